What follows belongs to an exercise in optimizing a design on an open flow for small area, a short achievable clock period and few clock cycles; a production flow would make more cautious choices.
Only simulation tests tie the RTL to the original design; equivalence was not proved.
Runs are listed by start time; runs that overlapped did not see each other's results, and the first one shown may already differ from the original design.
Some runs may be left out. An edit can pass the tests and still lose a function that they never use.
No activity file was given, so power comes from the tool's default toggle rates.

[flow/config.mk]
export PLATFORM = sky130hd
export DESIGN_NAME = ascon_core_sca
export DESIGN_NICKNAME = ascon_core_sca
export VERILOG_FILES = /design/flow/design.v
export SDC_FILE = /design/flow/constraint.sdc
export NUM_CORES = 4
export LEC_CHECK = 0
export CAP_MARGIN = 30
export CORE_MARGIN = 2
export CORE_UTILIZATION = 25
export GPL_ROUTABILITY_DRIVEN = 1
export PLACE_DENSITY = 0.35
export SLEW_MARGIN = 20
[flow/constraint.sdc]
create_clock -name core_clock -period 11.0 [get_ports {clk}]
set_input_delay 2.2000 -clock core_clock [delete_from_list [all_inputs] [get_ports {clk}]]
set_output_delay 2.2000 -clock core_clock [all_outputs]
set_load 0.01 [all_outputs]
[flow/design.v]
parameter unsigned LANES = 5;
parameter unsigned LANE_BITS = 64;
parameter unsigned KEY_BITS = 128;
parameter logic [63:0] IV_AEAD = 64'h0000000080400c06;
parameter unsigned ROUNDS_A = 12;
parameter unsigned ROUNDS_B = 6;
parameter logic [63:0] IV_HASH = 64'h0000010000400c00;
parameter unsigned CCW = 32;
parameter unsigned CCSW = 32;
parameter logic [3:0] OP_DO_ENC = 4'h0;
parameter logic [3:0] OP_DO_DEC = 4'h1;
parameter logic [3:0] OP_DO_HASH = 4'h2;
parameter logic [3:0] OP_LD_KEY = 4'h3;
parameter logic [3:0] OP_LD_NONCE = 4'h4;
parameter logic [3:0] OP_LD_AD = 4'h5;
parameter logic [3:0] OP_LD_PT = 4'h6;
parameter logic [3:0] OP_LD_CT = 4'h7;
parameter logic [3:0] OP_LD_TAG = 4'h8;
parameter logic [3:0] D_NULL = 4'h0;
parameter logic [3:0] D_NONCE = 4'h1;
parameter logic [3:0] D_AD = 4'h2;   
parameter logic [3:0] D_PTCT = 4'h3;   
parameter logic [3:0] D_TAG = 4'h4;
parameter logic [3:0] D_HASH = 4'h5;
parameter unsigned SBOX_LATENCY = 1;
parameter integer NUM_SHARES = 2;
parameter unsigned UROL = 1;
module dom_and #(parameter W = 64) (
    input  logic [2*W-1:0] a_i,   
    input  logic [2*W-1:0] b_i,   
    output logic [2*W-1:0] x_o    
);
  assign x_o[W-1:0]   = a_i[W-1:0] & b_i[2*W-1:W];
  assign x_o[2*W-1:W] = a_i[2*W-1:W] & b_i[W-1:0];
endmodule
module ascon_aff1 (
    input  logic [639:0] x_i,
    input  logic [  7:0] rc,
    output logic [639:0] a_o
);
  genvar s;
  for (s = 0; s < 2; s++) begin : g_s
    assign a_o[s*320+0*64 +: 64] = x_i[s*320+0*64 +: 64] ^ x_i[s*320+4*64 +: 64];
    assign a_o[s*320+1*64 +: 64] = x_i[s*320+1*64 +: 64];
    assign a_o[s*320+2*64 +: 64] = x_i[s*320+2*64 +: 64] ^ x_i[s*320+1*64 +: 64] ^
                                   ((s == 0) ? {56'd0, rc} : 64'd0);
    assign a_o[s*320+3*64 +: 64] = x_i[s*320+3*64 +: 64];
    assign a_o[s*320+4*64 +: 64] = x_i[s*320+4*64 +: 64] ^ x_i[s*320+3*64 +: 64];
  end
endmodule
module ascon_cross (
    input  logic [639:0] x_i,
    input  logic [  7:0] rc,
    output logic [639:0] c_o
);
  logic [639:0] a;
  ascon_aff1 u_aff1 (.x_i(x_i), .rc(rc), .a_o(a));
  genvar i;
  for (i = 0; i < 5; i++) begin : g_lane
    logic [127:0] c;
    dom_and #(.W(64)) u_and (
        .a_i({a[320+((i+1)%5)*64 +: 64], ~a[((i+1)%5)*64 +: 64]}),
        .b_i({a[320+((i+2)%5)*64 +: 64], a[((i+2)%5)*64 +: 64]}),
        .x_o(c)
    );
    assign c_o[i*64 +: 64]     = c[63:0];
    assign c_o[320+i*64 +: 64] = c[127:64];
  end
endmodule
module asconp (
    input  logic [639:0] x_i,    
    input  logic [639:0] c_i,    
    input  logic [  7:0] rc,     
    output logic [639:0] x_o     
);
  logic [639:0] a, chi;
  ascon_aff1 u_aff1 (.x_i(x_i), .rc(rc), .a_o(a));
  genvar s, i;
  for (s = 0; s < 2; s++) begin : g_s
    for (i = 0; i < 5; i++) begin : g_lane
      logic [63:0] n;
      assign n = (s == 0) ? ~a[s*320+((i+1)%5)*64 +: 64] : a[s*320+((i+1)%5)*64 +: 64];
      assign chi[s*320+i*64 +: 64] = a[s*320+i*64 +: 64] ^ (n & a[s*320+((i+2)%5)*64 +: 64]) ^
                                     c_i[s*320+i*64 +: 64];
    end
    logic [63:0] y0, y1, y2, y3, y4;
    assign y0 = chi[s*320+0*64 +: 64] ^ chi[s*320+4*64 +: 64];
    assign y1 = chi[s*320+1*64 +: 64] ^ chi[s*320+0*64 +: 64];
    assign y2 = chi[s*320+2*64 +: 64];
    assign y3 = chi[s*320+3*64 +: 64] ^ chi[s*320+2*64 +: 64];
    assign y4 = chi[s*320+4*64 +: 64];
    assign x_o[s*320+0*64 +: 64] = y0 ^ {y0[18:0], y0[63:19]} ^ {y0[27:0], y0[63:28]};
    assign x_o[s*320+1*64 +: 64] = y1 ^ {y1[60:0], y1[63:61]} ^ {y1[38:0], y1[63:39]};
    if (s == 0) begin : g_x2
      assign x_o[s*320+2*64 +: 64] = y2 ^ {y2[0], y2[63:1]} ^ {y2[5:0], y2[63:6]};
    end else begin : g_nx2
      assign x_o[s*320+2*64 +: 64] = ~(y2 ^ {y2[0], y2[63:1]} ^ {y2[5:0], y2[63:6]});
    end
    assign x_o[s*320+3*64 +: 64] = y3 ^ {y3[9:0], y3[63:10]} ^ {y3[16:0], y3[63:17]};
    assign x_o[s*320+4*64 +: 64] = y4 ^ {y4[6:0], y4[63:7]} ^ {y4[40:0], y4[63:41]};
  end
endmodule
module ascon_core_sca #(parameter D = NUM_SHARES) (
    input  logic              clk,
    input  logic              rst,
    input  logic [D*CCSW-1:0] key,
    input  logic              key_valid,
    output logic              key_ready,
    input  logic [ D*CCW-1:0] bdi,
    input  logic              bdi_valid,
    output logic              bdi_ready,
    input  logic [       3:0] bdi_type,
    input  logic              bdi_eot,
    input  logic              bdi_eoi,
    input  logic              decrypt,
    input  logic              hash,
    output logic [ D*CCW-1:0] bdo,
    output logic              bdo_valid,
    input  logic              bdo_ready,
    output logic [       3:0] bdo_type,
    output logic              bdo_eot,
    output logic              auth,
    output logic              auth_valid,
    input  logic              auth_ready
);
  localparam logic [319:0] HASH_S0 = 320'h5e8d41f43fad61388605739fcd2fad293697f8352b4c1977dc2f1d954a6561c411044c070e4afff5;
  localparam logic [319:0] HASH_S1 = 320'h6a02e43dea888078c51deabe75d74ec1821d6aeeb399c315579d05a48c6a71c6ff97d4add52d0fc8;
  localparam logic [639:0] HASH_S = {HASH_S1, HASH_S0};
  localparam logic [2:0] F_IDLE = 3'd0, F_NONCE = 3'd1, F_PERM = 3'd2, F_ABS = 3'd3,
                         F_SQZ = 3'd4, F_TAGV = 3'd5;
  localparam logic [2:0] P_INIT = 3'd0, P_AD = 3'd1, P_PT = 3'd2, P_FINAL = 3'd3,
                         P_HASH = 3'd4;
  function automatic integer wo(input integer s, input integer p);
    wo = s * 320 + (p / 2) * 64 + ((p % 2 == 0) ? 32 : 0);
  endfunction
  function automatic logic [7:0] rcon(input logic [3:0] t);
    rcon = {4'hF - t, t};
  endfunction
  function automatic logic [4:0] cons(input logic ibv, input logic [3:0] ity, input logic ih,
                                     input logic [2:0] f, input logic [3:0] tt,
                                     input logic [2:0] p, input logic fe, input logic fa,
                                     input logic fh, input logic [1:0] sg, input logic en,
                                     input logic [1:0] ep, input logic o2,
                                     input logic [1:0] w);
    logic lr, an, ac, hl;
    lr = (f == F_PERM) & (tt == 4'd11);
    case (p)
      P_INIT:  an = !fe;
      P_AD:    an = !(fa & fe);
      P_PT:    an = 1'b1;
      P_HASH:  an = !fa;
      default: an = 1'b0;
    endcase
    ac = (f == F_ABS) | (lr & an);
    hl = (f == F_IDLE) & (!en | ((ep == 2'd3) & !o2));
    cons[4] = ibv & (ity == D_NONCE) & (f == F_IDLE) & (!en | (ep != 2'd0) | !o2);
    cons[3] = ibv & (ity == D_AD) & ih & hl;
    cons[2] = ibv & (ity == D_NONCE) & (f == F_NONCE) & (!en | (ep > w) | ((ep == w) & !o2));
    cons[1] = ibv & ac & (ity == D_AD) & (fh | (sg != 2'd2));
    cons[0] = ibv & ac & (ity == D_PTCT) & !fh & (sg != 2'd1) & !o2;
  endfunction
  logic [639:0] x;            
  logic [639:0] cr;           
  logic [255:0] kr;           
  logic [  3:0] t;            
  logic [2:0] fsm, pk;
  logic [1:0] wc;             
  logic [1:0] seg;            
  logic [1:0] hcnt;           
  logic       sqw;            
  logic       fdec, fhash, feoi, fadeot, dsep;
  logic [1:0] kcnt;           
  logic       kbusy;          
  logic       eng;            
  logic [1:0] eptr;
  logic       aint, tailblk, rdy;
  logic        ib_v, ib_eot, ib_eoi, ib_hash, ib_dec;
  logic [ 3:0] ib_type;
  logic [63:0] ib_d;
  logic        ov, oe, ov2, oe2;
  logic [ 3:0] ot, ot2;
  logic [63:0] od, od2;
  logic [255:0] kl;
  assign kl = {kr[191:128], kr[255:192], kr[63:0], kr[127:64]};
  logic [639:0] r, xn, cn;
  logic [  3:0] tn;
  asconp i_asconp (.x_i(x), .c_i(cr), .rc(rcon(t)), .x_o(r));
  ascon_cross i_cross (.x_i(xn), .rc(rcon(tn)), .c_o(cn));
  logic lastr, abs_next, fin_direct, hl, rnd, sqz_rnd, blk_end;
  logic c_n0, c_h0, c_n, c_ad, c_pt, consume;
  logic start12, start6, kx12, kx34, dsep_now, pad_now, nonce_st;
  logic [4:0] cv;
  assign lastr = (fsm == F_PERM) & (t == 4'd11);
  always_comb begin
    case (pk)
      P_INIT:  abs_next = !feoi;
      P_AD:    abs_next = !(fadeot & feoi);
      P_PT:    abs_next = 1'b1;
      P_HASH:  abs_next = !fadeot;
      default: abs_next = 1'b0;
    endcase
  end
  assign fin_direct = lastr & (((pk == P_INIT) & feoi) | ((pk == P_AD) & fadeot & feoi));
  assign hl = (fsm == F_IDLE) & (!eng | ((eptr == 2'd3) & !ov2));
  assign cv = cons(ib_v, ib_type, ib_hash, fsm, t, pk, feoi, fadeot, fhash, seg, eng, eptr, ov2, wc);
  assign {c_n0, c_h0, c_n, c_ad, c_pt} = cv;
  assign consume = |cv;
  assign sqz_rnd = (fsm == F_SQZ) & sqw & !ov2 & (hcnt != 2'd3);
  assign rnd = (fsm == F_PERM) | sqz_rnd;
  assign blk_end = wc[0] | ib_eot;
  assign nonce_st = (fsm == F_NONCE);
  assign kx12 = nonce_st | fin_direct | (c_pt & ib_eot);
  assign kx34 = lastr & ((pk == P_INIT) | (pk == P_FINAL));
  assign dsep_now = (c_pt & dsep) | fin_direct;
  assign pad_now = fin_direct;
  assign start12 = (c_n & (wc == 2'd3)) | (c_h0 & ib_eot) | (c_ad & fhash & blk_end) |
                   (c_pt & ib_eot) | fin_direct;
  assign start6 = (c_ad & !fhash & blk_end) | (c_pt & !ib_eot & wc[0]);
  always_comb begin
    if (start6) tn = 4'd6;
    else if (start12 | lastr) tn = 4'd0;
    else if (rnd) tn = t + 4'd1;
    else tn = t;
  end
  always_comb begin
    for (int p = 0; p < 10; p++) begin
      logic ldw, sr, sx, sh, kx, dx;
      ldw = ((p < 2) & c_pt & fdec & (wc[0] == p[0])) | ((p == 6) & c_n0) |
            ((p >= 6) & c_n & (wc == p - 6));
      sr = rnd & !ldw;
      sh = hl & !ldw;
      sx = !rnd & !hl & !ldw & !(nonce_st & (p < 6));
      kx = ((p >= 2) & (p < 6) & kx12) | ((p >= 6) & kx34);
      dx = ((p < 2) & (c_ad | c_pt) & (wc[0] == p[0])) | ((p == 0) & c_h0) | ldw;
      for (int s = 0; s < 2; s++) begin
        logic [31:0] w;
        w = ({32{sr}} & r[wo(s, p) +: 32]) | ({32{sx}} & x[wo(s, p) +: 32]) |
            ({32{sh}} & HASH_S[wo(s, p) +: 32]);
        if (p >= 2) w = w ^ ({32{kx}} & kl[s*128 + wo(0, p) - ((p < 6) ? 64 : 192) +: 32]);
        w = w ^ ({32{dx}} & ib_d[s*32 +: 32]);
        if ((s == 0) & (p == 0)) w = w ^ ({32{nonce_st}} & IV_AEAD[31:0]);
        if ((s == 0) & (p == 1)) w = w ^ ({32{nonce_st}} & IV_AEAD[63:32]);
        if (p == 0) w[31] = w[31] ^ pad_now;
        if ((s == 0) & (p == 9)) w[0] = w[0] ^ dsep_now;
        xn[wo(s, p) +: 32] = w;
      end
    end
  end
  logic [63:0] pt_out;
  always_comb begin
    for (int s = 0; s < 2; s++)
      pt_out[s*32 +: 32] = (wc[0] ? (rnd ? r[wo(s, 1) +: 32] : x[wo(s, 1) +: 32])
                                  : (rnd ? r[wo(s, 0) +: 32] : x[wo(s, 0) +: 32])) ^
                           ib_d[s*32 +: 32];
  end
  logic cap, cap_tv, ktake;
  assign cap = bdi_valid & rdy & ((bdi_type != D_PTCT) | bdo_ready) & (fsm != F_TAGV);
  assign cap_tv = bdi_valid & rdy & (fsm == F_TAGV) & (bdi_type == D_TAG);
  assign ktake = key_valid & !kbusy;
  logic [31:0] tv_st;
  logic        tv_eq;
  always_comb begin
    tv_st = 32'd0;
    for (int w = 0; w < 4; w++)
      if (wc == w) tv_st = x[wo(0, 6 + w) +: 32] ^ x[wo(1, 6 + w) +: 32];
    tv_eq = ((bdi[31:0] ^ bdi[63:32]) == tv_st);
  end
  logic        push;
  logic [63:0] pd;
  logic [ 3:0] pty;
  logic        pe;
  always_comb begin
    push = 1'b0;
    pd = pt_out;
    pty = D_PTCT;
    pe = ib_eot;
    if (c_pt) begin
      push = 1'b1;
    end else if (lastr & (pk == P_FINAL) & !fdec & !ov2) begin
      push = 1'b1;
      pd = {xn[wo(1, 6) +: 32], xn[wo(0, 6) +: 32]};
      pty = D_TAG;
      pe = 1'b0;
    end else if (lastr & (pk == P_HASH) & fadeot & !ov2) begin
      push = 1'b1;
      pd = {r[wo(1, 0) +: 32], r[wo(0, 0) +: 32]};
      pty = D_HASH;
      pe = 1'b0;
    end else if ((fsm == F_SQZ) & !ov2) begin
      push = 1'b1;
      pd = sqw ? {x[wo(1, 1) +: 32], x[wo(0, 1) +: 32]} : {x[wo(1, 0) +: 32], x[wo(0, 0) +: 32]};
      pty = D_HASH;
      pe = sqw & (hcnt == 2'd3);
    end else if (eng & !ov2) begin
      push = 1'b1;
      for (int w = 0; w < 4; w++)
        if (eptr == w) pd = {x[wo(1, 6 + w) +: 32], x[wo(0, 6 + w) +: 32]};
      pty = D_TAG;
      pe = (eptr == 2'd3);
    end
  end
  logic [2:0] fsm_n, pk_n;
  logic [1:0] wc_n, seg_n, hcnt_n, kcnt_n, eptr_n;
  logic sqw_n, fdec_n, fhash_n, feoi_n, fadeot_n, dsep_n, kbusy_n, eng_n, aint_n, tailblk_n;
  logic auth_n, auth_valid_n, ib_v_n, ov_n, ov2_n, rdy_n;
  logic [3:0] ib_type_n;
  logic ib_hash_n;
  logic [4:0] cv_n;
  always_comb begin
    fsm_n = fsm;
    pk_n = pk;
    wc_n = wc;
    seg_n = seg;
    hcnt_n = hcnt;
    kcnt_n = kcnt;
    eptr_n = eptr;
    sqw_n = sqw;
    fdec_n = fdec;
    fhash_n = fhash;
    feoi_n = feoi;
    fadeot_n = fadeot;
    dsep_n = dsep;
    kbusy_n = kbusy;
    eng_n = eng;
    aint_n = aint;
    tailblk_n = tailblk;
    auth_n = auth;
    auth_valid_n = auth_valid;
    if (eng & !ov2) begin
      eptr_n = eptr + 2'd1;
      if (eptr == 2'd3) eng_n = 1'b0;
    end
    case (fsm)
      F_IDLE: begin
        if (c_n0) begin
          fsm_n = F_NONCE;
          wc_n = 2'd1;
          fdec_n = ib_dec;
          fhash_n = 1'b0;
          feoi_n = 1'b0;
          fadeot_n = 1'b0;
          seg_n = 2'd0;
          dsep_n = 1'b1;
          kbusy_n = 1'b1;
        end else if (c_h0) begin
          fsm_n = ib_eot ? F_PERM : F_ABS;
          pk_n = P_HASH;
          wc_n = ib_eot ? 2'd0 : 2'd1;
          fdec_n = 1'b0;
          fhash_n = 1'b1;
          feoi_n = ib_eoi;
          fadeot_n = ib_eot;
          hcnt_n = 2'd0;
        end
      end
      F_NONCE: begin
        if (c_n) begin
          wc_n = wc + 2'd1;
          if (wc == 2'd3) begin
            feoi_n = ib_eoi;
            fsm_n = F_PERM;
            pk_n = P_INIT;
          end
        end
      end
      F_SQZ: begin
        if (!ov2) begin
          sqw_n = 1'b1;
          if (sqw) begin
            sqw_n = 1'b0;
            if (hcnt == 2'd3) fsm_n = F_IDLE;
            else begin
              hcnt_n = hcnt + 2'd1;
              fsm_n = F_PERM;
              pk_n = P_HASH;
            end
          end
        end
      end
      F_TAGV: begin
        if (cap_tv) begin
          wc_n = wc + 2'd1;
          aint_n = aint & tv_eq;
          if (wc == 2'd3) begin
            auth_valid_n = 1'b1;
            auth_n = aint & tv_eq;
            fsm_n = F_IDLE;
          end
        end
      end
      default: ;
    endcase
    if (lastr) begin
      if (abs_next) begin
        fsm_n = F_ABS;
        wc_n = 2'd0;
      end else if (pk == P_FINAL) begin
        kbusy_n = 1'b0;
        if (fdec) begin
          fsm_n = F_TAGV;
          wc_n = 2'd0;
          aint_n = 1'b1;
          tailblk_n = 1'b0;
        end else begin
          fsm_n = F_IDLE;
          eng_n = 1'b1;
          eptr_n = ov2 ? 2'd0 : 2'd1;
        end
      end else if (pk == P_HASH) begin
        fsm_n = F_SQZ;
        sqw_n = !ov2;
      end else begin
        fsm_n = F_PERM;   
        pk_n = P_FINAL;
        dsep_n = 1'b0;
      end
    end
    if (c_ad) begin
      fadeot_n = ib_eot;
      feoi_n = feoi | ib_eoi;
      seg_n = ib_eot ? 2'd2 : 2'd1;
      if (fhash & ib_eot) hcnt_n = 2'd0;
      pk_n = fhash ? P_HASH : P_AD;
    end
    if (c_pt) begin
      seg_n = 2'd2;
      dsep_n = 1'b0;
      pk_n = ib_eot ? P_FINAL : P_PT;
    end
    if (c_ad | c_pt) begin
      if (blk_end) begin
        fsm_n = F_PERM;
        wc_n = 2'd0;
      end else begin
        fsm_n = F_ABS;
        wc_n = 2'd1;
      end
    end
    ib_v_n = cap | (ib_v & !consume);
    ib_type_n = cap ? bdi_type : ib_type;
    ib_hash_n = cap ? hash : ib_hash;
    if (cap | ktake) auth_valid_n = 1'b0;
    if (cap & bdi_eoi & decrypt & !hash) tailblk_n = 1'b1;
    if (ktake) kcnt_n = kcnt + 2'd1;
    ov_n = ov;
    ov2_n = ov2;
    if (!ov | bdo_ready) begin
      ov_n = ov2 | push;
      ov2_n = 1'b0;
    end else if (push) begin
      ov2_n = 1'b1;
    end
    if (rst) begin
      fsm_n = F_IDLE;
      eng_n = 1'b0;
      kbusy_n = 1'b0;
      kcnt_n = 2'd0;
      ib_v_n = 1'b0;
      ov_n = 1'b0;
      ov2_n = 1'b0;
      tailblk_n = 1'b0;
      auth_valid_n = 1'b0;
    end
    cv_n = cons(ib_v_n, ib_type_n, ib_hash_n, fsm_n, tn, pk_n, feoi_n, fadeot_n, fhash_n, seg_n,
                eng_n, eptr_n, ov2_n, wc_n);
    rdy_n = (fsm_n == F_TAGV) | (!tailblk_n & (!ib_v_n | (|cv_n)));
  end
  always_ff @(posedge clk) begin
    x <= xn;
    cr <= cn;
    t <= tn;
    fsm <= fsm_n;
    pk <= pk_n;
    wc <= wc_n;
    seg <= seg_n;
    hcnt <= hcnt_n;
    kcnt <= kcnt_n;
    eptr <= eptr_n;
    sqw <= sqw_n;
    fdec <= fdec_n;
    fhash <= fhash_n;
    feoi <= feoi_n;
    fadeot <= fadeot_n;
    dsep <= dsep_n;
    kbusy <= kbusy_n;
    eng <= eng_n;
    aint <= aint_n;
    tailblk <= tailblk_n;
    auth <= auth_n;
    auth_valid <= auth_valid_n;
    ib_v <= ib_v_n;
    ib_type <= ib_type_n;
    ib_hash <= ib_hash_n;
    rdy <= rdy_n;
    ov <= ov_n;
    ov2 <= ov2_n;
    if (cap) begin
      ib_d <= bdi;
      ib_eot <= bdi_eot;
      ib_eoi <= bdi_eoi;
      ib_dec <= decrypt;
    end
    if (ktake) begin
      for (int w = 0; w < 4; w++) begin
        if (kcnt == w) begin
          kr[(3-w)*32 +: 32] <= key[31:0];
          kr[128+(3-w)*32 +: 32] <= key[63:32];
        end
      end
    end
    if (!ov | bdo_ready) begin
      if (ov2) begin
        od <= od2;
        ot <= ot2;
        oe <= oe2;
      end else if (push) begin
        od <= pd;
        ot <= pty;
        oe <= pe;
      end
    end else if (push) begin
      od2 <= pd;
      ot2 <= pty;
      oe2 <= pe;
    end
  end
  assign key_ready = !kbusy;
  assign bdi_ready = rdy;
  assign bdo = od;
  assign bdo_valid = ov;
  assign bdo_type = ot;
  assign bdo_eot = oe;
endmodule
[flow/run.sh]
#!/bin/bash
# synth_recipe.tcl (not shown) runs the flow's synth.tcl, then flattens the netlist and writes it again
# the make line also repeats each setting of config.mk as NAME=value (left out here)
make -C /OpenROAD-flow-scripts/flow DESIGN_CONFIG=/design/flow/config.mk WORK_HOME=/design/flow/orfs CLKGATE_MAP_FILE= SYNTH_SCRIPT=/design/flow/synth_recipe.tcl finish
==> results.cfg, run 1 <==
[sta]
slew_headroom = 0.178
hold_viol = 0
period_needed_ns = 6.72
setup_tns_ns = 0
fin_crit_sh = 0.611
setup_viol = 0
tightest_slew_ns = 1.23
rsz0062_at_grt = false
maxSlewViolCount = 0
skew_ns = 0.0882
max_freq_mhz = 149

[layout]
final_core_util = 0.305
regArea_um2 = 40300
stdcell_count = 18300
drive_above_1_share = 0.129
final_nets = 12500
syn_to_final_growth_pct = 21.4
multi_input_area_um2 = 70100
postLayoutCellArea_um2 = 137000
fill_cells = 47000

[synthesis]
synthFlopType = dfxtp_1
yosysWarnings = 1
ys_seq_elements = 1780
synth-seq-area-share = 0.357
netlist_top_cells_area = dfxtp_1, xnor2_1, edfxtp_1, xor2_1, xnor3_1
synthArstFlopShare = 0
synth.cell_area_um2 = 113000
syn_nets = 12000
synth_top_area_share = 0.234
postSynthCellCount = 11600
synth_cell_type_count = 85
synth_edf_count = 461
avgSynthCellArea_um2 = 9.74
yosys.area.top_type = dfxtp_1

[worst_hold_path]
hp-class = reg -> reg
hold_path_end = seg[1]
holdPathStages = 2
worstHoldStart = seg[1]

[floorplanning]
die_area_um2 = 457000
start_util = 0.251
die_w_um = 676
row_count = 246
io-pin-count = 216
die_y_um = 676
coreArea_um2 = 449000

[placed_design]
placed_area_um2 = 128000
hpwl_um = 665000
place_inst = 17800
gp_congestion = 1.06
io_buffers = 213

[routing]
wl_per_cell_um = 46.6
first_pass_iters = 9
drt_iter0_markers = 15700
drc = 0
vias = 100000
routed_via_density = 5.47
routed_wl_um = 853000
ant_nets = 0

[clock_tree]
cts_setup_buffers = 0
cts_resized = 0
cts-root-buf = clkbuf_16
cts_tree = done
cts.htree.levels = 4
clk-insertion-delay-late_ns = 1.04
cts.sinks = 1780
path_clk_slew_ns = 0.06
clockBufferDepth = 4
cts_hold_buffers = 0
cts_made_buffers = 236

[grt]
grt_max_degree = 88
grt_pass1_vias = 93700
grt_antenna_before_repair = 136
grt_use_total = 0.362
grt_pass1_wl_um = 1060000
gr-total-overflow = 0

[worst_setup_path]
reg2reg_depth = 14
worst-setup-path-type = reg -> reg
r2r_slack_ns = 4.28
cp.arrival_ns = 7.37
worstPathMaxFanout = 19
rr_endpoint = auth
rr_startpoint = wc[0]
cp.required_ns = 11.65
cp-start-kind = flip-flop
endpoint_kind = flip-flop

[status]
outcome = finished clean

[run]
maxCapViolations = 0
stage by stage:
| step | setup WS [ns] | hold WS, ns |
|---|---|---|
| 2_1_floorplan | 4.64 | 0.431 |
| 3_3_place_gp | 4.70 | 0.456 |
| 3_5_place_dp | 4.77 | 0.447 |
| 4_1_cts | 4.76 | 0.455 |
| 5_1_grt | 4.51 | 0.474 |
| 6_report | 4.28 | 0.454 |
worst max-delay path by stage:
stage                     depth (start not counted)       to  slack (ns)       from
final                                            14     auth        4.28      wc[0]
after global routing                             13  cr[621]        4.51     fsm[1]
after global placement                           13   od[28]        4.70      wc[0]
after detailed placement                         14     auth        4.77      wc[0]
after CTS                                        14     auth        4.76      wc[0]
after floorplan                                   2   od2[0]        4.64  bdo_ready
layout make-up:
cell class	count	area share
Timing Repair Buffer	889	0.0589
Multi-Input combinational cell	8463	0.511
Inverter	733	0.0202
Sequential cell	1780	0.294
Clock buffer	337	0.0514
Clock inverter	107	0.00876
Tap cell	5952	0.0543
Antenna cell	72	0.00131
state kept, by name, summed over array words and instances (netlist names), 4 cells and up:
register  cells
cr          640
x           640
kr          256
ib_d         64
od2          64
od           64
ib_type       4
t             4
routing by layer:
metal / track usage / wire [um] / part of all wire
met1: 0.458 / 344000 / 0.40
met2: 0.513 / 345000 / 0.40
met3: 0.109 / 86300 / 0.10
met4: 0.281 / 77700 / 0.091
met5: 0.00295 / 512 / 0.00060
critical path: stages (launching register included):
cell,delay (ns)
dfxtp_4,0.51
inv_4,0.47
buf_4,0.68
ha_1,0.28
inv_1,0.09
nor2_4,0.40
buf_4,0.59
a221oi_1,0.19
a211oi_1,0.32
a21oi_1,0.25
xnor2_1,0.37
nor4_1,0.40
buf_4,0.29
nand4_1,0.36
nor4_2,1.06
synthesized netlist by cell type, types with 141 or more instances:
library cell and count:
a22oi_1 443, a221oi_1 160, nor2_1 695, xnor3_1 194
ha_1 265, xnor2_1 2500, mux2i_1 141, inv_1 730
clkbuf_1 459, dfxtp_1 1319, nor2b_1 145, o21ai_0 292
xor2_1 1123, nand2_1 891, and2_1 155, edfxtp_1 461
a21oi_1 390
layout by cell type, fill, tap and decap left out, types with 141 or more instances in the layout:
| master | count |
|---|---|
| nand2_1 | 882 |
| o21ai_0 | 289 |
| dfxtp_1 | 1317 |
| xor2_1 | 1100 |
| mux2i_1 | 141 |
| xnor3_1 | 193 |
| inv_1 | 729 |
| clkdlybuf4s50_1 | 213 |
| buf_4 | 581 |
| a22oi_1 | 443 |
| ha_1 | 259 |
| nor2b_1 | 145 |
| a21oi_1 | 385 |
| xnor2_2 | 243 |
| and2_1 | 145 |
| xnor2_1 | 2266 |
| edfxtp_1 | 461 |
| nor2_1 | 680 |
| a221oi_1 | 160 |
| clkbuf_16 | 247 |
logic make-up (layout without fill, tap and decap cells):
group,count (synthesis),count (layout),share of synthesized area
XOR/XNOR,3911,3911,0.338
AND/OR/NAND/NOR,2043,2043,0.0779
AO/OA/AOI/OAI,1878,1878,0.114
flip-flops,1780,1780,0.357
buffers and inverters,1340,2066,0.0456
adder cells (fa/ha/maj),373,373,0.0390
multiplexers,257,257,0.0290
other,1,73,0.0000332
Testbench counts, summed over its fixed seeds: cycles 20,743.
Power of run 1 is left out: the tool's default activity adds up to more than one toggle a clock period on the data nets, which glitch-free logic cannot reach.
==> inputs of run 2 (changes only) <==
--- a/flow/design.v
+++ b/flow/design.v
@@ -137,27 +137,4 @@
     rcon = {4'hF - t, t};
   endfunction
-  function automatic logic [4:0] cons(input logic ibv, input logic [3:0] ity, input logic ih,
-                                     input logic [2:0] f, input logic [3:0] tt,
-                                     input logic [2:0] p, input logic fe, input logic fa,
-                                     input logic fh, input logic [1:0] sg, input logic en,
-                                     input logic [1:0] ep, input logic o2,
-                                     input logic [1:0] w);
-    logic lr, an, ac, hl;
-    lr = (f == F_PERM) & (tt == 4'd11);
-    case (p)
-      P_INIT:  an = !fe;
-      P_AD:    an = !(fa & fe);
-      P_PT:    an = 1'b1;
-      P_HASH:  an = !fa;
-      default: an = 1'b0;
-    endcase
-    ac = (f == F_ABS) | (lr & an);
-    hl = (f == F_IDLE) & (!en | ((ep == 2'd3) & !o2));
-    cons[4] = ibv & (ity == D_NONCE) & (f == F_IDLE) & (!en | (ep != 2'd0) | !o2);
-    cons[3] = ibv & (ity == D_AD) & ih & hl;
-    cons[2] = ibv & (ity == D_NONCE) & (f == F_NONCE) & (!en | (ep > w) | ((ep == w) & !o2));
-    cons[1] = ibv & ac & (ity == D_AD) & (fh | (sg != 2'd2));
-    cons[0] = ibv & ac & (ity == D_PTCT) & !fh & (sg != 2'd1) & !o2;
-  endfunction
   logic [639:0] x;            
   logic [639:0] cr;           
@@ -174,8 +151,12 @@
   logic       eng;            
   logic [1:0] eptr;
-  logic       aint, tailblk, rdy;
+  logic       aint, rdy, kfree;
+  logic [1:0] za;             
   logic        ib_v, ib_eot, ib_eoi, ib_hash, ib_dec;
   logic [ 3:0] ib_type;
   logic [63:0] ib_d;
+  logic        ib1_v, ib1_eot, ib1_eoi, ib1_hash, ib1_dec;
+  logic [ 3:0] ib1_type;
+  logic [63:0] ib1_d;
   logic        ov, oe, ov2, oe2;
   logic [ 3:0] ot, ot2;
@@ -187,34 +168,19 @@
   asconp i_asconp (.x_i(x), .c_i(cr), .rc(rcon(t)), .x_o(r));
   ascon_cross i_cross (.x_i(xn), .rc(rcon(tn)), .c_o(cn));
-  logic lastr, abs_next, fin_direct, hl, rnd, sqz_rnd, blk_end;
-  logic c_n0, c_h0, c_n, c_ad, c_pt, consume;
-  logic start12, start6, kx12, kx34, dsep_now, pad_now, nonce_st;
-  logic [4:0] cv;
-  assign lastr = (fsm == F_PERM) & (t == 4'd11);
-  always_comb begin
-    case (pk)
-      P_INIT:  abs_next = !feoi;
-      P_AD:    abs_next = !(fadeot & feoi);
-      P_PT:    abs_next = 1'b1;
-      P_HASH:  abs_next = !fadeot;
-      default: abs_next = 1'b0;
-    endcase
-  end
-  assign fin_direct = lastr & (((pk == P_INIT) & feoi) | ((pk == P_AD) & fadeot & feoi));
-  assign hl = (fsm == F_IDLE) & (!eng | ((eptr == 2'd3) & !ov2));
-  assign cv = cons(ib_v, ib_type, ib_hash, fsm, t, pk, feoi, fadeot, fhash, seg, eng, eptr, ov2, wc);
-  assign {c_n0, c_h0, c_n, c_ad, c_pt} = cv;
-  assign consume = |cv;
-  assign sqz_rnd = (fsm == F_SQZ) & sqw & !ov2 & (hcnt != 2'd3);
-  assign rnd = (fsm == F_PERM) | sqz_rnd;
-  assign blk_end = wc[0] | ib_eot;
-  assign nonce_st = (fsm == F_NONCE);
-  assign kx12 = nonce_st | fin_direct | (c_pt & ib_eot);
-  assign kx34 = lastr & ((pk == P_INIT) | (pk == P_FINAL));
-  assign dsep_now = (c_pt & dsep) | fin_direct;
-  assign pad_now = fin_direct;
-  assign start12 = (c_n & (wc == 2'd3)) | (c_h0 & ib_eot) | (c_ad & fhash & blk_end) |
-                   (c_pt & ib_eot) | fin_direct;
-  assign start6 = (c_ad & !fhash & blk_end) | (c_pt & !ib_eot & wc[0]);
+  logic lastr, abs_next, fin_direct, abs_cyc, hl, rnd, sqz_rnd;
+  logic c_n0, c_h0, c_n, c_ad, c_pt, dual, c_data, cons1, cons2;
+  logic l_eot, l_eoi, blk_end, wl;
+  logic start12, start6, kx12, kx34, dsep_now, nonce_st;
+  logic dx_hi, dx_lo, dec_hi, dec_lo, tg0, tg1;
+  logic o_push, o_rhi, o_rlo, o_r6, o_xhi, o_xlo, o_d, o_k, o_t3, o_t4, o_pe;
+  logic [3:0] o_xe;
+  logic [9:0] w_sr, w_sx, w_sh, w_kx, w_dx;
+  localparam integer NDEC = 97;
+  logic [NDEC-1:0] dq, dn;
+  assign {lastr, abs_next, fin_direct, abs_cyc, hl, rnd, sqz_rnd,
+          c_n0, c_h0, c_n, c_ad, c_pt, dual, c_data, cons1, cons2,
+          l_eot, l_eoi, blk_end, wl, start12, start6, kx12, kx34, dsep_now, nonce_st,
+          dx_hi, dx_lo, dec_hi, dec_lo, tg0, tg1, w_sr, w_sx, w_sh, w_kx, w_dx,
+          o_push, o_rhi, o_rlo, o_r6, o_xhi, o_xlo, o_xe, o_d, o_k, o_t3, o_t4, o_pe} = dq;
   always_comb begin
     if (start6) tn = 4'd6;
@@ -223,14 +189,15 @@
     else tn = t;
   end
+  logic [63:0] d_hi, d_lo;
+  assign d_hi = ib_d;
+  assign d_lo = (dual | tg1) ? ib1_d : ib_d;
   always_comb begin
     for (int p = 0; p < 10; p++) begin
-      logic ldw, sr, sx, sh, kx, dx;
-      ldw = ((p < 2) & c_pt & fdec & (wc[0] == p[0])) | ((p == 6) & c_n0) |
-            ((p >= 6) & c_n & (wc == p - 6));
-      sr = rnd & !ldw;
-      sh = hl & !ldw;
-      sx = !rnd & !hl & !ldw & !(nonce_st & (p < 6));
-      kx = ((p >= 2) & (p < 6) & kx12) | ((p >= 6) & kx34);
-      dx = ((p < 2) & (c_ad | c_pt) & (wc[0] == p[0])) | ((p == 0) & c_h0) | ldw;
+      logic sr, sx, sh, kx, dx;
+      sr = w_sr[p];
+      sx = w_sx[p];
+      sh = w_sh[p];
+      kx = w_kx[p];
+      dx = w_dx[p];
       for (int s = 0; s < 2; s++) begin
         logic [31:0] w;
@@ -238,8 +205,9 @@
             ({32{sh}} & HASH_S[wo(s, p) +: 32]);
         if (p >= 2) w = w ^ ({32{kx}} & kl[s*128 + wo(0, p) - ((p < 6) ? 64 : 192) +: 32]);
-        w = w ^ ({32{dx}} & ib_d[s*32 +: 32]);
+        if ((p == 1) | (p == 7)) w = w ^ ({32{dx}} & d_lo[s*32 +: 32]);
+        else w = w ^ ({32{dx}} & d_hi[s*32 +: 32]);
         if ((s == 0) & (p == 0)) w = w ^ ({32{nonce_st}} & IV_AEAD[31:0]);
         if ((s == 0) & (p == 1)) w = w ^ ({32{nonce_st}} & IV_AEAD[63:32]);
-        if (p == 0) w[31] = w[31] ^ pad_now;
+        if (p == 0) w[31] = w[31] ^ fin_direct;
         if ((s == 0) & (p == 9)) w[0] = w[0] ^ dsep_now;
         xn[wo(s, p) +: 32] = w;
@@ -247,15 +215,8 @@
     end
   end
-  logic [63:0] pt_out;
-  always_comb begin
-    for (int s = 0; s < 2; s++)
-      pt_out[s*32 +: 32] = (wc[0] ? (rnd ? r[wo(s, 1) +: 32] : x[wo(s, 1) +: 32])
-                                  : (rnd ? r[wo(s, 0) +: 32] : x[wo(s, 0) +: 32])) ^
-                           ib_d[s*32 +: 32];
-  end
   logic cap, cap_tv, ktake;
   assign cap = bdi_valid & rdy & ((bdi_type != D_PTCT) | bdo_ready) & (fsm != F_TAGV);
   assign cap_tv = bdi_valid & rdy & (fsm == F_TAGV) & (bdi_type == D_TAG);
-  assign ktake = key_valid & !kbusy;
+  assign ktake = key_valid & kfree;
   logic [31:0] tv_st;
   logic        tv_eq;
@@ -266,45 +227,34 @@
     tv_eq = ((bdi[31:0] ^ bdi[63:32]) == tv_st);
   end
-  logic        push;
-  logic [63:0] pd;
+  logic tv_z;
+  assign tv_z = (!za[0] | ((x[wo(0, 6) +: 32] ^ x[wo(1, 6) +: 32]) == 32'd0)) &
+                (!za[1] | ((x[wo(0, 7) +: 32] ^ x[wo(1, 7) +: 32]) == 32'd0));
+  logic        push, push2;
+  logic [63:0] pd, pd2;
   logic [ 3:0] pty;
-  logic        pe;
+  logic        pe, pe2;
   always_comb begin
-    push = 1'b0;
-    pd = pt_out;
-    pty = D_PTCT;
-    pe = ib_eot;
-    if (c_pt) begin
-      push = 1'b1;
-    end else if (lastr & (pk == P_FINAL) & !fdec & !ov2) begin
-      push = 1'b1;
-      pd = {xn[wo(1, 6) +: 32], xn[wo(0, 6) +: 32]};
-      pty = D_TAG;
-      pe = 1'b0;
-    end else if (lastr & (pk == P_HASH) & fadeot & !ov2) begin
-      push = 1'b1;
-      pd = {r[wo(1, 0) +: 32], r[wo(0, 0) +: 32]};
-      pty = D_HASH;
-      pe = 1'b0;
-    end else if ((fsm == F_SQZ) & !ov2) begin
-      push = 1'b1;
-      pd = sqw ? {x[wo(1, 1) +: 32], x[wo(0, 1) +: 32]} : {x[wo(1, 0) +: 32], x[wo(0, 0) +: 32]};
-      pty = D_HASH;
-      pe = sqw & (hcnt == 2'd3);
-    end else if (eng & !ov2) begin
-      push = 1'b1;
-      for (int w = 0; w < 4; w++)
-        if (eptr == w) pd = {x[wo(1, 6 + w) +: 32], x[wo(0, 6 + w) +: 32]};
-      pty = D_TAG;
-      pe = (eptr == 2'd3);
-    end
+    for (int s = 0; s < 2; s++) begin
+      logic [31:0] rw, xw, mw;
+      rw = ({32{o_rhi}} & r[wo(s, 0) +: 32]) | ({32{o_rlo}} & r[wo(s, 1) +: 32]) |
+           ({32{o_r6}} & r[wo(s, 6) +: 32]);
+      xw = ({32{o_xhi}} & x[wo(s, 0) +: 32]) | ({32{o_xlo}} & x[wo(s, 1) +: 32]);
+      for (int w = 0; w < 4; w++) xw = xw | ({32{o_xe[w]}} & x[wo(s, 6 + w) +: 32]);
+      mw = ({32{o_d}} & ib_d[s*32 +: 32]) | ({32{o_k}} & kr[s*128 + 96 +: 32]);
+      pd[s*32 +: 32] = rw ^ (xw ^ mw);
+      pd2[s*32 +: 32] = (rnd ? r[wo(s, 1) +: 32] : x[wo(s, 1) +: 32]) ^ ib1_d[s*32 +: 32];
+    end
+    push = o_push;
+    push2 = c_pt & dual;
+    pty = o_t3 ? D_PTCT : o_t4 ? D_TAG : D_HASH;
+    pe = o_pe;
+    pe2 = ib1_eot;
   end
   logic [2:0] fsm_n, pk_n;
   logic [1:0] wc_n, seg_n, hcnt_n, kcnt_n, eptr_n;
-  logic sqw_n, fdec_n, fhash_n, feoi_n, fadeot_n, dsep_n, kbusy_n, eng_n, aint_n, tailblk_n;
-  logic auth_n, auth_valid_n, ib_v_n, ov_n, ov2_n, rdy_n;
-  logic [3:0] ib_type_n;
-  logic ib_hash_n;
-  logic [4:0] cv_n;
+  logic sqw_n, fdec_n, fhash_n, feoi_n, fadeot_n, dsep_n, kbusy_n, eng_n, aint_n;
+  logic [1:0] za_n;
+  logic auth_n, auth_valid_n, ov_n, ov2_n, rdy_n;
+  logic ib_v_n, ib1_v_n;
   always_comb begin
     fsm_n = fsm;
@@ -324,5 +274,5 @@
     eng_n = eng;
     aint_n = aint;
-    tailblk_n = tailblk;
+    za_n = za;
     auth_n = auth;
     auth_valid_n = auth_valid;
@@ -344,11 +294,8 @@
           kbusy_n = 1'b1;
         end else if (c_h0) begin
-          fsm_n = ib_eot ? F_PERM : F_ABS;
-          pk_n = P_HASH;
-          wc_n = ib_eot ? 2'd0 : 2'd1;
           fdec_n = 1'b0;
           fhash_n = 1'b1;
-          feoi_n = ib_eoi;
-          fadeot_n = ib_eot;
+          feoi_n = l_eoi;
+          fadeot_n = l_eot;
           hcnt_n = 2'd0;
         end
@@ -381,8 +328,8 @@
         if (cap_tv) begin
           wc_n = wc + 2'd1;
-          aint_n = aint & tv_eq;
+          aint_n = aint & tv_eq & tv_z;
           if (wc == 2'd3) begin
             auth_valid_n = 1'b1;
-            auth_n = aint & tv_eq;
+            auth_n = aint & tv_eq & tv_z;
             fsm_n = F_IDLE;
           end
@@ -399,7 +346,7 @@
         if (fdec) begin
           fsm_n = F_TAGV;
-          wc_n = 2'd0;
+          wc_n = {tg1, tg0 & !tg1};
+          za_n = {tg1, tg0};
           aint_n = 1'b1;
-          tailblk_n = 1'b0;
         end else begin
           fsm_n = F_IDLE;
@@ -417,16 +364,16 @@
     end
     if (c_ad) begin
-      fadeot_n = ib_eot;
-      feoi_n = feoi | ib_eoi;
-      seg_n = ib_eot ? 2'd2 : 2'd1;
-      if (fhash & ib_eot) hcnt_n = 2'd0;
-      pk_n = fhash ? P_HASH : P_AD;
+      fadeot_n = l_eot;
+      feoi_n = feoi | l_eoi;
+      seg_n = l_eot ? 2'd2 : 2'd1;
+      if (fhash & l_eot) hcnt_n = 2'd0;
     end
+    if (c_ad | c_h0) pk_n = fhash_n ? P_HASH : P_AD;
     if (c_pt) begin
       seg_n = 2'd2;
       dsep_n = 1'b0;
-      pk_n = ib_eot ? P_FINAL : P_PT;
+      pk_n = l_eot ? P_FINAL : P_PT;
     end
-    if (c_ad | c_pt) begin
+    if (c_data) begin
       if (blk_end) begin
         fsm_n = F_PERM;
@@ -437,9 +384,11 @@
       end
     end
-    ib_v_n = cap | (ib_v & !consume);
-    ib_type_n = cap ? bdi_type : ib_type;
-    ib_hash_n = cap ? hash : ib_hash;
+    ib_v_n = cons2 ? 1'b0 : cons1 ? ib1_v : ib_v;
+    ib1_v_n = (cons1 | cons2) ? 1'b0 : ib1_v;
+    if (cap) begin
+      if (ib_v_n) ib1_v_n = 1'b1;
+      else ib_v_n = 1'b1;
+    end
     if (cap | ktake) auth_valid_n = 1'b0;
-    if (cap & bdi_eoi & decrypt & !hash) tailblk_n = 1'b1;
     if (ktake) kcnt_n = kcnt + 2'd1;
     ov_n = ov;
@@ -447,5 +396,5 @@
     if (!ov | bdo_ready) begin
       ov_n = ov2 | push;
-      ov2_n = 1'b0;
+      ov2_n = push2;
     end else if (push) begin
       ov2_n = 1'b1;
@@ -457,16 +406,49 @@
       kcnt_n = 2'd0;
       ib_v_n = 1'b0;
+      ib1_v_n = 1'b0;
       ov_n = 1'b0;
       ov2_n = 1'b0;
-      tailblk_n = 1'b0;
       auth_valid_n = 1'b0;
     end
-    cv_n = cons(ib_v_n, ib_type_n, ib_hash_n, fsm_n, tn, pk_n, feoi_n, fadeot_n, fhash_n, seg_n,
-                eng_n, eptr_n, ov2_n, wc_n);
-    rdy_n = (fsm_n == F_TAGV) | (!tailblk_n & (!ib_v_n | (|cv_n)));
+    rdy_n = (fsm_n == F_TAGV) |
+            (!ib1_v_n & !((fsm_n == F_PERM) & (pk_n == P_FINAL) & fdec_n & (tn == 4'd11)));
   end
+  logic [3:0] ib_type_n, ib1_type_n;
+  logic ib_hash_n, ib_eot_n, ib_eoi_n, ib1_eot_n, ib1_eoi_n;
+  always_comb begin
+    ib_type_n = ib_type;
+    ib_hash_n = ib_hash;
+    ib_eot_n = ib_eot;
+    ib_eoi_n = ib_eoi;
+    if (ib_ld_cap) begin
+      ib_type_n = bdi_type;
+      ib_hash_n = hash;
+      ib_eot_n = bdi_eot;
+      ib_eoi_n = bdi_eoi;
+    end else if (ib_ld_shift) begin
+      ib_type_n = ib1_type;
+      ib_hash_n = ib1_hash;
+      ib_eot_n = ib1_eot;
+      ib_eoi_n = ib1_eoi;
+    end
+    ib1_type_n = ib1_ld_cap ? bdi_type : ib1_type;
+    ib1_eot_n = ib1_ld_cap ? bdi_eot : ib1_eot;
+    ib1_eoi_n = ib1_ld_cap ? bdi_eoi : ib1_eoi;
+  end
+  ascon_dec i_dec (
+      .fsm(fsm_n), .t(tn), .pk(pk_n), .feoi(feoi_n), .fadeot(fadeot_n), .fhash(fhash_n),
+      .fdec(fdec_n), .seg(seg_n), .eng(eng_n), .eptr(eptr_n), .ov(ov_n), .ov2(ov2_n),
+      .wc(wc_n), .ib_v(ib_v_n), .ib_type(ib_type_n), .ib_hash(ib_hash_n), .ib_eot(ib_eot_n),
+      .ib_eoi(ib_eoi_n), .ib1_v(ib1_v_n), .ib1_type(ib1_type_n), .ib1_eot(ib1_eot_n),
+      .ib1_eoi(ib1_eoi_n), .sqw(sqw_n), .hcnt(hcnt_n), .dsep(dsep_n), .d_o(dn)
+  );
+  logic ib_ld_cap, ib_ld_shift, ib1_ld_cap;
+  assign ib_ld_shift = cons1 & !cons2 & ib1_v;
+  assign ib_ld_cap = cap & !(cons2 ? 1'b0 : cons1 ? ib1_v : ib_v);
+  assign ib1_ld_cap = cap & (cons2 ? 1'b0 : cons1 ? ib1_v : ib_v);
   always_ff @(posedge clk) begin
     x <= xn;
     cr <= cn;
+    dq <= dn;
     t <= tn;
     fsm <= fsm_n;
@@ -486,18 +468,35 @@
     eng <= eng_n;
     aint <= aint_n;
-    tailblk <= tailblk_n;
+    za <= za_n;
+    kfree <= !kbusy_n;
     auth <= auth_n;
     auth_valid <= auth_valid_n;
     ib_v <= ib_v_n;
-    ib_type <= ib_type_n;
-    ib_hash <= ib_hash_n;
+    ib1_v <= ib1_v_n;
     rdy <= rdy_n;
     ov <= ov_n;
     ov2 <= ov2_n;
-    if (cap) begin
+    if (ib_ld_cap) begin
       ib_d <= bdi;
+      ib_type <= bdi_type;
       ib_eot <= bdi_eot;
       ib_eoi <= bdi_eoi;
+      ib_hash <= hash;
       ib_dec <= decrypt;
+    end else if (ib_ld_shift) begin
+      ib_d <= ib1_d;
+      ib_type <= ib1_type;
+      ib_eot <= ib1_eot;
+      ib_eoi <= ib1_eoi;
+      ib_hash <= ib1_hash;
+      ib_dec <= ib1_dec;
+    end
+    if (ib1_ld_cap) begin
+      ib1_d <= bdi;
+      ib1_type <= bdi_type;
+      ib1_eot <= bdi_eot;
+      ib1_eoi <= bdi_eoi;
+      ib1_hash <= hash;
+      ib1_dec <= decrypt;
     end
     if (ktake) begin
@@ -519,4 +518,9 @@
         oe <= pe;
       end
+      if (push2) begin
+        od2 <= pd2;
+        ot2 <= D_PTCT;
+        oe2 <= pe2;
+      end
     end else if (push) begin
       od2 <= pd;
@@ -525,5 +529,5 @@
     end
   end
-  assign key_ready = !kbusy;
+  assign key_ready = kfree;
   assign bdi_ready = rdy;
   assign bdo = od;
@@ -532,2 +536,113 @@
   assign bdo_eot = oe;
 endmodule
+module ascon_dec (
+    input  logic [2:0] fsm,
+    input  logic [3:0] t,
+    input  logic [2:0] pk,
+    input  logic       feoi, fadeot, fhash, fdec,
+    input  logic [1:0] seg,
+    input  logic       eng,
+    input  logic [1:0] eptr,
+    input  logic       ov, ov2,
+    input  logic [1:0] wc,
+    input  logic       ib_v,
+    input  logic [3:0] ib_type,
+    input  logic       ib_hash, ib_eot, ib_eoi, ib1_v,
+    input  logic [3:0] ib1_type,
+    input  logic       ib1_eot, ib1_eoi, sqw,
+    input  logic [1:0] hcnt,
+    input  logic       dsep,
+    output logic [96:0] d_o
+);
+  localparam logic [3:0] D_NONCE = 4'h1, D_AD = 4'h2, D_PTCT = 4'h3, D_TAG = 4'h4;
+  localparam logic [2:0] F_IDLE = 3'd0, F_NONCE = 3'd1, F_PERM = 3'd2, F_ABS = 3'd3,
+                         F_SQZ = 3'd4, F_TAGV = 3'd5;
+  localparam logic [2:0] P_INIT = 3'd0, P_AD = 3'd1, P_PT = 3'd2, P_FINAL = 3'd3,
+                         P_HASH = 3'd4;
+  logic lastr, abs_next, fin_direct, abs_cyc, hl, rnd, sqz_rnd;
+  logic c_n0, c_h0, c_n, c_ad, c_pt, dual, c_data, cons1, cons2;
+  logic l_eot, l_eoi, blk_end, wl;
+  logic start12, start6, kx12, kx34, dsep_now, nonce_st;
+  assign lastr = (fsm == F_PERM) & (t == 4'd11);
+  always_comb begin
+    case (pk)
+      P_INIT:  abs_next = !feoi;
+      P_AD:    abs_next = !(fadeot & feoi);
+      P_PT:    abs_next = 1'b1;
+      P_HASH:  abs_next = !fadeot;
+      default: abs_next = 1'b0;
+    endcase
+  end
+  assign fin_direct = lastr & (((pk == P_INIT) & feoi) | ((pk == P_AD) & fadeot & feoi));
+  assign abs_cyc = (fsm == F_ABS) | (lastr & abs_next);
+  assign hl = (fsm == F_IDLE) & (!eng | ((eptr == 2'd3) & !ov2));
+  assign c_n0 = ib_v & (ib_type == D_NONCE) & (fsm == F_IDLE) & (!eng | (eptr != 2'd0) | !ov2);
+  assign c_h0 = ib_v & (ib_type == D_AD) & ib_hash & hl;
+  assign c_n = ib_v & (ib_type == D_NONCE) & nonce_st &
+               (!eng | (eptr > wc) | ((eptr == wc) & !ov2));
+  assign c_ad = ib_v & abs_cyc & (ib_type == D_AD) & (fhash | (seg != 2'd2));
+  assign c_pt = ib_v & abs_cyc & (ib_type == D_PTCT) & !fhash & (seg != 2'd1) & !ov2;
+  assign dual = ib1_v & !ib_eot & ((c_h0 | (c_ad & !wc[0])) & (ib1_type == D_AD) |
+                                   (c_pt & !wc[0] & (ib1_type == D_PTCT) & !ov));
+  assign c_data = c_h0 | c_ad | c_pt;
+  assign cons1 = c_n0 | c_n | c_data | tg0;
+  assign cons2 = dual | tg1;
+  assign l_eot = dual ? ib1_eot : ib_eot;
+  assign l_eoi = dual ? ib1_eoi : ib_eoi;
+  assign wl = dual | (wc[0] & !c_h0);
+  assign blk_end = wl | l_eot;
+  assign sqz_rnd = (fsm == F_SQZ) & sqw & !ov2 & (hcnt != 2'd3);
+  assign rnd = (fsm == F_PERM) | sqz_rnd;
+  assign nonce_st = (fsm == F_NONCE);
+  assign kx12 = nonce_st | fin_direct | (c_pt & l_eot);
+  assign kx34 = lastr & ((pk == P_INIT) | (pk == P_FINAL));
+  assign dsep_now = (c_pt & dsep) | fin_direct;
+  assign start12 = (c_n & (wc == 2'd3)) | ((c_h0 | (c_ad & fhash)) & blk_end) |
+                   (c_pt & l_eot) | fin_direct;
+  assign start6 = (c_ad & !fhash & blk_end) | (c_pt & !l_eot & wl);
+  logic dx_hi, dx_lo, dec_hi, dec_lo, tg0, tg1;
+  assign tg0 = lastr & (pk == P_FINAL) & fdec & ib_v & (ib_type == D_TAG);
+  assign tg1 = tg0 & ib1_v & (ib1_type == D_TAG);
+  assign dx_hi = c_data & (!wc[0] | c_h0);
+  assign dx_lo = dual | (c_data & wc[0] & !c_h0);
+  assign dec_hi = c_pt & fdec & dx_hi;
+  assign dec_lo = c_pt & fdec & dx_lo;
+  logic tag0p, dig0p, sqzp, engp;
+  logic o_push, o_rhi, o_rlo, o_r6, o_xhi, o_xlo, o_d, o_k, o_t3, o_t4, o_pe;
+  logic [3:0] o_xe;
+  assign tag0p = lastr & (pk == P_FINAL) & !fdec & !ov2;
+  assign dig0p = lastr & (pk == P_HASH) & fadeot & !ov2;
+  assign sqzp = (fsm == F_SQZ) & !ov2;
+  assign engp = eng & !ov2 & !c_pt & !tag0p & !dig0p & !sqzp;
+  assign o_push = c_pt | tag0p | dig0p | sqzp | engp;
+  assign o_rhi = (c_pt & rnd & dx_hi) | dig0p;
+  assign o_rlo = c_pt & rnd & !dx_hi;
+  assign o_r6 = tag0p;
+  assign o_xhi = (c_pt & !rnd & dx_hi) | (sqzp & !sqw);
+  assign o_xlo = (c_pt & !rnd & !dx_hi) | (sqzp & sqw);
+  assign o_xe = {4{engp}} & (4'b0001 << eptr);
+  assign o_d = c_pt;
+  assign o_k = tag0p;
+  assign o_t3 = c_pt;
+  assign o_t4 = tag0p | engp;
+  assign o_pe = c_pt ? ib_eot : engp ? (eptr == 2'd3) : sqzp & sqw & (hcnt == 2'd3);
+  logic [9:0] w_sr, w_sx, w_sh, w_kx, w_dx;
+  always_comb begin
+    for (int p = 0; p < 10; p++) begin
+      logic ldw;
+      ldw = ((p == 0) & dec_hi) | ((p == 1) & dec_lo) | ((p == 6) & c_n0) |
+            ((p >= 6) & c_n & (wc == p - 6));
+      w_sr[p] = rnd & !ldw;
+      w_sh[p] = hl & !ldw;
+      w_sx[p] = !rnd & !hl & !ldw & !(nonce_st & (p < 6));
+      w_kx[p] = ((p >= 2) & (p < 6) & kx12) | ((p >= 6) & kx34);
+      w_dx[p] = ((p == 0) & dx_hi) | ((p == 1) & dx_lo) | ((p >= 6) & ldw) |
+                ((p == 6) & tg0) | ((p == 7) & tg1);
+    end
+  end
+  assign d_o = {lastr, abs_next, fin_direct, abs_cyc, hl, rnd, sqz_rnd,
+                c_n0, c_h0, c_n, c_ad, c_pt, dual, c_data, cons1, cons2,
+                l_eot, l_eoi, blk_end, wl, start12, start6, kx12, kx34, dsep_now, nonce_st,
+                dx_hi, dx_lo, dec_hi, dec_lo, tg0, tg1, w_sr, w_sx, w_sh, w_kx, w_dx,
+                o_push, o_rhi, o_rlo, o_r6, o_xhi, o_xlo, o_xe, o_d, o_k, o_t3, o_t4, o_pe};
+endmodule
==> flow/flow/run.sh (new file) <==
#!/bin/bash
# Layout: the standard flow (standard.sh, unchanged synthesis and steps)
# with ORFS's timing repair asked for more setup slack than the clock needs,
# so that it sizes and buffers the critical paths for a shorter period. The
# clock, constraints and everything else are the standard flow's. make's
# full output goes to make_finish.log in this folder; the tools' own logs
# are under orfs/logs.
set -o pipefail
bash standard.sh SETUP_SLACK_MARGIN=7.0 finish > make_finish.log 2>&1
==> flow/standard.sh (new file) <==
#!/bin/bash
# synth_recipe.tcl (not shown) runs the flow's synth.tcl, then flattens the netlist and writes it again
# the make line also repeats each setting of config.mk as NAME=value (left out here)
make -C /OpenROAD-flow-scripts/flow DESIGN_CONFIG=/design/flow/config.mk WORK_HOME=/design/flow/orfs CLKGATE_MAP_FILE= SYNTH_SCRIPT=/design/flow/synth_recipe.tcl "${@:-finish}"
--- a/flow/config.mk
+++ b/flow/config.mk
@@ -8,6 +8,7 @@
 export CAP_MARGIN = 30
 export CORE_MARGIN = 2
-export CORE_UTILIZATION = 25
+export CORE_UTILIZATION = 30
 export GPL_ROUTABILITY_DRIVEN = 1
-export PLACE_DENSITY = 0.35
+export GPL_TIMING_DRIVEN = 1
+export PLACE_DENSITY = 0.45
 export SLEW_MARGIN = 20
removed: flow/run.sh
==> run 2 against run 1 <==
Final cell count decreased by 0.98%; first-iteration DRC count increased by 0.12%; wire length increased by 6.9%; sequential share of layout area increased by 0.38 points; final area increased by 7.6%; fmax increased by 60%; core utilization increased by 7.0 points.
==> results.cfg, run 2 <==
[placed_design]
io_buffers = 213
hpwl_um = 717000
placed_area_um2 = 134000
dp_slack_ns = 4.59
gp_congestion = 1.11

[sta]
slew_headroom = 0.184
setup_slack_ns = 6.80
maxSlewViolCount = 0
hold_viol = 0
max_freq_mhz = 238
period_needed_ns = 4.20
setup_tns_ns = 0
skew_ns = 0.0620
tightest_slew_ns = 1.22
setup_viol = 0
fin_crit_sh = 0.382
rsz0062_at_grt = true

[floorplanning]
row_count = 230
die_y_um = 632
start_util = 0.302
io-pin-count = 216
die_area_um2 = 400000
die_w_um = 632
coreArea_um2 = 393000

[synthesis]
synth_commonest_cells = xnor2_1, dfxtp_1, nand2_1, xor2_1, inv_1
synth-simple-area-share = 0.0888
ys_seq_elements = 1917
synth_edf_count = 526
synth-xor-area-share = 0.353
synthFlopType = dfxtp_1
synth_top_family_by_area = XOR/XNOR gates
synth-seq-area-share = 0.368
synthMuxAreaShare = 0.0289
netlist_top_cells_area = dfxtp_1, xnor2_1, edfxtp_1, xor2_1, xnor3_1
postSynthCellCount = 11800
synth_compound_area_frac = 0.0856
synthArstFlopShare = 0
synth_fa_ha_area_frac = 0.0330
synth_cell_type_count = 89
synth.cell_area_um2 = 118000
yosys.area.top_type = dfxtp_1
avgSynthCellArea_um2 = 10.0
yosysWarnings = 2
syn_nets = 12200
yosys.cell_count.top_type = xnor2_1
synth_top_area_share = 0.235

[worst_setup_path]
path_common_cell = buf_6
rr_startpoint = x[462]
slowest_stage = and3_4
max_stage_delay_ns = 0.72
cp-start-kind = primary input
cp.required_ns = 11.56
cp.arrival_ns = 4.76
worstPathMaxFanout = 23
endpoint_kind = flip-flop
reg2reg_depth = 10
crit_path_start = key_valid
worst-setup-path-type = in -> reg
cp_cell_sequence = clkdlybuf4s50_1 -> and3_4 -> buf_6 -> buf_6

[clock_tree]
clk-insertion-delay-late_ns = 0.99
cts.htree.levels = 5
path_clk_slew_ns = 0.05
cts.sinks = 1917
clockBufferDepth = 4
cts_made_buffers = 266
cts-root-buf = clkbuf_16
cts_tree = done
cts_hold_buffers = 0

[layout]
postLayoutCellArea_um2 = 148000
drive_above_1_share = 0.168
mostFrequentLayoutCell = xnor2_1
syn_to_final_growth_pct = 24.5
final_cell_mix = xnor2_1, dfxtp_1, nand2_1
final_nets = 13000
reg_top3 = cr x640, x x640, kr x256

[power]
peakVddDrop_mv = 0.142
p_per_area_nw_per_um2 = 268
p_leak_nw = 59.2

[routing]
vias = 103000
ant_nets = 0
routed_wl_um = 912000
drt_iter0_markers = 15700
wl_per_cell_um = 50.2
drc = 0
first_pass_iters = 9
routed_via_density = 5.66

[worst_hold_path]
holdPathStages = 2
worstHoldStart = seg[1]
hp-class = reg -> reg

[grt]
grt_pass1_vias = 97300
grt_use_total = 0.444
gr-total-overflow = 0
grt_pass1_wl_um = 1130000
grt_antenna_before_repair = 141
grt_max_degree = 84

[status]
outcome = finished clean

[run]
maxCapViolations = 0
## run 2: path summary, 6_finish.rpt
check	endpoint	slack, ns
worst max register to register	cr[392]	6.85
worst max-delay path	kr[13]	6.80
worst min-delay path	seg[1]	0.48
worst min register to register	seg[1]	0.48
## run 2: per-stage QoR
stage	util	power (mW)	std cells	hold WS, ns
final	0.376	39.5	18200	0.479
after global routing	0.375	38.9	18100	0.510
after CTS	0.372	37.9	18000	0.483
after detailed placement	0.340	27.9	17400	0.472
after global placement	0.337	27.6	17300	0.466
after floorplan	-	15.8	11800	0.432
## run 2: final cells by class
class | count | area, um2
tap | 5220 | 6530
clock buffer | 405 | 8120
fill | 39500 | 245000
clock inverter | 75 | 778
timing repair buffer | 970 | 8930
inverter | 812 | 3060
antenna | 147 | 368
sequential | 1917 | 43900
multi-input combinational | 8608 | 75900
## run 2: timing repair
action	CTS	global route
setup endpoints to repair	875	223
resized for setup	584	215
buffers inserted	94	23
hold endpoints to repair	0	0
pin swaps	96	58
gates cloned	2	0
## run 2: where the power goes
group	leakage, nW	internal [mW]	switching [mW]
sequential	16.1	7.73	0.528
clock	4.39	5.36	3.81
combinational	38.7	6.69	15.3
total	59.2	19.8	19.7
## run 2: routing by layer
metal,track usage,routed length (um),vias up
met5,0,314,-
met4,0.398,99400,44
met3,0.128,90900,2097
met2,0.643,375000,6867
met1,0.532,347000,52800
li1,-,-,40900
## run 2: kinds of logic (layout without fill, tap and decap cells)
| group | Yosys count | count (layout) |
|---|---|---|
| compound gates | 1326 | 1326 |
| xor+xnor | 4216 | 4216 |
| fa+ha+maj | 326 | 326 |
| buf+inv | 1305 | 2262 |
| flops | 1917 | 1917 |
| mux | 333 | 333 |
| other cells | 1 | 148 |
| simple gates | 2404 | 2406 |
## run 2: critical path: cells and delay by family
kind                   cells  cell delay [ns]
and+or+nand+nor            1             0.72
buffers and inverters      3             1.62
Testbench counts for the RTL of run 2, summed over its fixed seeds: cycles 19,240.
==> inputs of run 3 (changes only) <==
--- a/flow/design.v
+++ b/flow/design.v
@@ -152,4 +152,5 @@
   logic [1:0] eptr;
   logic       aint, rdy, kfree;
+  logic [3:0] kwe;            
   logic [1:0] za;             
   logic        ib_v, ib_eot, ib_eoi, ib_hash, ib_dec;
@@ -470,4 +471,5 @@
     za <= za_n;
     kfree <= !kbusy_n;
+    kwe <= {4{!kbusy_n}} & (4'b0001 << kcnt_n);
     auth <= auth_n;
     auth_valid <= auth_valid_n;
@@ -500,10 +502,8 @@
       ib1_dec <= decrypt;
     end
-    if (ktake) begin
-      for (int w = 0; w < 4; w++) begin
-        if (kcnt == w) begin
-          kr[(3-w)*32 +: 32] <= key[31:0];
-          kr[128+(3-w)*32 +: 32] <= key[63:32];
-        end
+    for (int w = 0; w < 4; w++) begin
+      if (key_valid & kwe[w]) begin
+        kr[(3-w)*32 +: 32] <= key[31:0];
+        kr[128+(3-w)*32 +: 32] <= key[63:32];
       end
     end
--- a/flow/config.mk
+++ b/flow/config.mk
@@ -8,7 +8,7 @@
 export CAP_MARGIN = 30
 export CORE_MARGIN = 2
-export CORE_UTILIZATION = 30
+export CORE_UTILIZATION = 28
 export GPL_ROUTABILITY_DRIVEN = 1
 export GPL_TIMING_DRIVEN = 1
-export PLACE_DENSITY = 0.45
+export PLACE_DENSITY = 0.38
 export SLEW_MARGIN = 20
==> run 3 against run 2 <==
Clock skew is 0.0071 ns lower; still clean on timing, DRC and antenna; final area is 1.1% higher; via count is 0.66% lower; synthesized cell count is 0.24% higher; fmax is 1.1% lower; area after synthesis is 0.61% higher.
==> results.cfg, run 3 <==
[status]
outcome = finished clean

[grt]
met3_usage = 0.0920
grt-busiest-layer = met2
grt_pass1_vias = 97500
grt_use_met1 = 0.505
grt_antenna_before_repair = 127
gr-total-overflow = 0
use_met2 = 0.593
grt_max_degree = 96
grt_pass1_wl_um = 1120000
grt_use_total = 0.404

[routing]
drc = 0
first_pass_iters = 8
drt_iter0_markers = 14400
routed_wl_um = 898000
ant_nets = 0
vias = 102000
routed_via_density = 5.47
wl_per_cell_um = 48.1

[synthesis]
ys_seq_elements = 1921
synthFlopType = dfxtp_1
synth_cell_type_count = 97
yosys.area.top_type = dfxtp_1
synth_edf_count = 526
synthArstFlopShare = 0
synth_top_area_share = 0.234
netlist_top_cells_area = dfxtp_1, xnor2_1, edfxtp_1, xor2_1, xnor3_1
yosys.cell_count.top_type = xnor2_1
synth.cell_area_um2 = 119000
postSynthCellCount = 11900
avgSynthCellArea_um2 = 10.1
synth-seq-area-share = 0.367
syn_nets = 12300
synth_commonest_cells = xnor2_1, dfxtp_1, nand2_1, xor2_1, inv_1
yosysWarnings = 2

[sta]
rsz0062_at_grt = true
maxSlewViolCount = 0
skew_ns = 0.0550
period_needed_ns = 4.25
setup_tns_ns = 0
tightest_slew_ns = 1.22
max_freq_mhz = 236
setup_viol = 0
fin_crit_sh = 0.386
slew_headroom = 0.184
hold_viol = 0

[floorplanning]
coreArea_um2 = 424000
die_y_um = 656
die_area_um2 = 431000
die_w_um = 656
start_util = 0.281
row_count = 239
io-pin-count = 216

[clock_tree]
cts-root-buf = clkbuf_16
clockBufferDepth = 4
cts.sinks = 1921
cts.htree.levels = 5
path_clk_slew_ns = 0.06
cts_hold_buffers = 0
cts_made_buffers = 271
clk-insertion-delay-late_ns = 0.99
cts_tree = done

[layout]
syn_to_final_growth_pct = 25.2
final_core_util = 0.352
final_nets = 13000
mostFrequentLayoutCell = xnor2_1
drive_above_1_share = 0.166
reg_top3 = cr x640, x x640, kr x256
final_cell_mix = xnor2_1, dfxtp_1, nand2_1

[worst_setup_path]
cp.required_ns = 11.86
rr_startpoint = x[615]
cp.arrival_ns = 5.11
r2r_slack_ns = 6.81
cp-start-kind = primary input
endpoint_kind = flip-flop
worst-setup-path-type = in -> reg
rr_endpoint = od2[43]
reg2reg_depth = 10
worstPathMaxFanout = 6

[placed_design]
gp_congestion = 1.08
hpwl_um = 700000
io_buffers = 213

[worst_hold_path]
worstHoldStart = ib1_eoi
hp-class = reg -> reg
holdPathStages = 1
hold_path_end = ib1_eoi

[run]
maxCapViolations = 0
==> run 3: cell types whose count changed after synthesis, sizes merged, moves of 8 or more <==
| cell | previous run | this run |
|---|---|---|
| a21oi | 112 | 138 |
| a221o | 0 | 14 |
| a221oi | 356 | 343 |
| buf | 116 | 124 |
| inv | 811 | 797 |
| nand2b | 111 | 119 |
| nor2 | 534 | 523 |
| nor3 | 16 | 28 |
| xnor2 | 2729 | 2748 |
| xor2 | 1151 | 1136 |
==> run 3: cell families after synthesis <==
logic type,count (synthesis),share of synthesized area
other,1,0.0000315
XOR/XNOR,4220,0.355
adder cells (fa/ha/maj),322,0.0324
buffers and inverters,1294,0.0415
multiplexers,333,0.0288
AND/OR/NAND/NOR,2423,0.0894
AO/OA/AOI/OAI,1342,0.0857
flip-flops,1921,0.367
==> run 3: what timing repair did <==
item,in CTS,in global routing
setup buffers,109,39
cloned,8,0
resized for setup,577,164
pin swaps,95,63
endpoints found under the setup margin,831,189
==> run 3: per-stage QoR <==
step / hold slack (ns) / cells / setup WS (ns) / instance area, um2
after floorplan: 0.409 / 11900 / 5.94 / 119000
after global placement: 0.487 / 17700 / 4.59 / 133000
final: 0.505 / 18600 / 6.75 / 149000
after global routing: 0.516 / 18600 / 6.72 / 149000
after CTS: 0.509 / 18400 / 6.73 / 147000
after detailed placement: 0.496 / 17800 / 4.56 / 135000
==> run 3: how the worst max path moves through the flow <==
stage	depth (start not counted)	slack, ns	start	end
after global placement	11	4.59	bdi_type[0]	dq[81]
final	12	6.75	bdi_type[0]	dq[76]
after global routing	15	6.72	bdi_type[0]	dq[52]
after floorplan	12	5.94	bdi_type[0]	dq[76]
after detailed placement	11	4.56	bdi_type[2]	dq[81]
after CTS	13	6.73	bdi_type[1]	dq[76]
==> run 3: cell type report <==
type	count	area, um2
flip-flops and latches	1921	43900
fillers	43100	275000
multi-input cells	8643	76200
repair buffers	954	9320
clock buffers	402	8280
well taps	5663	7090
inverters	797	3000
diodes	179	448
clock inverters	90	876
==> run 3: critical path, stage by stage <==
cell	delay, ns
buf_8	0.11
or3b_4	0.43
o31a_1	0.31
or3_4	0.36
a31oi_4	0.28
buf_4	0.17
buf_6	0.10
nand3b_1	0.14
o21a_2	0.16
a2bb2oi_4	0.21
a32oi_1	0.20
a2111o_1	0.42
==> run 3: routing by layer <==
metal,routed length [um],part of all wire,up-vias
met1,358000,0.40,52700
met3,77000,0.086,1861
met2,374000,0.42,6351
met5,232,0.00026,-
met4,88800,0.099,32
li1,-,-,41100
Testbench counts for the RTL of run 3, summed over its fixed seeds: cycles 19,240.
Power of run 3 is not shown: the default activity estimate is doubtful for this run.
==> inputs of run 4 (changes only) <==
==> flow/flow/run.sh (replaced) <==
#!/bin/bash
# Layout: the standard flow (standard.sh, unchanged synthesis and steps)
# with two optimisation settings changed:
#  - ORFS's timing repair is asked for more setup slack than the clock needs,
#    so that it sizes and buffers the critical paths for a shorter period;
#  - the port buffers that placement inserts on every input and output are
#    buf_4 cells instead of the tool's default pick (a delay cell).
# The clock, constraints and everything else are the standard flow's. make's
# full output goes to make_finish.log in this folder; the tools' own logs
# are under orfs/logs.
set -o pipefail
bash standard.sh SETUP_SLACK_MARGIN=7.25 "BUFFER_PORTS_ARGS=-buffer_cell sky130_fd_sc_hd__buf_4" \
  finish > make_finish.log 2>&1
==> run 4 against run 3 <==
Final area increased by 2.5%; hold slack worse by 0.011 ns; core utilization is 0.87 points higher; first-iteration DRC count up 5.6%; worst setup slack worse by 0.062 ns; global-route usage shrank 1.8 points; largest cell class unchanged; critical endpoint is now dq[54]; die area stayed put; clock skew is 0.0033 ns lower; critical path depth is 3 higher.
==> results.cfg, run 4 <==
[floorplanning]
die_w_um = 656
die_area_um2 = 431000
die_y_um = 656
coreArea_um2 = 424000
row_count = 239
io-pin-count = 216
start_util = 0.281

[synthesis]
synthFlopType = dfxtp_1
yosysWarnings = 2
yosys.cell_count.top_type = xnor2_1
avgSynthCellArea_um2 = 10.1
synth_cell_type_count = 97
syn_nets = 12300
synth.cell_area_um2 = 119000
synth_commonest_cells = xnor2_1, dfxtp_1, nand2_1, xor2_1, inv_1
ys_seq_elements = 1921
postSynthCellCount = 11900
synth_top_area_share = 0.234
synth-seq-area-share = 0.367
netlist_top_cells_area = dfxtp_1, xnor2_1, edfxtp_1, xor2_1, xnor3_1
synth_edf_count = 526
synthArstFlopShare = 0
yosys.area.top_type = dfxtp_1

[routing]
wl_per_cell_um = 45.8
vias = 102000
ant_nets = 0
drc = 0
drt_iter0_markers = 15200
routed_wl_um = 860000
first_pass_iters = 9
routed_via_density = 5.44

[layout]
final_nets = 13100
drive_above_1_share = 0.223
reg_top3 = cr x640, x x640, kr x256
fill_cells = 42900
final_cell_mix = xnor2_1, nand2_1, dfxtp_1
mostFrequentLayoutCell = xnor2_1
postLayoutCellArea_um2 = 153000
syn_to_final_growth_pct = 28.3

[sta]
rsz0062_at_grt = true
hold_viol = 0
tightest_slew_ns = 1.23
fin_crit_sh = 0.392
setup_viol = 0
slew_headroom = 0.178
period_needed_ns = 4.31
setup_tns_ns = 0
max_freq_mhz = 232
skew_ns = 0.0517
maxSlewViolCount = 0

[worst_setup_path]
worstPathMaxFanout = 6
r2r_slack_ns = 7.02
cp-start-kind = primary input
endpoint_kind = flip-flop
cp.arrival_ns = 5.19
cp.required_ns = 11.88
worst-setup-path-type = in -> reg

[placed_design]
gp_congestion = 1.10
hpwl_um = 672000
placed_area_um2 = 133000
io_buffers = 213

[grt]
grt_use_total = 0.386
grt_pass1_vias = 97300
gr-total-overflow = 0
grt_pass1_wl_um = 1080000
grt_max_degree = 88
grt_antenna_before_repair = 134

[clock_tree]
clockBufferDepth = 4
cts_hold_buffers = 0
cts_tree = done
cts.sinks = 1921
cts-root-buf = clkbuf_16
path_clk_slew_ns = 0.06
clk-insertion-delay-late_ns = 0.99
cts.htree.levels = 5
cts_made_buffers = 265

[worst_hold_path]
hp-class = reg -> reg

[run]
maxCapViolations = 0

[status]
outcome = finished clean
[run 4: cell types whose count changed in the layout (fill, tap and decap cells not counted), sizes merged, moves of 2 or more]
cell / before / now
and2: 145 / 147
buf: 739 / 1119
bufbuf: 6 / 0
bufinv: 12 / 10
clkbuf: 403 / 385
clkdlybuf4s15: 6 / 0
clkdlybuf4s50: 113 / 0
diode: 179 / 158
dlygate4sd2: 88 / 0
inv: 806 / 819
[run 4: final timing paths]
check                                  from      to  cells past startpoint
worst max-delay path            bdi_type[0]  dq[54]                     15
worst min-delay path                  dq[1]  ot2[0]                      1
worst max register to register        wc[0]    aint                     13
worst min register to register        dq[1]  ot2[0]                      1
[run 4: worst max-delay path, cell delays in order]
cell and delay (ns):
buf_8 0.11, or3b_4 0.42, o31a_1 0.32, or3_4 0.36, a31oi_4 0.27, ha_4 0.25, nand2b_4 0.14, a21oi_2 0.14
a31oi_1 0.05, o211ai_1 0.26, inv_1 0.14, and3_4 0.17, buf_6 0.11, buf_6 0.11, nor3_2 0.13
[run 4: final cells by class]
class	count	area, um2	area share
clock buffers	382	8060	0.0527
flip-flops and latches	1921	44100	0.288
well taps	5663	7090	0.0464
clock inverters	102	927	0.00607
repair buffers	1122	10800	0.0706
inverters	797	3000	0.0196
diodes	158	395	0.00259
multi-input cells	8644	78500	0.514
[run 4: routing by layer]
metal / vias to the layer above / global-route usage / share of wire
met5: - / 0.000776 / 0.00025
met4: 28 / 0.322 / 0.10
met3: 1907 / 0.105 / 0.098
met2: 6638 / 0.564 / 0.41
met1: 52300 / 0.473 / 0.39
li1: 41400 / - / -
[run 4: cells by family after synthesis]
logic type | Yosys count | synth area share
buf+inv | 1294 | 0.0415
other cells | 1 | 0.0000315
xor+xnor | 4220 | 0.355
fa+ha+maj | 322 | 0.0324
compound gates | 1342 | 0.0857
flops | 1921 | 0.367
simple gates | 2423 | 0.0894
mux | 333 | 0.0288
[run 4: what timing repair did]
action,CTS,global route
buffers inserted,256,115
pin swaps,304,197
cloned,1,2
gates resized for setup,879,352
setup endpoints to repair,1095,423
hold endpoints to repair,0,0
[run 4: per-stage QoR]
| stage | cells | hold WS, ns | worst slack (ns) | util |
|---|---|---|---|---|
| 6_report | 18800 | 0.494 | 6.69 | 0.361 |
| 5_1_grt | 18700 | 0.499 | 6.63 | 0.360 |
| 4_1_cts | 18500 | 0.493 | 6.67 | 0.353 |
| 3_5_place_dp | 17800 | 0.483 | 5.26 | 0.314 |
| 3_3_place_gp | 17600 | 0.485 | 5.19 | 0.311 |
| 2_1_floorplan | 11900 | 0.409 | 5.94 | - |
Power of run 4 is not shown: the default activity estimate is doubtful for this run.
==> inputs of run 5 (changes only) <==
--- a/flow/design.v
+++ b/flow/design.v
@@ -154,4 +154,6 @@
   logic [3:0] kwe;            
   logic [1:0] za;             
+  logic [1:0] tw;             
+  logic       tv_done;        
   logic        ib_v, ib_eot, ib_eoi, ib_hash, ib_dec;
   logic [ 3:0] ib_type;
@@ -217,6 +219,6 @@
   end
   logic cap, cap_tv, ktake;
-  assign cap = bdi_valid & rdy & ((bdi_type != D_PTCT) | bdo_ready) & (fsm != F_TAGV);
-  assign cap_tv = bdi_valid & rdy & (fsm == F_TAGV) & (bdi_type == D_TAG);
+  assign cap = bdi_valid & rdy & ((bdi_type != D_PTCT) | bdo_ready) & ((fsm != F_TAGV) | tv_done);
+  assign cap_tv = bdi_valid & rdy & (fsm == F_TAGV) & !tv_done & (bdi_type == D_TAG);
   assign ktake = key_valid & kfree;
   logic [31:0] tv_st;
@@ -225,5 +227,5 @@
     tv_st = 32'd0;
     for (int w = 0; w < 4; w++)
-      if (wc == w) tv_st = x[wo(0, 6 + w) +: 32] ^ x[wo(1, 6 + w) +: 32];
+      if (tw == w) tv_st = x[wo(0, 6 + w) +: 32] ^ x[wo(1, 6 + w) +: 32];
     tv_eq = ((bdi[31:0] ^ bdi[63:32]) == tv_st);
   end
@@ -255,6 +257,8 @@
   logic [1:0] wc_n, seg_n, hcnt_n, kcnt_n, eptr_n;
   logic sqw_n, fdec_n, fhash_n, feoi_n, fadeot_n, dsep_n, kbusy_n, eng_n, aint_n;
-  logic [1:0] za_n;
-  logic auth_n, auth_valid_n, ov_n, ov2_n, rdy_n;
+  logic [1:0] za_n, tw_n;
+  logic tv_done_n;
+  logic auth_n, auth_valid_n, ov_n, ov2_n;
+  logic rdy_n;
   logic ib_v_n, ib1_v_n;
   always_comb begin
@@ -278,4 +282,15 @@
     auth_n = auth;
     auth_valid_n = auth_valid;
+    tw_n = tw;
+    tv_done_n = tv_done & (fsm != F_TAGV);
+    if (cap_tv) begin
+      tw_n = tw + 2'd1;
+      aint_n = aint & tv_eq & tv_z;
+      if (tw == 2'd3) begin
+        auth_valid_n = 1'b1;
+        auth_n = aint & tv_eq & tv_z;
+        tv_done_n = 1'b1;
+      end
+    end
     if (eng & !ov2) begin
       eptr_n = eptr + 2'd1;
@@ -327,13 +342,5 @@
       end
       F_TAGV: begin
-        if (cap_tv) begin
-          wc_n = wc + 2'd1;
-          aint_n = aint & tv_eq & tv_z;
-          if (wc == 2'd3) begin
-            auth_valid_n = 1'b1;
-            auth_n = aint & tv_eq & tv_z;
-            fsm_n = F_IDLE;
-          end
-        end
+        if (tv_done) fsm_n = F_IDLE;
       end
       default: ;
@@ -347,6 +354,6 @@
         if (fdec) begin
           fsm_n = F_TAGV;
-          wc_n = {tg1, tg0 & !tg1};
           za_n = {tg1, tg0};
+          tw_n = {tg1, tg0 & !tg1};
           aint_n = 1'b1;
         end else begin
@@ -401,18 +408,10 @@
       ov2_n = 1'b1;
     end
-    if (rst) begin
-      fsm_n = F_IDLE;
-      eng_n = 1'b0;
-      kbusy_n = 1'b0;
-      kcnt_n = 2'd0;
-      ib_v_n = 1'b0;
-      ib1_v_n = 1'b0;
-      ov_n = 1'b0;
-      ov2_n = 1'b0;
-      auth_valid_n = 1'b0;
-    end
-    rdy_n = (fsm_n == F_TAGV) |
-            (!ib1_v_n & !((fsm_n == F_PERM) & (pk_n == P_FINAL) & fdec_n & (tn == 4'd11)));
   end
+  logic dn_cons;
+  assign dn_cons = rst ? 1'b0 : bdo_ready ? (dn_p[82] | dn_p[81]) : (dn_q[82] | dn_q[81]);
+  assign rdy_n = (fsm_n == F_TAGV) |
+                 ((!ib1_v_n | dn_cons) &
+                  !((fsm_n == F_PERM) & (pk_n == P_FINAL) & fdec_n & (tn >= 4'd10)));
   logic [3:0] ib_type_n, ib1_type_n;
   logic ib_hash_n, ib_eot_n, ib_eoi_n, ib1_eot_n, ib1_eoi_n;
@@ -437,11 +436,45 @@
     ib1_eoi_n = ib1_ld_cap ? bdi_eoi : ib1_eoi;
   end
-  ascon_dec i_dec (
+  logic       dnc_v, dnc1_v, dnc_hash, dnc_eot, dnc_eoi, dnc1_eot, dnc1_eoi;
+  logic [3:0] dnc_type, dnc1_type;
+  logic       shift_nc;
+  assign shift_nc = cons1 & !cons2 & ib1_v;
+  assign dnc_v = cons2 ? 1'b0 : cons1 ? ib1_v : ib_v;
+  assign dnc1_v = (cons1 | cons2) ? 1'b0 : ib1_v;
+  assign dnc_type = shift_nc ? ib1_type : ib_type;
+  assign dnc_hash = shift_nc ? ib1_hash : ib_hash;
+  assign dnc_eot = shift_nc ? ib1_eot : ib_eot;
+  assign dnc_eoi = shift_nc ? ib1_eoi : ib_eoi;
+  assign dnc1_type = ib1_type;
+  assign dnc1_eot = ib1_eot;
+  assign dnc1_eoi = ib1_eoi;
+  logic ovp_n, ov2p_n, ovq_n, ov2q_n;
+  assign ovp_n = ov2 | push;
+  assign ov2p_n = push2;
+  assign ovq_n = ov ? ov : (ov2 | push);
+  assign ov2q_n = ov ? (ov2 | push) : push2;
+  logic [NDEC-1:0] dn_p, dn_q, dn_r;
+  ascon_dec i_dec_p (
       .fsm(fsm_n), .t(tn), .pk(pk_n), .feoi(feoi_n), .fadeot(fadeot_n), .fhash(fhash_n),
-      .fdec(fdec_n), .seg(seg_n), .eng(eng_n), .eptr(eptr_n), .ov(ov_n), .ov2(ov2_n),
-      .wc(wc_n), .ib_v(ib_v_n), .ib_type(ib_type_n), .ib_hash(ib_hash_n), .ib_eot(ib_eot_n),
-      .ib_eoi(ib_eoi_n), .ib1_v(ib1_v_n), .ib1_type(ib1_type_n), .ib1_eot(ib1_eot_n),
-      .ib1_eoi(ib1_eoi_n), .sqw(sqw_n), .hcnt(hcnt_n), .dsep(dsep_n), .d_o(dn)
+      .fdec(fdec_n), .seg(seg_n), .eng(eng_n), .eptr(eptr_n), .ov(ovp_n), .ov2(ov2p_n),
+      .wc(wc_n), .ib_v(dnc_v), .ib_type(dnc_type), .ib_hash(dnc_hash), .ib_eot(dnc_eot),
+      .ib_eoi(dnc_eoi), .ib1_v(dnc1_v), .ib1_type(dnc1_type), .ib1_eot(dnc1_eot),
+      .ib1_eoi(dnc1_eoi), .sqw(sqw_n), .hcnt(hcnt_n), .dsep(dsep_n), .d_o(dn_p)
+  );
+  ascon_dec i_dec_q (
+      .fsm(fsm_n), .t(tn), .pk(pk_n), .feoi(feoi_n), .fadeot(fadeot_n), .fhash(fhash_n),
+      .fdec(fdec_n), .seg(seg_n), .eng(eng_n), .eptr(eptr_n), .ov(ovq_n), .ov2(ov2q_n),
+      .wc(wc_n), .ib_v(dnc_v), .ib_type(dnc_type), .ib_hash(dnc_hash), .ib_eot(dnc_eot),
+      .ib_eoi(dnc_eoi), .ib1_v(dnc1_v), .ib1_type(dnc1_type), .ib1_eot(dnc1_eot),
+      .ib1_eoi(dnc1_eoi), .sqw(sqw_n), .hcnt(hcnt_n), .dsep(dsep_n), .d_o(dn_q)
+  );
+  ascon_dec i_dec_r (
+      .fsm(F_IDLE), .t(4'd0), .pk(3'd0), .feoi(1'b0), .fadeot(1'b0), .fhash(1'b0),
+      .fdec(1'b0), .seg(2'd0), .eng(1'b0), .eptr(2'd0), .ov(1'b0), .ov2(1'b0),
+      .wc(2'd0), .ib_v(1'b0), .ib_type(4'd0), .ib_hash(1'b0), .ib_eot(1'b0),
+      .ib_eoi(1'b0), .ib1_v(1'b0), .ib1_type(4'd0), .ib1_eot(1'b0),
+      .ib1_eoi(1'b0), .sqw(1'b0), .hcnt(2'd0), .dsep(1'b0), .d_o(dn_r)
   );
+  assign dn = rst ? dn_r : bdo_ready ? dn_p : dn_q;
   logic ib_ld_cap, ib_ld_shift, ib1_ld_cap;
   assign ib_ld_shift = cons1 & !cons2 & ib1_v;
@@ -453,10 +486,10 @@
     dq <= dn;
     t <= tn;
-    fsm <= fsm_n;
+    fsm <= rst ? F_IDLE : fsm_n;
     pk <= pk_n;
     wc <= wc_n;
     seg <= seg_n;
     hcnt <= hcnt_n;
-    kcnt <= kcnt_n;
+    kcnt <= rst ? 2'd0 : kcnt_n;
     eptr <= eptr_n;
     sqw <= sqw_n;
@@ -466,17 +499,19 @@
     fadeot <= fadeot_n;
     dsep <= dsep_n;
-    kbusy <= kbusy_n;
-    eng <= eng_n;
+    kbusy <= !rst & kbusy_n;
+    eng <= !rst & eng_n;
     aint <= aint_n;
     za <= za_n;
-    kfree <= !kbusy_n;
-    kwe <= {4{!kbusy_n}} & (4'b0001 << kcnt_n);
+    kfree <= rst | !kbusy_n;
+    kwe <= rst ? 4'b0001 : {4{!kbusy_n}} & (4'b0001 << kcnt_n);
     auth <= auth_n;
-    auth_valid <= auth_valid_n;
-    ib_v <= ib_v_n;
-    ib1_v <= ib1_v_n;
-    rdy <= rdy_n;
-    ov <= ov_n;
-    ov2 <= ov2_n;
+    auth_valid <= !rst & auth_valid_n;
+    ib_v <= !rst & ib_v_n;
+    ib1_v <= !rst & ib1_v_n;
+    rdy <= rst | rdy_n;
+    ov <= !rst & ov_n;
+    ov2 <= !rst & ov2_n;
+    tw <= tw_n;
+    tv_done <= !rst & tv_done_n;
     if (ib_ld_cap) begin
       ib_d <= bdi;
==> run 5 against run 4 <==
Fmax increased by 10%; final area decreased by 1.1%; critical path depth decreased by 9; worst setup slack improved by 0.40 ns; register-to-register slack improved by 0.08 ns.
==> results.cfg, run 5 <==
[status]
outcome = finished clean

[floorplanning]
start_util = 0.281
row_count = 239
io-pin-count = 216
die_y_um = 657
coreArea_um2 = 424000
die_w_um = 657
die_area_um2 = 431000

[placed_design]
hpwl_um = 676000
gp_congestion = 1.08
io_buffers = 213

[sta]
rsz0062_at_grt = true
tightest_slew_ns = 1.23
hold_viol = 0
skew_ns = 0.0585
fin_crit_sh = 0.355
period_needed_ns = 3.91
setup_viol = 0
setup_tns_ns = 0
slew_headroom = 0.177
maxSlewViolCount = 0
max_freq_mhz = 256
hold_ws_ns = 0.440

[clock_tree]
path_clk_slew_ns = 0.06
clockBufferDepth = 4
cts_made_buffers = 266
cts.sinks = 1924
clk-insertion-delay-late_ns = 1.01
cts-root-buf = clkbuf_16
cts_tree = done
cts.htree.levels = 5
cts_hold_buffers = 0

[worst_setup_path]
cp-start-kind = primary input
crit_path_start = bdi[57]
endpoint_kind = flip-flop
r2r_slack_ns = 7.10
rr_startpoint = x[230]
cp.required_ns = 11.79
worst-setup-path-type = in -> reg
cp.arrival_ns = 4.70
worstPathMaxFanout = 4

[routing]
wl_per_cell_um = 46.1
routed_via_density = 5.44
first_pass_iters = 7
routed_wl_um = 861000
vias = 102000
drc = 0
ant_nets = 0
drt_iter0_markers = 14600

[layout]
final_cell_mix = xnor2_1, dfxtp_1, nand2_1
syn_to_final_growth_pct = 26.7
reg_top3 = cr x640, x x640, kr x256
mostFrequentLayoutCell = xnor2_1
drive_above_1_share = 0.210
final_core_util = 0.357
final_nets = 13100

[synthesis]
netlist_top_cells_area = dfxtp_1, xnor2_1, edfxtp_1, xor2_1, xnor3_1
postSynthCellCount = 11900
ys_seq_elements = 1924
yosysWarnings = 2
synth_top_area_share = 0.234
synth_cell_type_count = 91
yosys.cell_count.top_type = xnor2_1
synthFlopType = dfxtp_1
synth_edf_count = 532
syn_nets = 12300
yosys.area.top_type = dfxtp_1
synth_commonest_cells = xnor2_1, dfxtp_1, xor2_1, nand2_1, inv_1
synth-seq-area-share = 0.368
avgSynthCellArea_um2 = 10.0
synthArstFlopShare = 0
synth.cell_area_um2 = 119000

[grt]
gr-total-overflow = 0
grt_use_total = 0.386
grt_pass1_wl_um = 1080000
grt_max_degree = 99
grt_pass1_vias = 96800
grt_antenna_before_repair = 102

[worst_hold_path]
hp-class = reg -> reg
worstHoldStart = dq[66]

[run]
maxCapViolations = 0
## run 5: metal layers
layer / vias to the layer above / part of all wire / track usage / wire, um
li1: 41400 / - / - / -
met1: 52300 / 0.40 / 0.492 / 343000
met2: 6200 / 0.42 / 0.570 / 359000
met3: 1656 / 0.094 / 0.0899 / 80700
met4: 34 / 0.090 / 0.282 / 77500
met5: - / 0.00026 / 0 / 225
## run 5: timing repair
action	CTS	global route
gates resized for setup	813	358
pin swaps	206	162
endpoints found under the setup margin	1031	400
buffers inserted	166	83
gates cloned	4	1
## run 5: layout make-up
class                      count  area [um2]
sequential                  1924       44200
antenna                       98         245
clock buffer                 389        7910
clock inverter                98         903
timing repair buffer        1033       10000
inverter                     832        3140
fill                       43100      273000
tap                         5663        7090
multi-input combinational   8629       77700
## run 5: logic make-up after synthesis
logic type,Yosys count,synth area share
AO/OA/AOI/OAI,1389,0.0881
XOR/XNOR,4208,0.351
multiplexers,387,0.0338
buffers and inverters,1329,0.0421
AND/OR/NAND/NOR,2317,0.0852
other,1,0.0000314
flip-flops,1924,0.368
adder cells (fa/ha/maj),325,0.0327
## run 5: per-stage QoR
step	cells	setup slack (ns)	cell area [um2]
2_1_floorplan	11900	6.72	119000
3_3_place_gp	17700	5.10	132000
3_5_place_dp	17800	5.08	134000
4_1_cts	18500	7.07	148000
5_1_grt	18600	7.11	151000
6_report	18700	7.09	151000
## run 5: final timing paths
path | end | depth (start not counted)
worst max register to register | od[10] | 10
worst min register to register | za[0] | 0
worst min-delay path | za[0] | 0
worst max-delay path | auth | 6
## run 5: worst max-delay path, cell delays in order
cell and delay [ns]:
buf_4 0.14, xnor2_1 0.85, o22ai_1 0.27, or4_1 0.61, nor4_4 0.32, buf_6 0.26
Testbench counts for the RTL of run 5, summed over its fixed seeds: cycles 19,418.
Power of run 5 is left out: the tool's default activity adds up to more than one toggle a clock period on the data nets, which glitch-free logic cannot reach.
==> inputs of run 6 (changes only) <==
--- a/flow/design.v
+++ b/flow/design.v
@@ -505,5 +505,5 @@
     kfree <= rst | !kbusy_n;
     kwe <= rst ? 4'b0001 : {4{!kbusy_n}} & (4'b0001 << kcnt_n);
-    auth <= auth_n;
+    auth <= auth_q;
     auth_valid <= !rst & auth_valid_n;
     ib_v <= !rst & ib_v_n;
@@ -543,14 +543,8 @@
       end
     end
+    od <= od_n;
+    ot <= ot_n;
+    oe <= oe_n;
     if (!ov | bdo_ready) begin
-      if (ov2) begin
-        od <= od2;
-        ot <= ot2;
-        oe <= oe2;
-      end else if (push) begin
-        od <= pd;
-        ot <= pty;
-        oe <= pe;
-      end
       if (push2) begin
         od2 <= pd2;
@@ -564,4 +558,16 @@
     end
   end
+  logic        o_sel2, o_selp, o_selh;
+  logic [63:0] od_n;
+  logic [ 3:0] ot_n;
+  logic        oe_n, auth_q, a_set;
+  assign o_sel2 = (!ov | bdo_ready) & ov2;
+  assign o_selp = (!ov | bdo_ready) & !ov2 & push;
+  assign o_selh = !(o_sel2 | o_selp);
+  assign od_n = ({64{o_sel2}} & od2) | ({64{o_selp}} & pd) | ({64{o_selh}} & od);
+  assign ot_n = ({4{o_sel2}} & ot2) | ({4{o_selp}} & pty) | ({4{o_selh}} & ot);
+  assign oe_n = (o_sel2 & oe2) | (o_selp & pe) | (o_selh & oe);
+  assign a_set = cap_tv & (tw == 2'd3);
+  assign auth_q = (a_set & aint & tv_eq & tv_z) | (!a_set & auth);
   assign key_ready = kfree;
   assign bdi_ready = rdy;
--- a/flow/flow/run.sh
+++ b/flow/flow/run.sh
@@ -10,4 +10,4 @@
 # are under orfs/logs.
 set -o pipefail
-bash standard.sh SETUP_SLACK_MARGIN=7.25 "BUFFER_PORTS_ARGS=-buffer_cell sky130_fd_sc_hd__buf_4" \
+bash standard.sh SETUP_SLACK_MARGIN=7.35 "BUFFER_PORTS_ARGS=-buffer_cell sky130_fd_sc_hd__buf_4" \
   finish > make_finish.log 2>&1
==> run 6 against run 5 <==
Still clean; fmax down 0.44%; flip-flop and latch count up 1; global-route usage up 1.5 points; clock skew up 0.0025 ns; wire length up 3.9%; non-clock buffer count up 184; register-to-register slack better by 0.06 ns; synthesized cell count up 1.7%; first-iteration DRC count up 8.5%; critical endpoint is now bdo[59].
==> results.cfg, run 6 <==
[status]
outcome = finished clean

[placed_design]
gp_congestion = 1.10
io_buffers = 214
dp_slack_ns = 4.94
hpwl_um = 684000
placed_area_um2 = 134000
place_inst = 18100

[synthesis]
yosys.cell_count.top_type = xnor2_1
synth_commonest_cells = xnor2_1, dfxtp_1, nand2_1, xor2_1, inv_1
synth_top_area_share = 0.246
synth_edf_count = 463
ys_seq_elements = 1925
synth-seq-area-share = 0.363
synth_cell_type_count = 87
netlist_top_cells_area = dfxtp_1, xnor2_1, edfxtp_1, xor2_1, xnor3_1
postSynthCellCount = 12100
synth.cell_area_um2 = 119000
synthArstFlopShare = 0
syn_nets = 12500
yosys.area.top_type = dfxtp_1
avgSynthCellArea_um2 = 9.85
yosysWarnings = 2
synthFlopType = dfxtp_1

[worst_setup_path]
r2r_slack_ns = 7.16
cp.required_ns = 8.80
rr_startpoint = x[522]
worstPathMaxFanout = 2
reg2reg_depth = 11
max_stage_delay_ns = 0.55
cpLargestDelayFamily = flip-flops
slowest_stage = dfxtp_4
cp.buffers_inverters = 1
worst-setup-path-type = reg -> out
cp.arrival_ns = 1.73
cp-start-kind = flip-flop
endpoint_kind = output pin
rr_endpoint = aint
cp_cell_sequence = buf_6

[worst_hold_path]
holdPathStages = 0
hold_path_end = za[0]
worstHoldStart = dq[66]
hp-class = reg -> reg

[clock_tree]
cts.htree.levels = 5
cts_hold_buffers = 0
cts_made_buffers = 268
clk-insertion-delay-late_ns = 1.01
cts_tree = done
path_clk_slew_ns = 0.06
clockBufferDepth = 4
cts-root-buf = clkbuf_16
cts.sinks = 1925

[sta]
setup_slack_ns = 7.07
tightest_slew_ns = 1.42
maxSlewViolCount = 0
period_needed_ns = 3.93
rsz0062_at_grt = true
slew_headroom = 0.0522
setup_tns_ns = 0
hold_viol = 0
fin_crit_sh = 0.357
skew_ns = 0.0610
setup_viol = 0
max_freq_mhz = 255

[grt]
grt_antenna_before_repair = 126
gr-total-overflow = 0
grt_max_degree = 98
grt_pass1_vias = 98500
grt_pass1_wl_um = 1110000
grt_use_total = 0.401

[layout]
regArea_um2 = 43800
multi_input_area_um2 = 79600
reg_top3 = cr x640, x x640, kr x256
syn_to_final_growth_pct = 29.9
final_nets = 13500
postLayoutCellArea_um2 = 155000
mostFrequentLayoutCell = xnor2_1
final_cell_mix = xnor2_1, nand2_1, dfxtp_1
stdcell_count = 19000
drive_above_1_share = 0.236
fill_cells = 42800

[floorplanning]
start_util = 0.281
coreArea_um2 = 423000
die_y_um = 656
die_w_um = 656
row_count = 239
die_area_um2 = 430000
io-pin-count = 216

[routing]
drt_iter0_markers = 15800
routed_wl_um = 894000
first_pass_iters = 9
ant_nets = 0
routed_via_density = 5.55
drc = 0
vias = 105000
wl_per_cell_um = 47.1

[run]
maxCapViolations = 0
==> run 6: cell count changes in the layout (fill, tap and decap cells not counted), moves of 69 or more <==
cell / change
buf_4: +85
dfxtp_2: +82
xnor2_1: -82
xnor2_2: +80
nand2_1: +74
edfxtp_1: -69
==> run 6: how the worst max path moves through the flow <==
stage / depth (start not counted) / slack, ns / startpoint / to
3_5_place_dp: 8 / 4.94 / bdo_ready / ib_d[46]
2_1_floorplan: 8 / 6.89 / bdo_ready / rdy
5_1_grt: 1 / 7.09 / od[3] / bdo[3]
4_1_cts: 1 / 7.08 / od[3] / bdo[3]
6_report: 1 / 7.07 / od[59] / bdo[59]
3_3_place_gp: 8 / 4.93 / bdo_ready / ib_d[10]
==> run 6: area by class of cell <==
cell class | count | share of cell area
antenna | 49 | 0.000793
clock buffer | 402 | 0.0519
clock inverter | 82 | 0.00474
inverter | 829 | 0.0202
multi-input combinational | 8817 | 0.515
sequential | 1925 | 0.283
tap | 5663 | 0.0458
timing repair buffer | 1217 | 0.0788
==> run 6: metal layers <==
layer / part of all wire / up-vias / GRT usage / routed length (um)
met5: 0.00045 / - / 0 / 400
met4: 0.082 / 40 / 0.261 / 73200
met3: 0.12 / 1742 / 0.141 / 108000
met2: 0.39 / 7137 / 0.549 / 346000
met1: 0.41 / 54100 / 0.528 / 366000
li1: - / 42300 / - / -
==> run 6: per-stage QoR <==
step	hold slack, ns	utilization
finish	0.436	0.365
CTS	0.444	0.355
floorplan	0.408	-
global route	0.466	0.365
detailed placement	0.439	0.316
global placement	0.432	0.313
==> run 6: cell families (layout without fill, tap and decap cells) <==
| group | after synthesis | in the layout | share of synthesized area |
|---|---|---|---|
| xor gates and xnor gates | 4224 | 4224 | 0.350 |
| DFF | 1925 | 1925 | 0.363 |
| and+or+nand+nor | 2421 | 2428 | 0.0895 |
| muxes | 326 | 326 | 0.0281 |
| adders and majority gates | 326 | 326 | 0.0328 |
| buffers and inverters | 1349 | 2530 | 0.0428 |
| other | 0 | 49 | 0 |
| AOI/OAI and AO/OA | 1513 | 1513 | 0.0946 |
==> run 6: what timing repair did <==
action / 4_1_cts / 5_1_grt
gates cloned: 11 / 0
setup buffers: 215 / 172
gates resized for setup: 1115 / 505
endpoints found under the setup margin: 1225 / 463
pin swaps: 269 / 251
Testbench counts for the RTL of run 6, summed over its fixed seeds: cycles 19,418.
Power of run 6 is left out for the same reason.
==> inputs of run 7 (changes only) <==
--- a/flow/flow/run.sh
+++ b/flow/flow/run.sh
@@ -10,4 +10,4 @@
 # are under orfs/logs.
 set -o pipefail
-bash standard.sh SETUP_SLACK_MARGIN=7.35 "BUFFER_PORTS_ARGS=-buffer_cell sky130_fd_sc_hd__buf_4" \
+bash standard.sh SETUP_SLACK_MARGIN=7.1 "BUFFER_PORTS_ARGS=-buffer_cell sky130_fd_sc_hd__buf_4" \
   finish > make_finish.log 2>&1
==> run 7 against run 6 <==
Count of clock-buffer cells in the layout down 10; sequential share of layout area up 0.70 points; hold slack worse by 0.034 ns; flip-flop and latch count unchanged; worst setup slack worse by 0.096 ns; first-iteration DRC count up 0.39%; critical endpoint is now od2[60].
==> results.cfg, run 7 <==
[synthesis]
synth.cell_area_um2 = 119000
yosysWarnings = 2
ys_seq_elements = 1925
synth-xor-area-share = 0.350
postSynthCellCount = 12100
yosys.area.top_type = dfxtp_1
synth_compound_area_frac = 0.0946
synth-seq-area-share = 0.363
synth-simple-area-share = 0.0895
synth_commonest_cells = xnor2_1, dfxtp_1, nand2_1, xor2_1, inv_1
synthMuxAreaShare = 0.0281
synth_top_family_by_area = XOR/XNOR gates
synth_cell_type_count = 87
yosys.cell_count.top_type = xnor2_1
avgSynthCellArea_um2 = 9.85
synth_fa_ha_area_frac = 0.0328
synth_edf_count = 463
netlist_top_cells_area = dfxtp_1, xnor2_1, edfxtp_1, xor2_1, xnor3_1
synth_top_area_share = 0.246
synthFlopType = dfxtp_1
synthArstFlopShare = 0
syn_nets = 12500

[worst_setup_path]
max_stage_delay_ns = 0.65
cp.arrival_ns = 4.70
path_common_cell = xnor2_4
cp.buffers_inverters = 1
cpLargestDelayFamily = XOR/XNOR gates
cp-start-kind = flip-flop
endpoint_kind = flip-flop
worstPathMaxFanout = 4
worst-setup-path-type = reg -> reg
slowest_stage = a222oi_1
cp_cell_sequence = inv_1 -> ha_1 -> xor2_1 -> xnor2_4 -> xnor2_4 -> xnor3_1 -> a222oi_1 -> xnor2_4 -> o21ai_0
cp.required_ns = 11.68

[layout]
final_cell_mix = xnor2_1, dfxtp_1, nand2_1
syn_to_final_growth_pct = 25.9
postLayoutCellArea_um2 = 150000
drive_above_1_share = 0.191
fill_cells = 43100
stdcell_count = 18800
reg_top3 = cr x640, x x640, kr x256
mostFrequentLayoutCell = xnor2_1
final_nets = 13300
final_core_util = 0.354

[sta]
hold_viol = 0
max_freq_mhz = 249
fin_crit_sh = 0.366
tightest_slew_ns = 1.24
setup_tns_ns = 0
slew_headroom = 0.169
rsz0062_at_grt = true
skew_ns = 0.0579
period_needed_ns = 4.02
maxSlewViolCount = 0
setup_viol = 0

[grt]
grt_pass1_wl_um = 1150000
gr-total-overflow = 0
grt_antenna_before_repair = 123
grt_use_total = 0.415
grt_max_degree = 100
grt_pass1_vias = 97800

[clock_tree]
path_clk_slew_ns = 0.06
cts_made_buffers = 271
cts-root-buf = clkbuf_16
cts.sinks = 1925
cts.htree.levels = 5
clk-insertion-delay-late_ns = 0.99
cts_hold_buffers = 0
cts_tree = done
clockBufferDepth = 4

[floorplanning]
die_area_um2 = 430000
row_count = 239
start_util = 0.281
die_w_um = 656
coreArea_um2 = 423000
die_y_um = 656
io-pin-count = 216

[routing]
wl_met1_um = 392000
drt_iter0_markers = 15900
vias = 104000
wl_met3_um = 99200
ant_nets = 0
routed.top_layer = met5
first_pass_iters = 9
wl_per_cell_um = 49.3
drc = 0
routed_wl_um = 927000
wl_met2_um = 367000
routed_via_density = 5.54

[worst_hold_path]
hp-class = reg -> reg

[placed_design]
gp_congestion = 1.07
hpwl_um = 718000
placed_area_um2 = 134000
place_inst = 18100
io_buffers = 214

[run]
maxCapViolations = 0

[status]
outcome = finished clean
==> run 7: kinds of logic after synthesis <==
logic type,Yosys count
simple gates,2421
flops,1925
compound gates,1513
mux,326
fa+ha+maj,326
buf+inv,1349
xor+xnor,4224
==> run 7: stage by stage <==
stage,worst slack [ns],hold WS (ns)
floorplan,6.90,0.408
global placement,4.86,0.427
detailed placement,5.14,0.423
CTS,6.98,0.408
global route,6.99,0.439
finish,6.98,0.402
==> run 7: final cells by class <==
cell class,instances,area (um2),share of cell area
clock inverters,103,1090,0.00729
clock buffers,392,8090,0.0540
repair buffers,1018,9520,0.0635
inverters,829,3120,0.0208
flip-flops and latches,1925,43500,0.290
multi-input cells,8815,77400,0.516
diodes,51,128,0.000851
well taps,5663,7090,0.0473
==> run 7: metal layers <==
| layer | GRT usage | vias to the layer above |
|---|---|---|
| li1 | - | 42000 |
| met1 | 0.561 | 54000 |
| met2 | 0.580 | 6622 |
| met3 | 0.121 | 1484 |
| met4 | 0.249 | 30 |
| met5 | 0 | - |
==> run 7: what timing repair did <==
action                                  4_1_cts  5_1_grt
gates resized for setup                     513      289
setup buffers                               120       52
endpoints found under the setup margin      820      323
pin swaps                                   117       96
hold endpoints to repair                      0        0
cloned                                        5        2
==> run 7: path summary, 6_finish.rpt <==
path / from / end / slack (ns) / depth (start not counted)
worst max register to register: x[461] / od2[60] / 6.98 / 9
worst min-delay path: dq[66] / za[0] / 0.40 / 0
worst min register to register: dq[66] / za[0] / 0.40 / 0
worst max-delay path: x[461] / od2[60] / 6.98 / 9
Power of run 7 is left out for the same reason.
==> inputs of run 8 (changes only) <==
--- a/flow/design.v
+++ b/flow/design.v
@@ -505,5 +505,5 @@
     kfree <= rst | !kbusy_n;
     kwe <= rst ? 4'b0001 : {4{!kbusy_n}} & (4'b0001 << kcnt_n);
-    auth <= auth_q;
+    auth <= auth_n;
     auth_valid <= !rst & auth_valid_n;
     ib_v <= !rst & ib_v_n;
@@ -543,8 +543,14 @@
       end
     end
-    od <= od_n;
-    ot <= ot_n;
-    oe <= oe_n;
     if (!ov | bdo_ready) begin
+      if (ov2) begin
+        od <= od2;
+        ot <= ot2;
+        oe <= oe2;
+      end else if (push) begin
+        od <= pd;
+        ot <= pty;
+        oe <= pe;
+      end
       if (push2) begin
         od2 <= pd2;
@@ -558,16 +564,4 @@
     end
   end
-  logic        o_sel2, o_selp, o_selh;
-  logic [63:0] od_n;
-  logic [ 3:0] ot_n;
-  logic        oe_n, auth_q, a_set;
-  assign o_sel2 = (!ov | bdo_ready) & ov2;
-  assign o_selp = (!ov | bdo_ready) & !ov2 & push;
-  assign o_selh = !(o_sel2 | o_selp);
-  assign od_n = ({64{o_sel2}} & od2) | ({64{o_selp}} & pd) | ({64{o_selh}} & od);
-  assign ot_n = ({4{o_sel2}} & ot2) | ({4{o_selp}} & pty) | ({4{o_selh}} & ot);
-  assign oe_n = (o_sel2 & oe2) | (o_selp & pe) | (o_selh & oe);
-  assign a_set = cap_tv & (tw == 2'd3);
-  assign auth_q = (a_set & aint & tv_eq & tv_z) | (!a_set & auth);
   assign key_ready = kfree;
   assign bdi_ready = rdy;
--- a/flow/flow/run.sh
+++ b/flow/flow/run.sh
@@ -10,4 +10,4 @@
 # are under orfs/logs.
 set -o pipefail
-bash standard.sh SETUP_SLACK_MARGIN=7.1 "BUFFER_PORTS_ARGS=-buffer_cell sky130_fd_sc_hd__buf_4" \
+bash standard.sh SETUP_SLACK_MARGIN=7.25 "BUFFER_PORTS_ARGS=-buffer_cell sky130_fd_sc_hd__buf_4" \
   finish > make_finish.log 2>&1
--- a/flow/config.mk
+++ b/flow/config.mk
@@ -13,2 +13,3 @@
 export PLACE_DENSITY = 0.38
 export SLEW_MARGIN = 20
+export TNS_END_PERCENT = 10
==> run 8 against run 7 <==
Global-route usage shrank 3.9 points; area after synthesis up 0.20%; final area down 1.3%; flip-flop and latch count down 1; non-clock buffer count down 72; still clean; critical endpoint is now aint; core utilization fell by 0.53 points; hold slack better by 0.032 ns; fmax fell by 6.3%; register-to-register slack worse by 0.27 ns; first-iteration DRC count is 5.0% lower; worst setup slack got worse by 0.27 ns; via count is 2.4% lower; critical path type unchanged.
==> results.cfg, run 8 <==
[status]
outcome = finished clean

[sta]
rsz0062_at_grt = true
hold_viol = 0
skew_ns = 0.0684
max_freq_mhz = 233
slew_headroom = 0.0861
fin_crit_sh = 0.390
tightest_slew_ns = 1.37
maxSlewViolCount = 0
setup_slack_ns = 6.71
setup_viol = 0
period_needed_ns = 4.29
setup_tns_ns = 0

[synthesis]
yosys.cell_count.top_type = xnor2_1
synthFlopType = dfxtp_1
syn_nets = 12300
synth_cell_type_count = 91
yosysWarnings = 2
synth_commonest_cells = xnor2_1, dfxtp_1, xor2_1, nand2_1, inv_1
avgSynthCellArea_um2 = 10.0
netlist_top_cells_area = dfxtp_1, xnor2_1, edfxtp_1, xor2_1, xnor3_1
postSynthCellCount = 11900
yosys.area.top_type = dfxtp_1
synth_edf_count = 532
synth-seq-area-share = 0.368
synth_top_area_share = 0.234
synthArstFlopShare = 0
synth.cell_area_um2 = 119000
ys_seq_elements = 1924

[grt]
gr-total-overflow = 0
use_met2 = 0.543
grt_max_degree = 91
grt_use_met1 = 0.477
grt_pass1_vias = 96400
grt-busiest-layer = met2
grt_antenna_before_repair = 111
met3_usage = 0.0963
grt_pass1_wl_um = 1050000
grt_use_total = 0.376

[worst_setup_path]
endpoint_kind = flip-flop
rr_endpoint = aint
timing.critical_path.to = aint
r2r_slack_ns = 6.71
crit_path_start = x[529]
reg2reg_depth = 10
cp.required_ns = 11.92
worst-setup-path-type = reg -> reg
cp-start-kind = flip-flop
cp.arrival_ns = 5.22
rr_startpoint = x[529]
worstPathMaxFanout = 6

[clock_tree]
cts.htree.levels = 5
cts-root-buf = clkbuf_16
clockBufferDepth = 4
clk-insertion-delay-late_ns = 1.00
cts_tree = done
cts_made_buffers = 265
path_clk_slew_ns = 0.07
cts_hold_buffers = 0
cts.sinks = 1924

[layout]
mostFrequentLayoutCell = xnor2_1
reg_top3 = cr x640, x x640, kr x256
fill_cells = 43400
drive_above_1_share = 0.183
final_cell_mix = xnor2_1, dfxtp_1, nand2_1
syn_to_final_growth_pct = 24.0
final_nets = 13000

[routing]
ant_nets = 0
vias = 102000
drc = 0
wl_per_cell_um = 45.1
routed_wl_um = 839000
first_pass_iters = 7
routed_via_density = 5.46
drt_iter0_markers = 15100

[floorplanning]
die_area_um2 = 431000
row_count = 239
start_util = 0.281
die_w_um = 657
coreArea_um2 = 424000
die_y_um = 657
io-pin-count = 216

[worst_hold_path]
hp-class = reg -> reg

[placed_design]
io_buffers = 213
hpwl_um = 653000
gp_congestion = 1.10
dp_slack_ns = 5.12

[run]
maxCapViolations = 0
## run 8: changes by cell type after synthesis, moves of 26 or more
| cell | delta |
|---|---|
| nand2_1 | -80 |
| dfxtp_1 | -70 |
| edfxtp_1 | +69 |
| o211ai_1 | -60 |
| mux2_2 | +54 |
| o21ai_0 | -53 |
| xor2_1 | -26 |
## run 8: cell type report
class	instances	area [um2]	share of cell area
multi-input cells	8628	75800	0.513
flip-flops and latches	1924	44100	0.298
repair buffers	946	8500	0.0575
clock buffers	379	7860	0.0532
well taps	5663	7090	0.0479
inverters	832	3130	0.0212
clock inverters	101	981	0.00663
diodes	140	350	0.00237
## run 8: critical path, cell delays in order (launching register included)
cell      delay, ns
dfxtp_1        0.49
xor2_1         0.35
nor4_1         0.69
nand4_1        0.61
o21ai_0        0.35
nand3_1        0.25
a211oi_1       0.47
nand4_1        0.22
nor4_2         0.34
buf_4          0.30
a211o_1        0.14
## run 8: cell families after synthesis
kind of cell,count (synthesis),synth area share
AO/OA/AOI/OAI,1389,0.0881
XOR/XNOR,4208,0.351
adder cells (fa/ha/maj),325,0.0327
buffers and inverters,1329,0.0421
flip-flops,1924,0.368
multiplexers,387,0.0338
other,1,0.0000314
AND/OR/NAND/NOR,2317,0.0852
## run 8: metal layers
metal / part of all wire / routed length [um]
met1: 0.40 / 332000
met2: 0.41 / 345000
met3: 0.10 / 83900
met4: 0.093 / 77600
met5: 0.00032 / 268
## run 8: timing repair
item	in CTS	in global routing
setup endpoints to repair	1055	776
endpoints found under the hold margin	0	0
pin swaps	91	115
cloned	2	0
setup buffers	72	95
gates resized for setup	448	306
## run 8: worst min-delay path by stage
| stage | start | end | slack, ns | cells after the start |
|---|---|---|---|---|
| after floorplan | dq[66] | za[0] | 0.41 | 0 |
| after global placement | dq[66] | za[0] | 0.43 | 0 |
| after detailed placement | dq[66] | za[0] | 0.42 | 0 |
| after CTS | dq[66] | za[0] | 0.43 | 0 |
| after global routing | dq[66] | za[0] | 0.45 | 0 |
| final | dq[66] | za[0] | 0.43 | 0 |
## run 8: through the flow
stage                util  hold WS (ns)  instance area [um2]  cells
floorplan               -         0.408               119000  11900
global placement    0.310         0.427               132000  17700
detailed placement  0.314         0.424               133000  17800
CTS                 0.342         0.430               145000  18400
global route        0.348         0.453               148000  18600
finish              0.349         0.434               148000  18600
Testbench counts for the RTL of run 8, summed over its fixed seeds: cycles 19,418.
Power of run 8 is left out for the same reason.
==> inputs of run 9 (changes only) <==
--- a/flow/flow/run.sh
+++ b/flow/flow/run.sh
@@ -10,4 +10,4 @@
 # are under orfs/logs.
 set -o pipefail
-bash standard.sh SETUP_SLACK_MARGIN=7.25 "BUFFER_PORTS_ARGS=-buffer_cell sky130_fd_sc_hd__buf_4" \
+bash standard.sh SETUP_SLACK_MARGIN=7.3 "BUFFER_PORTS_ARGS=-buffer_cell sky130_fd_sc_hd__buf_4" \
   finish > make_finish.log 2>&1
--- a/flow/config.mk
+++ b/flow/config.mk
@@ -13,3 +13,2 @@
 export PLACE_DENSITY = 0.38
 export SLEW_MARGIN = 20
-export TNS_END_PERCENT = 10
==> run 9 against run 8 <==
Still clean; hold slack better by 0.015 ns; sequential share of layout area decreased by 0.61 points; clock skew is 0.013 ns lower; worst setup slack gained 0.17 ns; register-to-register slack improved by 0.17 ns; final area grew 2.2%; die area unchanged; critical endpoint is now auth.
==> results.cfg, run 9 <==
[layout]
reg_top3 = cr x640, x x640, kr x256
final_nets = 13100
drive_above_1_share = 0.205
final_cell_mix = xnor2_1, dfxtp_1, nand2_1
syn_to_final_growth_pct = 26.7
fill_cells = 43100
mostFrequentLayoutCell = xnor2_1

[synthesis]
synth-seq-area-share = 0.368
synth.cell_area_um2 = 119000
synthMuxAreaShare = 0.0338
avgSynthCellArea_um2 = 10.0
synthFlopType = dfxtp_1
synth_top_family_by_area = XOR/XNOR gates
yosysWarnings = 2
synth_commonest_cells = xnor2_1, dfxtp_1, xor2_1, nand2_1, inv_1
synthArstFlopShare = 0
ys_seq_elements = 1924
yosys.area.top_type = dfxtp_1
synth-simple-area-share = 0.0852
syn_nets = 12300
netlist_top_cells_area = dfxtp_1, xnor2_1, edfxtp_1, xor2_1, xnor3_1
synth_edf_count = 532
synth_compound_area_frac = 0.0881
synth_top_area_share = 0.234
synth_fa_ha_area_frac = 0.0327
synth_cell_type_count = 91
yosys.cell_count.top_type = xnor2_1
synth-xor-area-share = 0.351
postSynthCellCount = 11900

[placed_design]
dp_slack_ns = 5.22
hpwl_um = 638000
io_buffers = 213
gp_congestion = 1.14

[floorplanning]
die_w_um = 657
start_util = 0.281
row_count = 239
die_area_um2 = 431000
coreArea_um2 = 424000
io-pin-count = 216
die_y_um = 657

[clock_tree]
clockBufferDepth = 4
path_clk_slew_ns = 0.06
cts.htree.levels = 5
cts_tree = done
cts-root-buf = clkbuf_16
cts_made_buffers = 262
cts_hold_buffers = 0
cts.sinks = 1924
clk-insertion-delay-late_ns = 0.98

[routing]
wl_met1_um = 321000
wl_met2_um = 333000
drt_iter0_markers = 14700
routed_via_density = 5.44
wl_per_cell_um = 43.8
routed.top_layer = met5
drc = 0
vias = 102000
routed_wl_um = 818000
ant_nets = 0
wl_met3_um = 87100
first_pass_iters = 6

[grt]
gr-total-overflow = 0
grt_pass1_wl_um = 1030000
grt_antenna_before_repair = 114
grt_pass1_vias = 96500
grt_use_total = 0.367
grt_max_degree = 108

[worst_setup_path]
cp.required_ns = 11.78
worstPathMaxFanout = 6
cp.arrival_ns = 4.90
endpoint_kind = flip-flop
worst-setup-path-type = reg -> reg
reg2reg_depth = 9
cp-start-kind = flip-flop

[sta]
tightest_slew_ns = 1.27
slew_headroom = 0.155
setup_tns_ns = 0
maxSlewViolCount = 0
skew_ns = 0.0557
setup_slack_ns = 6.88
max_freq_mhz = 243
setup_viol = 0
rsz0062_at_grt = true
fin_crit_sh = 0.375
period_needed_ns = 4.12
hold_viol = 0

[worst_hold_path]
hp-class = reg -> reg
holdPathStages = 0

[run]
maxCapViolations = 0

[status]
outcome = finished clean
## run 9: cell counts after synthesis
No cell type changed its count.
## run 9: what timing repair did
action	4_1_cts	5_1_grt
cloned	3	1
pin swaps	205	188
setup buffers	164	103
resized for setup	812	353
setup endpoints to repair	1147	468
hold endpoints to repair	0	0
## run 9: area by class of cell
type / instances / area [um2] / share of cell area
timing repair buffer: 1031 / 10100 / 0.0668
multi-input combinational: 8629 / 77500 / 0.513
tap: 5663 / 7090 / 0.0469
inverter: 832 / 3140 / 0.0208
sequential: 1924 / 44200 / 0.292
clock buffer: 379 / 7730 / 0.0512
clock inverter: 96 / 1050 / 0.00692
antenna: 125 / 313 / 0.00207
## run 9: worst max-delay path, cell delays in order (launching register included)
cell and delay, ns:
dfxtp_1 0.55, xor2_2 0.30, nor4_2 0.53, nand4_1 0.70
o21ai_1 0.38, nand3_2 0.22, a211oi_2 0.23, nand4_1 0.29
nor4_2 0.45, buf_6 0.27
## run 9: cell families (layout without fill, tap and decap cells)
| family | count (synthesis) | in the layout |
|---|---|---|
| DFF | 1924 | 1924 |
| AOI/OAI and AO/OA | 1389 | 1389 |
| and+or+nand+nor | 2317 | 2319 |
| xor gates and xnor gates | 4208 | 4208 |
| muxes | 387 | 387 |
| other | 1 | 126 |
| buffers and inverters | 1329 | 2338 |
| adders and majority gates | 325 | 325 |
## run 9: final timing paths
path                              from  slack [ns]     to
worst min register to register  dq[66]        0.45  za[0]
worst max-delay path            x[561]        6.88   auth
worst max register to register  x[561]        6.88   auth
worst min-delay path            dq[66]        0.45  za[0]
## run 9: per-stage QoR
stage               cell area, um2  cells  hold slack [ns]   util
finish                      151000  18700            0.449  0.356
detailed placement          133000  17800            0.435  0.314
global route                151000  18600            0.456  0.356
global placement            132000  17700            0.427  0.310
CTS                         148000  18400            0.448  0.349
floorplan                   119000  11900            0.408      -
## run 9: layer usage
metal,vias up,global-route usage
met5,-,0.00310
met4,45,0.277
met3,1752,0.107
met2,6701,0.529
met1,51600,0.461
li1,41400,-
Power of run 9 is left out for the same reason.

## separate check: timing with driven ports
In the flow no input, the clock included, has a driving cell. The finished layouts below were timed again as built, in two steps.
Step 1: set_driving_cell puts a clkbuf_16 on clk and a buf_2 on each other input, an assumption about the parent block.
Step 2 moves the port delays by t, midway between the first and last clock arrival at a register: inputs arrive t later, outputs are due t later. That takes back most of the time a late clock gives input paths.
Slacks: ideal ports / drivers / drivers and shift; pairs: ideal ports / drivers.
run | shift t [ns] | setup slack, ns | worst setup path at the end | clock arrival spread, ns | worst data-port slew with drivers (ns)
run 1 | 1.121 | 4.282 / 4.282 / 4.282 | register to register | 0.088 / 0.089 | 0.37
run 2 | 1.087 | 6.801 / 6.849 / 5.801 | input to register | 0.063 / 0.062 | 0.26
run 3 | 1.092 | 6.754 / 6.809 / 5.745 | input to register | 0.056 / 0.056 | 0.25
run 4 | 1.094 | 6.692 / 6.780 / 5.686 | input to register | 0.054 / 0.053 | 0.27
run 5 | 1.107 | 7.091 / 7.005 / 6.057 | input to register | 0.060 / 0.060 | 0.24
run 6 | 1.119 | 7.074 / 6.937 / 6.228 | input to register | 0.064 / 0.065 | 0.30
run 7 | 1.090 | 6.977 / 6.860 / 6.186 | input to register | 0.059 / 0.058 | 0.36
run 8 | 1.097 | 6.707 / 6.707 / 6.016 | input to register | 0.069 / 0.069 | 0.25
run 9 | 1.076 | 6.880 / 6.880 / 5.985 | input to register | 0.060 / 0.060 | 0.32
After both steps setup and hold are still met in every run listed. For run 5, which loses most, drivers alone change the setup slack by -0.086 ns; drivers and shift together by -1.034 ns.
